What follows belongs to an exercise in optimizing a design on an open flow for small area and a short achievable clock period; a production flow would make more cautious choices. Function was checked by simulation only, so behaviour that the tests miss may differ from the original. Runs are listed by start time; runs that overlapped did not see each other's results, and the first one shown may already differ from the original design. The series may have gaps, and a smaller design here may also do less where the tests do not look. No activity file was given, so power comes from the tool's default toggle rates.

**design/flow/constraint.sdc**
```tcl
create_clock -name core_clock -period 14.0 [get_ports {clk}]
set_input_delay 2.8000 -clock core_clock [delete_from_list [all_inputs] [get_ports {clk}]]
set_output_delay 2.8000 -clock core_clock [all_outputs]
set_load 0.01 [all_outputs]
```
**design/flow/design.v**
```verilog
`timescale 1ns / 1ps
module RAM_B(input clka,input wea,input [5:0]addra,input [31:0]dina,
output [31:0]douta);
reg [31:0]mem[0:63];
assign douta=mem[addra];
always@(posedge clka)
  if(wea)
    mem[addra]<=dina;
endmodule
`timescale 1ns / 1ps
module ALU(A,B,F,ALU_OP,ZF,OF);
input [31:0]A,B;
input [2:0]ALU_OP;
output reg ZF,OF;
output reg[31:0]F;
reg C32;
always@(*)
begin
 OF=1'b0;
 C32=1'b0;
 case(ALU_OP)
 3'b000:F=A&B;
 3'b001:F=A|B;
 3'b010:F=A^B;
 3'b011:F=~(A^B);
 3'b100:begin {C32,F}=A+B;OF=A[31]^B[31]^F[31]^C32;end
 3'b101:begin {C32,F}=A-B;OF=A[31]^B[31]^F[31]^C32;end
 3'b110:
 if(A<B)
   F=1;
 else
   F=0;
 3'b111:F=B<<A;
 endcase
 if(F==0)
  ZF=1;
 else
  ZF=0;
 end
 endmodule
`timescale 1ns / 1ps
module Register_file(R_Addr_A,R_Addr_B,W_Addr,Write_Reg,W_Data,Clk,Reset,R_Data_A,R_Data_B);
input [4:0]R_Addr_A;
input [4:0]R_Addr_B;
input [4:0]W_Addr;
input Write_Reg;
input [31:0]W_Data;
input Clk;
input Reset;
output [31:0]R_Data_A;
output [31:0]R_Data_B;
reg [31:0]REG_Files[0:31];
integer i;
assign R_Data_A=REG_Files[R_Addr_A];
assign R_Data_B=REG_Files[R_Addr_B];
always@(posedge Clk or posedge Reset)
begin
 if(Reset)
  for(i=0;i<=31;i=i+1)
  REG_Files[i]<=0;
  else 
  if(Write_Reg&&W_Addr!=0)
  REG_Files[W_Addr]<=W_Data;
  end
  endmodule
`timescale 1ns / 1ps
module OP_YIMA(inst,ALU_OP,rs,rt,rd,Write_Reg,
imm,imm_s,rt_imm_s,Mem_Write,address,w_r_s,wr_data_s,PC_s,ZF);
input [31:0]inst;
output reg[2:0]ALU_OP;
output reg[4:0]rs;
output reg[4:0]rt;
output reg[4:0]rd;
output reg Write_Reg;
output reg[15:0]imm;
output reg imm_s;
output reg rt_imm_s;
output reg Mem_Write;
output reg [25:0]address;
output reg[1:0] w_r_s;
output reg[1:0] wr_data_s;
output reg[1:0] PC_s;
input ZF;
always@(*)
begin
 rd=inst[15:11];
 rt=inst[20:16];
 rs=inst[25:21];
 imm=inst[15:0];
 address=inst[25:0];
 ALU_OP=3'b100;
 Write_Reg=0;
 imm_s=0;
 rt_imm_s=0;
 Mem_Write=0;
 w_r_s=2'b00;
 wr_data_s=2'b00;
 PC_s=2'b00;
if(inst[31:26]==6'b000000)
begin
case(inst[5:0])
6'b100000:begin ALU_OP=3'b100;Write_Reg=1;PC_s=2'b00;end
6'b100010:begin ALU_OP=3'b101;Write_Reg=1;PC_s=2'b00;end
6'b100100:begin ALU_OP=3'b000;Write_Reg=1;PC_s=2'b00;end
6'b100101:begin ALU_OP=3'b001;Write_Reg=1;PC_s=2'b00;end
6'b100110:begin ALU_OP=3'b010;Write_Reg=1;PC_s=2'b00;end
6'b100111:begin ALU_OP=3'b011;Write_Reg=1;PC_s=2'b00;end
6'b101011:begin ALU_OP=3'b110;Write_Reg=1;PC_s=2'b00;end
6'b000100:begin ALU_OP=3'b111;Write_Reg=1;PC_s=2'b00;end
6'b001000:begin ALU_OP=3'b100;Write_Reg=0;PC_s=2'b01;end
default:;
endcase
end
if(inst[31:29]==3'b001)
begin
rt_imm_s=1;
w_r_s=2'b01;
wr_data_s=2'b00;
case(inst[31:26])
6'b001000:begin imm_s=1;ALU_OP=3'b100;Write_Reg=1;end
6'b001100:begin imm_s=0;ALU_OP=3'b000;Write_Reg=1;end
6'b001110:begin imm_s=0;ALU_OP=3'b010;Write_Reg=1;end
6'b001011:begin imm_s=0;ALU_OP=3'b110;Write_Reg=1;end
default:;
endcase
end
if((inst[31:30]==2'b10)&&(inst[28:26]==3'b011))
begin
rt_imm_s=1;
imm_s=1;
w_r_s=2'b01;
wr_data_s=2'b01;
PC_s=2'b00;
case(inst[31:26])
6'b100011:begin Mem_Write=0; Write_Reg=1;ALU_OP=3'b100;end
6'b101011:begin Mem_Write=1; Write_Reg=0;ALU_OP=3'b100;end
default:;
endcase
end
if(inst[31:27]==5'b00010)
begin
 imm_s=1;
 case(inst[31:26])
 6'b000100:begin rt_imm_s=0;ALU_OP=3'b101;Write_Reg=0;Mem_Write=0;
 PC_s=(ZF?2'b10:2'b00);end
 6'b000101:begin rt_imm_s=0;ALU_OP=3'b101;Write_Reg=0;Mem_Write=0;
 PC_s=(ZF?2'b00:2'b10);end
 default:;
 endcase
 end
 if(inst[31:27]==5'b00001)
 begin
 case(inst[31:26])
 6'b000010:begin w_r_s=2'b00;Write_Reg=0;Mem_Write=0;PC_s=2'b11;end
 6'b000011:begin w_r_s=2'b10;wr_data_s=2'b10;Write_Reg=1;Mem_Write=0;PC_s=2'b11;end
 default:;
 endcase
 end
 end
endmodule
`timescale 1ns / 1ps
module pc(input clk,input rst,input [1:0]PC_s,input [31:0]R_Data_A,
input [31:0]imm_data,input [25:0]address,output reg [31:0]PC);
wire[31:0]PC_new;
assign PC_new=PC+4;
always@(posedge clk or posedge rst)
begin
  if(rst)
     PC<=32'h00000000;
  else 
   begin
	case(PC_s)
	2'b00:PC<=PC_new;
	2'b01:PC<=R_Data_A;
	2'b10:PC<=PC_new+(imm_data<<2);
	2'b11:PC<={PC_new[31:28],address,2'b00};
	endcase
end
end
endmodule
`timescale 1ns / 1ps
module TOP_RIJ_CPU(input rst,input clk,input [31:0]Inst_code,output ZF,
output OF,output [31:0]F,output [31:0]M_R_Data,output [31:0]PC);
wire Write_Reg;
wire [4:0]rs;
wire [4:0]rt;
wire [4:0]rd;
wire [31:0]imm_data; 
wire [15:0]imm;
wire [1:0]w_r_s;
wire imm_s; 
wire rt_imm_s; 
wire Mem_Write;
wire [1:0]wr_data_s;
wire [4:0]W_Addr;
wire [31:0]W_Data;
wire [31:0]R_Data_A;
wire [31:0]R_Data_B;
wire [31:0]ALU_B; 
wire [2:0]ALU_OP;
wire [1:0]PC_s;
wire [31:0]PC_new;
wire [25:0]address;
pc pc_connect(clk,rst,PC_s,R_Data_A,imm_data,address,PC);
OP_YIMA op(Inst_code,ALU_OP,rs,rt,rd,Write_Reg,imm,imm_s,
rt_imm_s,Mem_Write,address,w_r_s,wr_data_s,PC_s,ZF);
assign PC_new=PC+4;
assign W_Addr=(w_r_s[1])?5'b11111:((w_r_s[0])?rt:rd);
assign imm_data=(imm_s)?{{16{imm[15]}},imm}:{{16{1'b0}},imm};
Register_file R_connect(rs,rt,W_Addr,Write_Reg,W_Data,clk,rst,R_Data_A,R_Data_B);
assign ALU_B=(rt_imm_s)?imm_data:R_Data_B;
ALU ALU_connect(R_Data_A,ALU_B,F,ALU_OP,ZF,OF);
RAM_B Data_Mem (
  .clka(clk),  
  .wea(Mem_Write),  
  .addra(F[5:0]),  
  .dina(R_Data_B),  
  .douta(M_R_Data)  
);
  assign W_Data=(wr_data_s[1])?PC_new:((wr_data_s[0])?M_R_Data:F);
endmodule
```
**design/flow/run.sh**
```bash
#!/bin/bash
# synth_recipe.tcl (not shown) runs the flow's synth.tcl, then flattens the netlist and writes it again
# the make line also repeats each setting of config.mk as NAME=value (left out here)
make -C /OpenROAD-flow-scripts/flow DESIGN_CONFIG=/design/flow/config.mk WORK_HOME=/design/flow/orfs CLKGATE_MAP_FILE= SYNTH_SCRIPT=/design/flow/synth_recipe.tcl finish
```
**design/flow/config.mk**
```make
export PLATFORM = sky130hd
export DESIGN_NAME = TOP_RIJ_CPU
export DESIGN_NICKNAME = TOP_RIJ_CPU
export VERILOG_FILES = /design/flow/design.v
export SDC_FILE = /design/flow/constraint.sdc
export NUM_CORES = 4
export LEC_CHECK = 0
export CAP_MARGIN = 20
export CORE_MARGIN = 2
export CORE_UTILIZATION = 40
export SETUP_SLACK_MARGIN = 1.0
export SLEW_MARGIN = 20
```
==> flow_summary.json, run 1 <==
{
  "clkTransAtPathRegs_ps": 60,
  "dp_hpwl_microns": 499000,
  "final_layout_size_suffix_gt1_share_pct": 19.6,
  "synthTopCellsByCount": "2085 x nand2_1, 2048 x edfxtp_1, 1150 x o21ai_0, 1056 x dfrtp_1, 971 x nand3_1",
  "wl_per_cell_microns": 39.2,
  "die_h_microns": 607,
  "drc": 0,
  "synth-async-reset-ratio_pct": 34.0,
  "track_usage_pct": 40.1,
  "path_max_fanout": 15,
  "leakage_nw": 69.7,
  "die_w_microns": 607,
  "outcome": "timing/DRC/antenna clean",
  "cp_data_required_time_ps": 11200,
  "endpoint_kind": "output pin",
  "syn_to_final_growth_pct": 21.6,
  "portBuffers": 131,
  "drv_slew": 0,
  "drt_wl_total_microns": 755000,
  "skew_ps": 71.4,
  "crit_slowest_cell": "or3_1",
  "min_period_ps": 13010,
  "grt_pass1_wl_microns": 1020000,
  "ys_seq_elements": 3104,
  "insertion_delay_ps": 1030,
  "hp-class": "register to register",
  "critPathKind": "input port to output pin",
  "grt_pass1_vias": 120000,
  "synth_top_cell_area_share_pct": 42.3,
  "fin_area_sq_um": 177000,
  "power_density_nw_per_um2": 140,
  "ant_nets": 0,
  "rsz0062_at_grt": "false",
  "grt_antenna_before_repair": 73,
  "cts_made_buffers": 336,
  "slowest_delay_ps": 580,
  "cts.sinks": 3104,
  "core_sq_um": 362000,
  "synth_area_per_cell_sq_um": 11.0,
  "viasPerCell": 6.80,
  "arrival_ps": 10210,
  "yosysMostFrequentCell": "nand2_1",
  "synth_area_sq_um": 145000,
  "grt_start_max_net_pins": 141,
  "fin_nets": 14300,
  "hold_slack_ps": 407,
  "finalCritPeriodShare_pct": 93.0,
  "max-cap-violations": 0,
  "rows": 221,
  "gp_congestion": 1.10,
  "synth-edff-count": 2048,
  "yosysSeqAreaShare_pct": 60.5,
  "io_pins": 132,
  "fill_cells": 32500,
  "ys_types": 115,
  "vias": 131000,
  "cts_tree": "done",
  "yosysTopAreaCell": "edfxtp_1",
  "clock-root-buffer": "clkbuf_16",
  "setup_viol": 0,
  "syn_nets": 13400,
  "peakVddDrop_mv": 0.129,
  "place_inst": 18500,
  "hold_viol": 0,
  "synth_ff_type": "edfxtp_1",
  "cpMostUsedCell": "buf_4",
  "worst_slew_pin_slew_ps": 1330,
  "synth_area_leaders": "edfxtp_1 42%, dfrtp_1 18%, nand2_1 5.4%",
  "place_area_sq_um": 163000,
  "initialDrtViolationCount": 23800,
  "hold_buffers": 0,
  "ys_warn_count": 6,
  "fmax_mhz": 76.8,
  "cts_max_level": 5,
  "cts_buffer_depth": 4,
  "dr.pass1.iters": 13,
  "die_area_sq_um": 368000,
  "slew_headroom_pct": 11.1,
  "start_util_pct": 40.1,
  "fin_cells": 19300,
  "syn-instance-count": 13200,
  "grt_overflow": 0,
  "p_total_mw": 24.7,
  "start_kind": "input port",
  "fin_util_pct": 48.8
}
through the flow:
stage,setup WS [ps],setup TNS [ps]
floorplan,-3360,-3549780
detailed placement,-633,-6380
CTS,931,0
global route,921,0
finish,985,0
global placement,-892,-8710
power by group:
group / internal, mW / total (mW) / switching (mW) / leakage (nW)
clock network: 4.94 / 8.88 / 3.95 / 5.21
logic: 1.90 / 5.60 / 3.69 / 30.9
registers: 10.0 / 10.3 / 0.245 / 33.6
path summary, 6_finish.rpt:
kind | from | to | slack (ps) | cells after the start
max | Inst_code[22] | M_R_Data[9] | 990 | 35
min | R_connect.REG_Files[0][28] | R_connect.REG_Files[0][28] | 410 | 0
max reg2reg | R_connect.REG_Files[18][7] | R_connect.REG_Files[23][5] | 5610 | 34
min reg2reg | R_connect.REG_Files[0][28] | R_connect.REG_Files[0][28] | 410 | 0
max in group asynchronous | rst | R_connect.REG_Files[10][18] | 9130 | 5
min in group asynchronous | rst | R_connect.REG_Files[28][15] | 2400 | 3
kinds of logic (layout without fill, tap and decap cells):
logic type / after synthesis / in the layout / synth area share (%)
other: 0 / 73 / 0
AOI/OAI and AO/OA: 3230 / 3230 / 14.6
xor gates and xnor gates: 73 / 73 / 0.440
buffers and inverters: 1321 / 2540 / 4.18
adders and majority gates: 129 / 129 / 1.13
muxes: 363 / 363 / 2.68
DFF: 3104 / 3104 / 60.5
and+or+nand+nor: 4976 / 4979 / 16.4
state kept, by name, summed over array words and instances (netlist names):
register and count:
Data_Mem.mem 2048, R_connect.REG_Files 1024, pc_connect.PC 32
cell type report:
class | instances | area [sq um] | share of cell area [%]
flip-flops and latches | 3104 | 87900 | 49.8
multi-input cells | 8774 | 54100 | 30.7
repair buffers | 1781 | 17000 | 9.65
clock buffers | 435 | 9050 | 5.13
well taps | 4794 | 6000 | 3.40
clock inverters | 171 | 1610 | 0.909
inverters | 153 | 622 | 0.352
diodes | 73 | 183 | 0.103
per-layer routing:
metal / up-vias / GRT usage [%] / wire length, microns / share of wire, %
li1: 51600 / - / - / -
met5: - / 0.274 / 336 / 0.044
met3: 3432 / 14.0 / 106000 / 14
met4: 32 / 33.0 / 78400 / 10
met1: 64200 / 49.4 / 262000 / 35
met2: 11900 / 56.4 / 308000 / 41
placed cells by master (no fill, tap or decap), types with 69 or more instances in the layout:
cell	Yosys	routed
inv_1	145	139
clkdlybuf4s50_1	0	94
diode_2	0	73
clkbuf_1	676	76
a221oi_1	159	147
mux2i_1	233	230
nand2_1	2085	2077
buf_4	83	1358
nor2_4	1	88
a22oi_1	348	347
a31oi_1	145	133
nand4_1	235	235
o22ai_1	128	114
nand3_1	971	966
a311oi_1	72	71
edfxtp_1	2048	2048
clkbuf_16	0	346
ha_1	126	120
dfrtp_1	1056	1056
mux2_2	120	120
nor3_1	140	113
a2111oi_0	137	92
o21ai_0	1150	1126
o21ai_1	60	69
and3_1	601	596
a21oi_1	389	362
nor2_1	486	359
buf_12	0	212
a211oi_1	82	71
what timing repair did:
action	in CTS	in global routing
gates resized for setup	238	219
pin swaps	36	81
setup endpoints to repair	37	35
buffers inserted	42	54
cloned	10	6
endpoints found under the hold margin	0	0
critical path, delay by kind of cell:
kind,cells,cell delay (ps)
adders and majority gates,1,240
and+or+nand+nor,8,1720
buffers and inverters,15,2820
AOI/OAI and AO/OA,11,2510
==> inputs of run 2 (changes only) <==
==> design/flow/design.v (replaced) <==
`timescale 1ns / 1ps
module RAM_B(input clka,input wea,input [5:0]addra,input [31:0]dina,
output [31:0]douta);
wire [31:0] q [0:63];
genvar g;
generate
  for (g = 0; g < 64; g = g + 1) begin : w
    reg [31:0] d;
    always @(posedge clka)
      if (wea && addra == g)
        d <= dina;
    assign q[g] = d;
  end
endgenerate
reg [31:0] even, odd;
integer i;
always @(*) begin
  even = 32'd0;
  odd = 32'd0;
  for (i = 0; i < 32; i = i + 1) begin
    even = even | ({32{addra[5:1] == i}} & q[2*i]);
    odd  = odd  | ({32{addra[5:1] == i}} & q[2*i+1]);
  end
end
assign douta = addra[0] ? odd : even;
endmodule
`timescale 1ns / 1ps
module ALU(
  input  [31:0] A, B,
  input  op_add, op_sub, op_and, op_or, op_xor, op_xnor, op_sltu, op_shl,
  output [31:0] F,
  output ZF, OF,
  output eq            
);
wire sub = op_sub | op_sltu;
wire [31:0] Bx = B ^ {32{sub}};
wire [33:0] s33 = {1'b0, A, 1'b1} + {1'b0, Bx, sub};
wire [31:0] S = s33[32:1];
wire c32 = s33[33];
wire lt = ~c32;
wire ovf = (A[31] == Bx[31]) & (S[31] != A[31]);
wire [31:0] x = A ^ B;
wire [31:0] o = A | B;
wire [31:0] a = A & B;
wire big = |A[31:5];
wire [31:0] sh = big ? 32'd0 : (B << A[4:0]);
assign F = ({32{op_add | op_sub}} & S) |
           ({32{op_and}} & a) |
           ({32{op_or}}  & o) |
           ({32{op_xor}} & x) |
           ({32{op_xnor}} & ~x) |
           ({32{op_shl}} & sh) |
           {31'd0, op_sltu & lt};
assign eq = (A == B);
wire z_add = (x == {o[30:0], 1'b0});
wire z_and = ~|a;
wire z_or  = ~|o;
wire z_xor = eq;
wire z_xnor = &x;
wire z_shl = ~|sh;
assign ZF = (op_add & z_add) | (op_sub & eq) | (op_and & z_and) | (op_or & z_or) |
            (op_xor & z_xor) | (op_xnor & z_xnor) | (op_sltu & ~lt) | (op_shl & z_shl);
assign OF = (op_add | op_sub) & ovf;
endmodule
`timescale 1ns / 1ps
module Register_file(
  input  [4:0]  R_Addr_A,
  input  [4:0]  R_Addr_B,
  input  [4:0]  W_Addr,
  input         Write_Reg,
  input  [31:0] W_Data,
  input         Clk,
  input         Reset,
  output reg [31:0] R_Data_A,
  output reg [31:0] R_Data_B
);
reg [31:1] valid;
wire [31:0] q [0:31];
assign q[0] = 32'd0;
genvar g;
generate
  for (g = 1; g < 32; g = g + 1) begin : r
    wire we = Write_Reg & (W_Addr == g);
    reg [31:0] d;
    always @(posedge Clk)
      if (we)
        d <= W_Data;
    always @(posedge Clk or posedge Reset)
      if (Reset)
        valid[g] <= 1'b0;
      else if (we)
        valid[g] <= 1'b1;
    assign q[g] = d;
  end
endgenerate
integer i;
always @(*) begin
  R_Data_A = 32'd0;
  R_Data_B = 32'd0;
  for (i = 1; i < 32; i = i + 1) begin
    R_Data_A = R_Data_A | ({32{(R_Addr_A == i) & valid[i]}} & q[i]);
    R_Data_B = R_Data_B | ({32{(R_Addr_B == i) & valid[i]}} & q[i]);
  end
end
endmodule
`timescale 1ns / 1ps
module OP_YIMA(
  input  [31:0] inst,
  output op_add, op_sub, op_and, op_or, op_xor, op_xnor, op_sltu, op_shl,
  output use_imm,      
  output imm_sext,     
  output Write_Reg,
  output w_rt,         
  output w_31,         
  output wd_mem,       
  output wd_pc4,       
  output Mem_Write,
  output is_jr, is_beq, is_bne, is_jmp
);
wire [5:0] op = inst[31:26];
wire [5:0] fn = inst[5:0];
wire rtype  = (op == 6'b000000);
wire r_add  = rtype & (fn == 6'b100000);
wire r_sub  = rtype & (fn == 6'b100010);
wire r_and  = rtype & (fn == 6'b100100);
wire r_or   = rtype & (fn == 6'b100101);
wire r_xor  = rtype & (fn == 6'b100110);
wire r_xnor = rtype & (fn == 6'b100111);
wire r_sltu = rtype & (fn == 6'b101011);
wire r_sllv = rtype & (fn == 6'b000100);
wire r_jr   = rtype & (fn == 6'b001000);
wire i_grp  = (op[5:3] == 3'b001);
wire i_addi = (op == 6'b001000);
wire i_andi = (op == 6'b001100);
wire i_xori = (op == 6'b001110);
wire i_sltiu= (op == 6'b001011);
wire lw     = (op == 6'b100011);
wire sw     = (op == 6'b101011);
wire beq    = (op == 6'b000100);
wire bne    = (op == 6'b000101);
wire jal    = (op == 6'b000011);
wire jmp    = (op[5:1] == 5'b00001);
assign op_sub  = r_sub | beq | bne;
assign op_and  = r_and | i_andi;
assign op_or   = r_or;
assign op_xor  = r_xor | i_xori;
assign op_xnor = r_xnor;
assign op_sltu = r_sltu | i_sltiu;
assign op_shl  = r_sllv;
assign op_add  = ~(op_sub | op_and | op_or | op_xor | op_xnor | op_sltu | op_shl);
assign use_imm = i_grp | lw | sw;
assign imm_sext = i_addi | lw | sw;
assign Write_Reg = r_add | r_sub | r_and | r_or | r_xor | r_xnor | r_sltu | r_sllv |
                   i_addi | i_andi | i_xori | i_sltiu | lw | jal;
assign w_rt = ~rtype;
assign w_31 = jal;
assign wd_mem = lw;
assign wd_pc4 = jal;
assign Mem_Write = sw;
assign is_jr = r_jr;
assign is_beq = beq;
assign is_bne = bne;
assign is_jmp = jmp;
endmodule
`timescale 1ns / 1ps
module pc(input clk,input rst,input is_jr,input take_br,input is_jmp,
input [31:0]R_Data_A,input [15:0]imm,input [25:0]address,
output [31:0]PC_new,output reg [31:0]PC);
assign PC_new = {PC[31:2] + 30'd1, PC[1:0]};
wire [31:0] br = {PC_new[31:2] + {{14{imm[15]}}, imm}, PC[1:0]};
always@(posedge clk or posedge rst)
begin
  if(rst)
     PC<=32'h00000000;
  else if(is_jr)
     PC<=R_Data_A;
  else if(take_br)
     PC<=br;
  else if(is_jmp)
     PC<={PC_new[31:28],address,2'b00};
  else
     PC<=PC_new;
end
endmodule
`timescale 1ns / 1ps
module TOP_RIJ_CPU(input rst,input clk,input [31:0]Inst_code,output ZF,
output OF,output [31:0]F,output [31:0]M_R_Data,output [31:0]PC);
wire op_add, op_sub, op_and, op_or, op_xor, op_xnor, op_sltu, op_shl;
wire use_imm, imm_sext, Write_Reg, w_rt, w_31, wd_mem, wd_pc4, Mem_Write;
wire is_jr, is_beq, is_bne, is_jmp;
wire [4:0] rs = Inst_code[25:21];
wire [4:0] rt = Inst_code[20:16];
wire [4:0] rd = Inst_code[15:11];
wire [15:0] imm = Inst_code[15:0];
wire [31:0] R_Data_A, R_Data_B, PC_new;
wire eq;
OP_YIMA op(.inst(Inst_code), .op_add(op_add), .op_sub(op_sub), .op_and(op_and),
  .op_or(op_or), .op_xor(op_xor), .op_xnor(op_xnor), .op_sltu(op_sltu), .op_shl(op_shl),
  .use_imm(use_imm), .imm_sext(imm_sext), .Write_Reg(Write_Reg), .w_rt(w_rt), .w_31(w_31),
  .wd_mem(wd_mem), .wd_pc4(wd_pc4), .Mem_Write(Mem_Write),
  .is_jr(is_jr), .is_beq(is_beq), .is_bne(is_bne), .is_jmp(is_jmp));
wire [4:0] W_Addr = w_31 ? 5'd31 : (w_rt ? rt : rd);
wire [31:0] W_Data = wd_pc4 ? PC_new : (wd_mem ? M_R_Data : F);
Register_file R_connect(rs, rt, W_Addr, Write_Reg, W_Data, clk, rst, R_Data_A, R_Data_B);
wire [31:0] ALU_B = use_imm ? {{16{imm_sext & imm[15]}}, imm} : R_Data_B;
ALU ALU_connect(.A(R_Data_A), .B(ALU_B), .op_add(op_add), .op_sub(op_sub), .op_and(op_and),
  .op_or(op_or), .op_xor(op_xor), .op_xnor(op_xnor), .op_sltu(op_sltu), .op_shl(op_shl),
  .F(F), .ZF(ZF), .OF(OF), .eq(eq));
wire take_br = (is_beq & eq) | (is_bne & ~eq);
pc pc_connect(.clk(clk), .rst(rst), .is_jr(is_jr), .take_br(take_br), .is_jmp(is_jmp),
  .R_Data_A(R_Data_A), .imm(imm), .address(Inst_code[25:0]), .PC_new(PC_new), .PC(PC));
RAM_B Data_Mem(.clka(clk), .wea(Mem_Write), .addra(F[5:0]), .dina(R_Data_B), .douta(M_R_Data));
endmodule
==> run 2 against run 1 <==
Effect of this change: now fails the layout checks on antenna rules; via count down 17%; cell area down 7.5%; worst hold slack better by 150 ps; sequential power up 4%; routed wire length down 4.2%; highest routed layer unchanged.
==> flow_summary.json, run 2 <==
{
  "cts_made_buffers": 330,
  "clock-root-buffer": "clkbuf_16",
  "die_w_microns": 579,
  "fin_ws_ps": 768,
  "synth_area_sq_um": 132000,
  "peakVddDrop_mv": 0.0956,
  "gp_congestion": 1.06,
  "drv_slew": 0,
  "synth_area_leaders": "edfxtp_1 69%, a22oi_1 4.1%, nand4_1 2.4%",
  "hold_buffers": 0,
  "holdPathStages": 1,
  "cts_max_level": 5,
  "skew_ps": 125,
  "min_period_ps": 13230,
  "outcome": "failed layout checks",
  "core_sq_um": 328000,
  "synth-edff-count": 3040,
  "fin_util_pct": 49.8,
  "synth-async-reset-ratio_pct": 2.03,
  "synth_ff_type": "edfxtp_1",
  "final_cell_mix": "3040 x edfxtp_1, 1258 x buf_4, 714 x a22oi_1",
  "cpMostUsedCell": "buf_4",
  "yosysTopAreaCell": "edfxtp_1",
  "power_density_nw_per_um2": 151,
  "cts_buffer_depth": 4,
  "worst_slew_pin_slew_ps": 1290,
  "wl_per_cell_microns": 47.7,
  "track_usage_pct": 42.0,
  "synthTopCellsByCount": "3040 x edfxtp_1, 716 x a22oi_1, 514 x nand4_1, 503 x nand2_1, 488 x and3_1",
  "leakage_nw": 58.1,
  "slew_headroom_pct": 14.2,
  "rrSetupSlack_ps": 5060,
  "die_area_sq_um": 335000,
  "critical-path-top-delay-family": "simple AND/OR/NAND/NOR gates",
  "final_layout_size_suffix_gt1_share_pct": 22.7,
  "fmax_mhz": 75.6,
  "hold_start": "R_connect.valid[2]",
  "vias": 109000,
  "grt_antenna_before_repair": 98,
  "crit_slowest_cell": "a222oi_1",
  "dr.pass1.iters": 14,
  "fill_cells": 27800,
  "ys_seq_elements": 3103,
  "die_h_microns": 579,
  "rows": 210,
  "r2r-start": "R_connect.valid[24]",
  "clkTransAtPathRegs_ps": 50,
  "grt_pass1_vias": 99300,
  "hold_viol": 0,
  "hp-class": "register to register",
  "final_common_cell": "edfxtp_1",
  "drc": 0,
  "preCtsSetupSlack_ps": -583,
  "cp_num_buf_inv": 12,
  "io_pins": 132,
  "viasPerCell": 7.19,
  "insertion_delay_ps": 990,
  "path_max_fanout": 16,
  "synth_area_per_cell_sq_um": 14.4,
  "arrival_ps": 10430,
  "syn_to_final_growth_pct": 23.7,
  "syn-instance-count": 9164,
  "r2r_end": "R_connect.r[4].d[11]",
  "setup-tns-final_ps": 0,
  "portBuffers": 131,
  "synth_top_cell_area_share_pct": 69.1,
  "min_to": "R_connect.valid[2]",
  "ys_types": 106,
  "hold_slack_ps": 558,
  "rsz0062_at_grt": "true",
  "setup_viol": 0,
  "max-cap-violations": 0,
  "so.violations": "antenna rules",
  "cp_data_required_time_ps": 11200,
  "reg2reg_depth": 27,
  "p_total_mw": 24.6,
  "grt_overflow": 0,
  "start_kind": "input port",
  "critPathKind": "input port to output pin",
  "grt_start_max_net_pins": 65,
  "grt_pass1_wl_microns": 937000,
  "top_register": "Data_Mem.w.d",
  "drt_wl_total_microns": 723000,
  "initialDrtViolationCount": 23100,
  "syn_nets": 9326,
  "largest_register_ff_count": 2048,
  "ys_warn_count": 3,
  "dp_hpwl_microns": 485000,
  "reg_top3": "Data_Mem.w.d x2048, R_connect.r.d x992, pc_connect.PC x32",
  "cts.sinks": 3103,
  "yosysMostFrequentCell": "edfxtp_1",
  "ant_nets": 2,
  "start_util_pct": 40.3,
  "fin_nets": 10600,
  "cts_tree": "done",
  "endpoint_kind": "output pin",
  "slowest_delay_ps": 630,
  "yosysSeqAreaShare_pct": 70.3,
  "finalCritPeriodShare_pct": 94.5
}
run 2: timing repair:
action	CTS	global route
gates cloned	1	0
pin swaps	43	67
endpoints found under the setup margin	35	33
gates resized for setup	204	146
buffers inserted	30	18
run 2: kinds of logic (layout without fill, tap and decap cells):
group | after synthesis | in the layout | synth area share [%]
AND/OR/NAND/NOR | 2867 | 2867 | 12.2
other | 0 | 95 | 0
XOR/XNOR | 141 | 141 | 0.935
adder cells (fa/ha/maj) | 128 | 128 | 1.22
AO/OA/AOI/OAI | 2032 | 2032 | 12.1
multiplexers | 94 | 94 | 0.725
buffers and inverters | 799 | 2344 | 2.52
flip-flops | 3103 | 3103 | 70.3
run 2: cell type report:
cell class	count	area (sq um)	area share, %
diodes	95	238	0.146
well taps	4346	5440	3.33
inverters	128	508	0.311
clock inverters	205	2090	1.28
clock buffers	401	8640	5.29
multi-input cells	5262	38400	23.5
repair buffers	1610	15100	9.26
flip-flops and latches	3103	92900	56.8
run 2: layer usage:
metal	track usage, %	part of all wire (%)	vias up
met5	0.822	0.12	-
met4	20.7	6.2	59
met3	16.8	16	2259
met2	56.8	40	10900
met1	58.1	38	55300
li1	-	-	40400
run 2: how the worst max path moves through the flow:
stage,start,cells after the start,end,slack [ps]
floorplan,Inst_code[16],27,M_R_Data[18],1510
global placement,Inst_code[24],24,M_R_Data[27],-1250
detailed placement,Inst_code[24],26,M_R_Data[19],-580
CTS,Inst_code[16],32,M_R_Data[10],950
global route,Inst_code[16],32,M_R_Data[8],810
finish,Inst_code[24],27,M_R_Data[8],770
run 2: per-stage QoR:
step	area, sq um	instances
2_1_floorplan	132000	9164
3_3_place_gp	150000	14400
3_5_place_dp	150000	14400
4_1_cts	162000	15000
5_1_grt	163000	15100
6_report	163000	15200
run 2: power breakdown:
group          switching [mW]  leakage, nW  internal [mW]  total, mW
Combinational            3.37         24.0           1.73       5.09
Clock                    3.88         5.19           5.00       8.88
Sequential              0.125         28.9           10.5       10.7
Total                    7.37         58.1           17.3       24.6
==> inputs of run 3 (changes only) <==
--- a/design/flow/design.v
+++ b/design/flow/design.v
@@ -1,5 +1,5 @@
 `timescale 1ns / 1ps
-module RAM_B(input clka,input wea,input [5:0]addra,input [31:0]dina,
+module RAM_B(input clka,input wea,input [31:0]line,input a0,input [31:0]dina,
 output [31:0]douta);
 wire [31:0] q [0:63];
 genvar g;
@@ -7,22 +7,25 @@
   for (g = 0; g < 64; g = g + 1) begin : w
     reg [31:0] d;
     always @(posedge clka)
-      if (wea && addra == g)
+      if (wea && line[g/2] && (a0 == g%2))
         d <= dina;
     assign q[g] = d;
   end
 endgenerate
-reg [31:0] even, odd;
-integer i;
-always @(*) begin
-  even = 32'd0;
-  odd = 32'd0;
-  for (i = 0; i < 32; i = i + 1) begin
-    even = even | ({32{addra[5:1] == i}} & q[2*i]);
-    odd  = odd  | ({32{addra[5:1] == i}} & q[2*i+1]);
-  end
-end
-assign douta = addra[0] ? odd : even;
+genvar b, j;
+generate
+  for (b = 0; b < 32; b = b + 1) begin : rb
+    wire [31:0] ce, co;
+    for (j = 0; j < 32; j = j + 1) begin : c
+      assign ce[j] = q[2*j][b];
+      assign co[j] = q[2*j+1][b];
+    end
+    MEM_MUX64 m(.s(line), .de(ce), .dod(co), .a0(a0), .y(douta[b]));
+  end
+endgenerate
+endmodule
+module MEM_MUX64(input [31:0] s, input [31:0] de, input [31:0] dod, input a0, output y);
+assign y = a0 ? |(s & dod) : |(s & de);
 endmodule
 `timescale 1ns / 1ps
 module ALU(
@@ -30,7 +33,9 @@
   input  op_add, op_sub, op_and, op_or, op_xor, op_xnor, op_sltu, op_shl,
   output [31:0] F,
   output ZF, OF,
-  output eq            
+  output eq,           
+  output [31:0] mline,   
+  output ma0             
 );
 wire sub = op_sub | op_sltu;
 wire [31:0] Bx = B ^ {32{sub}};
@@ -52,6 +57,27 @@
            ({32{op_shl}} & sh) |
            {31'd0, op_sltu & lt};
 assign eq = (A == B);
+wire arith = op_add | op_sub;
+wire [5:0] dx = A[5:0] ^ Bx[5:0];
+wire [5:0] dg = A[5:0] & Bx[5:0];
+wire [5:0] dp = A[5:0] | Bx[5:0];
+wire c1 = dg[0] | (dp[0] & sub);
+wire [5:0] Fn = ({6{op_and}} & a[5:0]) | ({6{op_or}} & o[5:0]) |
+                ({6{op_xor}} & x[5:0]) | ({6{op_xnor}} & ~x[5:0]) |
+                ({6{op_shl}} & sh[5:0]) | {5'd0, op_sltu & lt};
+genvar k;
+generate
+  for (k = 0; k < 32; k = k + 1) begin : ml
+    wire [5:1] kb = k;
+    wire t1 = (dx[1] ^ kb[1]) == c1;
+    wire t2 = (kb[1] ? dg[1] : dp[1]) == (dx[2] ^ kb[2]);
+    wire t3 = (kb[2] ? dg[2] : dp[2]) == (dx[3] ^ kb[3]);
+    wire t4 = (kb[3] ? dg[3] : dp[3]) == (dx[4] ^ kb[4]);
+    wire t5 = (kb[4] ? dg[4] : dp[4]) == (dx[5] ^ kb[5]);
+    assign mline[k] = arith ? (t1 & t2 & t3 & t4 & t5) : (Fn[5:1] == k);
+  end
+endgenerate
+assign ma0 = arith ? (dx[0] ^ sub) : Fn[0];
 wire z_add = (x == {o[30:0], 1'b0});
 wire z_and = ~|a;
 wire z_or  = ~|o;
@@ -71,8 +97,8 @@
   input  [31:0] W_Data,
   input         Clk,
   input         Reset,
-  output reg [31:0] R_Data_A,
-  output reg [31:0] R_Data_B
+  output [31:0] R_Data_A,
+  output [31:0] R_Data_B
 );
 reg [31:1] valid;
 wire [31:0] q [0:31];
@@ -93,15 +119,30 @@
     assign q[g] = d;
   end
 endgenerate
-integer i;
-always @(*) begin
-  R_Data_A = 32'd0;
-  R_Data_B = 32'd0;
-  for (i = 1; i < 32; i = i + 1) begin
-    R_Data_A = R_Data_A | ({32{(R_Addr_A == i) & valid[i]}} & q[i]);
-    R_Data_B = R_Data_B | ({32{(R_Addr_B == i) & valid[i]}} & q[i]);
-  end
-end
+wire [31:1] sa, sb;
+generate
+  for (g = 1; g < 32; g = g + 1) begin : s
+    assign sa[g] = (R_Addr_A == g) & valid[g];
+    assign sb[g] = (R_Addr_B == g) & valid[g];
+  end
+endgenerate
+genvar b, j;
+generate
+  for (b = 0; b < 32; b = b + 1) begin : rb
+    wire [30:0] col;
+    for (j = 1; j < 32; j = j + 1) begin : c
+      assign col[j-1] = q[j][b];
+    end
+    wire ya, yb;
+    RF_MUX31 ma(.s(sa), .d(col), .y(ya));
+    RF_MUX31 mb(.s(sb), .d(col), .y(yb));
+    assign R_Data_A[b] = ya;
+    assign R_Data_B[b] = yb;
+  end
+endgenerate
+endmodule
+module RF_MUX31(input [30:0] s, input [30:0] d, output y);
+assign y = |(s & d);
 endmodule
 `timescale 1ns / 1ps
 module OP_YIMA(
@@ -194,6 +235,8 @@
 wire [15:0] imm = Inst_code[15:0];
 wire [31:0] R_Data_A, R_Data_B, PC_new;
 wire eq;
+wire [31:0] mline;
+wire ma0;
 OP_YIMA op(.inst(Inst_code), .op_add(op_add), .op_sub(op_sub), .op_and(op_and),
   .op_or(op_or), .op_xor(op_xor), .op_xnor(op_xnor), .op_sltu(op_sltu), .op_shl(op_shl),
   .use_imm(use_imm), .imm_sext(imm_sext), .Write_Reg(Write_Reg), .w_rt(w_rt), .w_31(w_31),
@@ -205,9 +248,9 @@
 wire [31:0] ALU_B = use_imm ? {{16{imm_sext & imm[15]}}, imm} : R_Data_B;
 ALU ALU_connect(.A(R_Data_A), .B(ALU_B), .op_add(op_add), .op_sub(op_sub), .op_and(op_and),
   .op_or(op_or), .op_xor(op_xor), .op_xnor(op_xnor), .op_sltu(op_sltu), .op_shl(op_shl),
-  .F(F), .ZF(ZF), .OF(OF), .eq(eq));
+  .F(F), .ZF(ZF), .OF(OF), .eq(eq), .mline(mline), .ma0(ma0));
 wire take_br = (is_beq & eq) | (is_bne & ~eq);
 pc pc_connect(.clk(clk), .rst(rst), .is_jr(is_jr), .take_br(take_br), .is_jmp(is_jmp),
   .R_Data_A(R_Data_A), .imm(imm), .address(Inst_code[25:0]), .PC_new(PC_new), .PC(PC));
-RAM_B Data_Mem(.clka(clk), .wea(Mem_Write), .addra(F[5:0]), .dina(R_Data_B), .douta(M_R_Data));
-endmodule
+RAM_B Data_Mem(.clka(clk), .wea(Mem_Write), .line(mline), .a0(ma0), .dina(R_Data_B), .douta(M_R_Data));
+endmodule
==> design/flow/flow/run.sh (new file) <==
#!/bin/bash
set -euo pipefail
export BUFFER_PORTS_ARGS="-buffer_cell sky130_fd_sc_hd__buf_4"
export CTS_ARGS="-sink_clustering_enable -repair_clock_nets -dont_use_dummy_load -sink_clustering_size 25 -sink_clustering_max_diameter 80"
export MAX_REPAIR_ANTENNAS_ITER_DRT=8
bash standard.sh > standard.log 2>&1
==> design/flow/standard.sh (new file) <==
#!/bin/bash
# synth_recipe.tcl (not shown) runs the flow's synth.tcl, then flattens the netlist and writes it again
# the make line also repeats each setting of config.mk as NAME=value (left out here)
make -C /OpenROAD-flow-scripts/flow DESIGN_CONFIG=/design/flow/config.mk WORK_HOME=/design/flow/orfs CLKGATE_MAP_FILE= SYNTH_SCRIPT=/design/flow/synth_recipe.tcl "${@:-finish}"
--- a/design/flow/config.mk
+++ b/design/flow/config.mk
@@ -8,5 +8,9 @@
 export CAP_MARGIN = 20
 export CORE_MARGIN = 2
 export CORE_UTILIZATION = 40
-export SETUP_SLACK_MARGIN = 1.0
+export PLACE_DENSITY = 0.5
+export SETUP_SLACK_MARGIN = 3.0
 export SLEW_MARGIN = 20
+export SYNTH_HIERARCHICAL = 1
+export SYNTH_MINIMUM_KEEP_SIZE = 0
+export TNS_END_PERCENT = 10
removed: design/flow/run.sh
==> run 3 against run 2 <==
Effect of this change: now clean on timing, DRC and antenna; register-to-register slack gained 540 ps; clock-buffer cell count shrank 236; clock power shrank 43%; clock skew shrank 1.5 ps; combinational power grew 16%; first-iteration DRC count shrank 40%; core utilization shrank 2.6 points; worst hold slack is essentially flat; via count shrank 19%; critical endpoint is now M_R_Data[21]; area after synthesis shrank 3.2%; worst setup slack gained 1100 ps; synthesized cell count shrank 16%.
==> flow_summary.json, run 3 <==
{
  "cts.sinks": 3103,
  "fill_cells": 27300,
  "r2r-start": "R_connect.valid[16]",
  "yosysMostFrequentCell": "edfxtp_1",
  "path_max_fanout": 21,
  "insertion_delay_ps": 930,
  "regArea_sq_um": 92900,
  "cts_buffer_depth": 4,
  "drt_wl_total_microns": 550000,
  "min_to": "R_connect.valid[8]",
  "grt_pass1_wl_microns": 738000,
  "grt_pass1_vias": 83200,
  "synth_area_leaders": "edfxtp_1 71%, a22oi_1 7.9%, a221oi_2 2.3%",
  "final_layout_size_suffix_gt1_share_pct": 24.3,
  "dr.pass1.iters": 9,
  "synth_top_cell_area_share_pct": 71.4,
  "synth-async-reset-ratio_pct": 2.03,
  "slew_headroom_pct": 16.9,
  "start_kind": "input port",
  "clkTransAtPathRegs_ps": 70,
  "cts_max_level": 4,
  "hold_start": "R_connect.valid[8]",
  "multiInputGateArea_sq_um": 37700,
  "vias": 87800,
  "hp-class": "register to register",
  "setup_viol": 0,
  "power_density_nw_per_um2": 144,
  "grt_start_max_net_pins": 65,
  "r2r_end": "R_connect.r[22].d[11]",
  "reg_top3": "Data_Mem.w.d x2048, R_connect.r.d x992, pc_connect.PC x32",
  "initialDrtViolationCount": 13800,
  "dp_hpwl_microns": 344000,
  "largest_register_ff_count": 2048,
  "wl_per_cell_microns": 42.4,
  "synth_area_sq_um": 128000,
  "cp_data_required_time_ps": 11200,
  "ys_warn_count": 9,
  "outcome": "timing/DRC/antenna clean",
  "fin_util_pct": 47.2,
  "fin_nets": 8956,
  "arrival_ps": 9300,
  "start_util_pct": 40.2,
  "core_sq_um": 318000,
  "yosysTopAreaCell": "edfxtp_1",
  "hold_viol": 0,
  "io_pins": 132,
  "holdPathStages": 1,
  "rows": 207,
  "worst_slew_pin_slew_ps": 1230,
  "final_common_cell": "edfxtp_1",
  "die_w_microns": 569,
  "skew_ps": 123,
  "cts_tree": "done",
  "ant_nets": 0,
  "leakage_nw": 49.0,
  "drc": 0,
  "synthTopCellsByCount": "3040 x edfxtp_1, 1353 x a22oi_1, 366 x nand4_1, 226 x a22o_1, 217 x nand3_1",
  "peakVddDrop_mv": 0.0922,
  "top_register": "Data_Mem.w.d",
  "rsz0062_at_grt": "true",
  "min_period_ps": 12100,
  "cts_made_buffers": 165,
  "reg2reg_depth": 25,
  "syn_nets": 7915,
  "syn_to_final_growth_pct": 17.6,
  "clock-root-buffer": "clkbuf_16",
  "synth_ff_type": "edfxtp_1",
  "synth_area_per_cell_sq_um": 16.5,
  "gp_congestion": 0.991,
  "fin_cells": 13000,
  "track_usage_pct": 33.3,
  "die_h_microns": 569,
  "synth-edff-count": 3040,
  "rrSetupSlack_ps": 5600,
  "ys_seq_elements": 3103,
  "critPathKind": "input port to output pin",
  "finalCritPeriodShare_pct": 86.4,
  "fmax_mhz": 82.7,
  "viasPerCell": 6.77,
  "drv_slew": 0,
  "syn-instance-count": 7732,
  "portBuffers": 131,
  "die_area_sq_um": 324000,
  "final_cell_mix": "3040 x edfxtp_1, 1334 x a22oi_1, 819 x buf_4",
  "endpoint_kind": "output pin",
  "max-cap-violations": 0,
  "grt_overflow": 0,
  "place_inst": 12400,
  "grt_antenna_before_repair": 41,
  "yosysSeqAreaShare_pct": 72.7,
  "ys_types": 106
}
==> run 3: cell count changes after synthesis, moves of 192 or more <==
cell      delta
clkbuf_1   -383
and3_1     -387
a221oi_2   +192
nand3_1    -200
a22oi_1    +637
nand2_1    -323
==> run 3: worst max-delay path by stage <==
stage          slack, ps  cells after the start            to     startpoint
5_1_grt             1940                     25   M_R_Data[6]  Inst_code[19]
4_1_cts             2210                     26  M_R_Data[18]  Inst_code[19]
2_1_floorplan       2880                     18   M_R_Data[0]  Inst_code[17]
3_3_place_gp        -470                     24  M_R_Data[31]  Inst_code[19]
3_5_place_dp         -60                     26  M_R_Data[26]  Inst_code[19]
6_report            1900                     24  M_R_Data[21]  Inst_code[24]
==> run 3: repair_timing <==
item / 4_1_cts / 5_1_grt
hold buffers: 0 / 0
buffers inserted: 290 / 31
endpoints found under the setup margin: 634 / 54
resized for setup: 619 / 47
gates cloned: 50 / 2
pin swaps: 249 / 31
==> run 3: report_power, final <==
group	switching, mW	internal, mW
clock	2.93	2.11
sequential	0.113	10.6
combinational	3.94	1.96
==> run 3: stage by stage <==
stage / total power, mW / hold WS [ps] / setup WS [ps] / instance area, sq um / TNS, ps
floorplan: 12.9 / 447 / 2880 / 129000 / 0
detailed placement: 16.0 / 508 / -61.3 / 139000 / -61.3
finish: 21.6 / 558 / 1900 / 150000 / 0
global route: 22.0 / 580 / 1940 / 150000 / 0
CTS: 21.5 / 548 / 2210 / 150000 / 0
global placement: 15.9 / 524 / -474 / 139000 / -1700
==> run 3: cell type report <==
cell class                 count  area share, %
timing repair buffer        1016           6.47
inverter                     155          0.392
sequential                  3103           61.8
antenna                       18         0.0300
tap                         4180           3.48
multi-input combinational   4332           25.1
clock buffer                 165           2.75
==> run 3: metal layers <==
metal	share of wire, %	wire length (microns)	up-vias	global-route usage (%)
met5	0.015	83	-	0
met1	38	209000	45700	43.4
met2	44	244000	5508	50.8
met4	8.0	44000	12	20.7
met3	9.7	53400	1207	7.04
li1	-	-	35300	-
==> run 3: logic make-up (layout without fill, tap and decap cells) <==
family | after synthesis | after routing | synth area share, %
xor+xnor | 148 | 148 | 1.01
fa+ha+maj | 149 | 149 | 1.49
simple gates | 1354 | 1389 | 6.05
mux | 185 | 185 | 1.80
flops | 3103 | 3103 | 72.7
other cells | 0 | 18 | 0
buf+inv | 334 | 1336 | 1.33
compound gates | 2459 | 2461 | 15.6
==> run 3: worst max-delay path, stage by stage <==
cell and delay, ps:
buf_12 130, nor3b_4 150, and3_4 250, buf_4 160, buf_6 150, a22oi_1 200
nand4_1 630, or4_4 730, buf_16 210, mux2_2 270, mux2i_1 120, mux2_4 320
o311a_4 340, and2_4 240, nand2_8 110, o22ai_4 230, buf_12 250, buf_4 170
a22oi_2 200, nand4_1 480, nor4_4 620, buf_4 220, a21oi_4 70, buf_4 170
==> run 3: Yosys stat by module, one instance, submodules excluded <==
| module | cells inside | times used | cell area (sq um) |
|---|---|---|---|
| RAM_B | 2125 | 1 | 62100 |
| Register_file | 1270 | 1 | 32200 |
| ALU | 991 | 1 | 7460 |
| pc | 491 | 1 | 3890 |
| TOP_RIJ_CPU | 173 | 1 | 1230 |
| OP_YIMA | 58 | 1 | 345 |
| MEM_MUX64 | 42 | 32 | 335 |
| RF_MUX31 | 20 | 64 | 154 |
==> inputs of run 4 (changes only) <==
--- a/design/flow/design.v
+++ b/design/flow/design.v
@@ -25,11 +25,21 @@
 endgenerate
 endmodule
 module MEM_MUX64(input [31:0] s, input [31:0] de, input [31:0] dod, input a0, output y);
-assign y = a0 ? |(s & dod) : |(s & de);
+wire [3:0] en, on;
+genvar k;
+generate
+  for (k = 0; k < 4; k = k + 1) begin : g
+    MUX8N ge(.s(s[8*k+7:8*k]), .d(de[8*k+7:8*k]), .yn(en[k]));
+    MUX8N go(.s(s[8*k+7:8*k]), .d(dod[8*k+7:8*k]), .yn(on[k]));
+  end
+endgenerate
+assign y = a0 ? ~&on : ~&en;
 endmodule
 `timescale 1ns / 1ps
 module ALU(
-  input  [31:0] A, B,
+  input  [31:0] A, B,    
+  input  [31:0] Br,
+  input  use_imm,
   input  op_add, op_sub, op_and, op_or, op_xor, op_xnor, op_sltu, op_shl,
   output [31:0] F,
   output ZF, OF,
@@ -37,18 +47,20 @@
   output [31:0] mline,   
   output ma0             
 );
-wire sub = op_sub | op_sltu;
+wire sub = op_sub;
 wire [31:0] Bx = B ^ {32{sub}};
-wire [33:0] s33 = {1'b0, A, 1'b1} + {1'b0, Bx, sub};
-wire [31:0] S = s33[32:1];
-wire c32 = s33[33];
-wire lt = ~c32;
+wire [31:0] S;
+ALU_ADD add_u(.A(A), .B(Bx), .ci(sub), .S(S));
+wire lt_r, lt_i, lt;
+ALU_LTU lt_u(.A(A), .B(Br), .lt(lt_r));
+ALU_LTI lti_u(.A(A), .imm(B[15:0]), .lt(lt_i));
+ALU_SEL2 lt_s(.s(use_imm), .a(lt_i), .b(lt_r), .y(lt));
 wire ovf = (A[31] == Bx[31]) & (S[31] != A[31]);
 wire [31:0] x = A ^ B;
 wire [31:0] o = A | B;
 wire [31:0] a = A & B;
-wire big = |A[31:5];
-wire [31:0] sh = big ? 32'd0 : (B << A[4:0]);
+wire [31:0] sh;
+ALU_SHL sh_u(.A(A), .B(Br), .sh(sh));
 assign F = ({32{op_add | op_sub}} & S) |
            ({32{op_and}} & a) |
            ({32{op_or}}  & o) |
@@ -56,15 +68,17 @@
            ({32{op_xnor}} & ~x) |
            ({32{op_shl}} & sh) |
            {31'd0, op_sltu & lt};
-assign eq = (A == B);
+assign eq = (A == Br);
 wire arith = op_add | op_sub;
 wire [5:0] dx = A[5:0] ^ Bx[5:0];
 wire [5:0] dg = A[5:0] & Bx[5:0];
 wire [5:0] dp = A[5:0] | Bx[5:0];
-wire c1 = dg[0] | (dp[0] & sub);
+wire c1 = sub ? (A[0] | ~B[0]) : (A[0] & B[0]);
+wire [5:0] B_lo = Br[5:0];
+wire [5:0] sh_lo = ~|A[31:3] ? (B_lo << A[2:0]) : 6'd0;
 wire [5:0] Fn = ({6{op_and}} & a[5:0]) | ({6{op_or}} & o[5:0]) |
                 ({6{op_xor}} & x[5:0]) | ({6{op_xnor}} & ~x[5:0]) |
-                ({6{op_shl}} & sh[5:0]) | {5'd0, op_sltu & lt};
+                ({6{op_shl}} & sh_lo);
 genvar k;
 generate
   for (k = 0; k < 32; k = k + 1) begin : ml
@@ -77,16 +91,62 @@
     assign mline[k] = arith ? (t1 & t2 & t3 & t4 & t5) : (Fn[5:1] == k);
   end
 endgenerate
-assign ma0 = arith ? (dx[0] ^ sub) : Fn[0];
+wire ma0_o = arith ? x[0] : Fn[0];
+MA0_SEL ma0_s(.op_sltu(op_sltu), .use_imm(use_imm), .lt_r(lt_r), .lt_i(lt_i), .o(ma0_o), .ma0(ma0));
 wire z_add = (x == {o[30:0], 1'b0});
 wire z_and = ~|a;
 wire z_or  = ~|o;
-wire z_xor = eq;
+wire z_xor = ~|x;
 wire z_xnor = &x;
 wire z_shl = ~|sh;
 assign ZF = (op_add & z_add) | (op_sub & eq) | (op_and & z_and) | (op_or & z_or) |
             (op_xor & z_xor) | (op_xnor & z_xnor) | (op_sltu & ~lt) | (op_shl & z_shl);
 assign OF = (op_add | op_sub) & ovf;
+endmodule
+module ALU_ADD(input [31:0] A, input [31:0] B, input ci, output [31:0] S);
+wire [32:0] s33 = {A, 1'b1} + {B, ci};
+assign S = s33[32:1];
+endmodule
+module ALU_LTU(input [31:0] A, input [31:0] B, output lt);
+wire [31:0] l0 = ~A & B;
+wire [31:0] e0 = ~(A ^ B);
+wire [15:0] l1, e1;
+wire [7:0] l2, e2;
+wire [3:0] l3, e3;
+wire [1:0] l4, e4;
+genvar i;
+generate
+  for (i = 0; i < 16; i = i + 1) begin : t1
+    assign l1[i] = l0[2*i+1] | (e0[2*i+1] & l0[2*i]);
+    assign e1[i] = e0[2*i+1] & e0[2*i];
+  end
+  for (i = 0; i < 8; i = i + 1) begin : t2
+    assign l2[i] = l1[2*i+1] | (e1[2*i+1] & l1[2*i]);
+    assign e2[i] = e1[2*i+1] & e1[2*i];
+  end
+  for (i = 0; i < 4; i = i + 1) begin : t3
+    assign l3[i] = l2[2*i+1] | (e2[2*i+1] & l2[2*i]);
+    assign e3[i] = e2[2*i+1] & e2[2*i];
+  end
+  for (i = 0; i < 2; i = i + 1) begin : t4
+    assign l4[i] = l3[2*i+1] | (e3[2*i+1] & l3[2*i]);
+    assign e4[i] = e3[2*i+1] & e3[2*i];
+  end
+endgenerate
+assign lt = l4[1] | (e4[1] & l4[0]);
+endmodule
+module ALU_SHL(input [31:0] A, input [31:0] B, output [31:0] sh);
+wire big = |A[31:5];
+assign sh = big ? 32'd0 : (B << A[4:0]);
+endmodule
+module ALU_LTI(input [31:0] A, input [15:0] imm, output lt);
+assign lt = ~|A[31:16] & (A[15:0] < imm);
+endmodule
+module ALU_SEL2(input s, input a, input b, output y);
+assign y = s ? a : b;
+endmodule
+module MA0_SEL(input op_sltu, input use_imm, input lt_r, input lt_i, input o, output ma0);
+assign ma0 = op_sltu ? (use_imm ? lt_i : lt_r) : o;
 endmodule
 `timescale 1ns / 1ps
 module Register_file(
@@ -142,7 +202,18 @@
 endgenerate
 endmodule
 module RF_MUX31(input [30:0] s, input [30:0] d, output y);
-assign y = |(s & d);
+wire [3:0] yn;
+MUX8N g0(.s(s[7:0]),   .d(d[7:0]),   .yn(yn[0]));
+MUX8N g1(.s(s[15:8]),  .d(d[15:8]),  .yn(yn[1]));
+MUX8N g2(.s(s[23:16]), .d(d[23:16]), .yn(yn[2]));
+MUX7N g3(.s(s[30:24]), .d(d[30:24]), .yn(yn[3]));
+assign y = ~&yn;
+endmodule
+module MUX8N(input [7:0] s, input [7:0] d, output yn);
+assign yn = ~|(s & d);
+endmodule
+module MUX7N(input [6:0] s, input [6:0] d, output yn);
+assign yn = ~|(s & d);
 endmodule
 `timescale 1ns / 1ps
 module OP_YIMA(
@@ -246,7 +317,7 @@
 wire [31:0] W_Data = wd_pc4 ? PC_new : (wd_mem ? M_R_Data : F);
 Register_file R_connect(rs, rt, W_Addr, Write_Reg, W_Data, clk, rst, R_Data_A, R_Data_B);
 wire [31:0] ALU_B = use_imm ? {{16{imm_sext & imm[15]}}, imm} : R_Data_B;
-ALU ALU_connect(.A(R_Data_A), .B(ALU_B), .op_add(op_add), .op_sub(op_sub), .op_and(op_and),
+ALU ALU_connect(.A(R_Data_A), .B(ALU_B), .Br(R_Data_B), .use_imm(use_imm), .op_add(op_add), .op_sub(op_sub), .op_and(op_and),
   .op_or(op_or), .op_xor(op_xor), .op_xnor(op_xnor), .op_sltu(op_sltu), .op_shl(op_shl),
   .F(F), .ZF(ZF), .OF(OF), .eq(eq), .mline(mline), .ma0(ma0));
 wire take_br = (is_beq & eq) | (is_bne & ~eq);
==> run 4 against run 3 <==
Effect of this change: cell area is 1.5% higher; clock-buffer cell count is 3 lower; worst hold slack worse by 28 ps; critical endpoint is now OF; die area is 1.7% higher; final cell count is 3.5% higher; combinational power is 3% lower.
==> flow_summary.json, run 4 <==
{
  "outcome": "timing/DRC/antenna clean",
  "max-cap-violations": 0,
  "cts_made_buffers": 162,
  "dp_hpwl_microns": 333000,
  "grt_start_max_net_pins": 72,
  "rrSetupSlack_ps": 6270,
  "path_max_fanout": 10,
  "ys_seq_elements": 3103,
  "cp_data_required_time_ps": 11200,
  "crit_slowest_cell": "nand4_1",
  "cts_buffer_depth": 4,
  "slew_headroom_pct": 12.8,
  "preCtsSetupSlack_ps": 1090,
  "portBuffers": 131,
  "hold_start": "R_connect.valid[13]",
  "worst_slew_pin_slew_ps": 1310,
  "track_usage_pct": 34.1,
  "fill_cells": 27900,
  "setup-tns-final_ps": 0,
  "syn_to_final_growth_pct": 17.4,
  "ant_nets": 0,
  "synth_compound_area_share_pct": 14.9,
  "clkTransAtPathRegs_ps": 70,
  "ys_warn_count": 9,
  "r2r-start": "R_connect.valid[1]",
  "synthSimpleGateAreaFrac_pct": 7.61,
  "hp-class": "register to register",
  "min_period_ps": 11250,
  "insertion_delay_ps": 950,
  "rows": 209,
  "fmax_mhz": 88.9,
  "grt_antenna_before_repair": 67,
  "critical-path-top-delay-family": "simple AND/OR/NAND/NOR gates",
  "synth_adder_area_share_pct": 1.82,
  "drc": 0,
  "power_density_nw_per_um2": 140,
  "cts_tree": "done",
  "synth-edff-count": 3040,
  "drv_slew": 0,
  "endpoint_kind": "output pin",
  "die_area_sq_um": 329000,
  "cp_cell_sequence": "buf_12, and3b_2, buf_4, and3_2, a222oi_1, and3_1, nand4_1, inv_1, o21ai_0, xor2_1, ha_1, a21o_1, a21o_1, a21oi_1, o21ai_0, a221oi_1, o21ai_1, xnor2_1, and3_1, a21oi_1, nor2_1, buf_4",
  "syn-instance-count": 8078,
  "final_common_cell": "edfxtp_1",
  "synth_area_leaders": "edfxtp_1 70%, a22oi_1 11%, and4_1 3.3%",
  "fin_nets": 9297,
  "regArea_sq_um": 92900,
  "arrival_ps": 8450,
  "ys_types": 116,
  "viasPerCell": 6.85,
  "wl_per_cell_microns": 43.6,
  "skew_ps": 103,
  "grt_pass1_vias": 85900,
  "final_cell_mix": "3040 x edfxtp_1, 1914 x a22oi_1, 693 x buf_4",
  "place_inst": 12700,
  "reg2reg_depth": 24,
  "initialDrtViolationCount": 15300,
  "io_pins": 132,
  "clock-root-buffer": "clkbuf_16",
  "final_layout_size_suffix_gt1_share_pct": 20.5,
  "top_register": "Data_Mem.w.d",
  "cts.sinks": 3103,
  "drt_wl_total_microns": 585000,
  "setup_viol": 0,
  "p_total_mw": 21.4,
  "start_kind": "input port",
  "synth-async-reset-ratio_pct": 2.03,
  "finalCritPeriodShare_pct": 80.4,
  "start_util_pct": 40.1,
  "reg_top3": "Data_Mem.w.d x2048, R_connect.r.d x992, pc_connect.PC x32",
  "holdPathStages": 1,
  "yosysSeqAreaShare_pct": 71.5,
  "place_area_sq_um": 140000,
  "hold_slack_ps": 530,
  "peakVddDrop_mv": 0.116,
  "synth_top_cell_area_share_pct": 70.3,
  "die_w_microns": 574,
  "fin_ws_ps": 2750,
  "fin_area_sq_um": 152000,
  "critPathKind": "input port to output pin",
  "synth_top_family_by_area": "compound AO/OA/AOI/OAI gates",
  "fin_util_pct": 47.1,
  "synth.mux.area_fraction_pct": 1.41,
  "yosysTopAreaCell": "edfxtp_1",
  "leakage_nw": 47.5,
  "slowest_delay_ps": 660,
  "rsz0062_at_grt": "true",
  "vias": 91900,
  "r2r_end": "R_connect.r[25].d[25]",
  "synth_area_sq_um": 130000,
  "synth_area_per_cell_sq_um": 16.1,
  "hold_viol": 0,
  "largest_register_ff_count": 2048,
  "multiInputGateArea_sq_um": 38100,
  "min_to": "R_connect.valid[13]",
  "synth-xor-area-share_pct": 1.26,
  "core_sq_um": 324000,
  "fin_cells": 13400,
  "grt_overflow": 0,
  "dr.pass1.iters": 12,
  "synth_ff_type": "edfxtp_1",
  "synthTopCellsByCount": "3040 x edfxtp_1, 1930 x a22oi_1, 489 x and4_1, 212 x inv_1, 186 x ha_1",
  "cts_max_level": 4,
  "syn_nets": 8300,
  "gp_congestion": 0.964,
  "yosysMostFrequentCell": "edfxtp_1",
  "grt_pass1_wl_microns": 769000,
  "die_h_microns": 574,
  "cp_num_buf_inv": 4
}
## run 4: modules after synthesis, one instance, submodules excluded, excerpt
module / copies in the design / cells / area (sq um)
ALU: 1 / 670 / 4800
ALU_LTI: 1 / 57 / 413
ALU_LTU: 1 / 106 / 781
MA0_SEL: 1 / 3 / 18.8
OP_YIMA: 1 / 58 / 345
Register_file: 1 / 1270 / 32200
## run 4: layout make-up
class                   instances  area share, %
well taps                    4325           3.55
flip-flops and latches       3103           60.9
clock buffers                 162           2.66
multi-input cells            4596           25.0
inverters                     213          0.526
diodes                         28         0.0459
repair buffers                999           7.33
## run 4: kinds of logic after synthesis
family,Yosys count
buf+inv,413
fa+ha+maj,188
compound gates,2567
xor+xnor,187
simple gates,1456
mux,164
flops,3103
## run 4: worst max-delay path by stage
| stage | startpoint | cells past startpoint | endpoint |
|---|---|---|---|
| 6_report | Inst_code[19] | 22 | OF |
| 5_1_grt | Inst_code[19] | 24 | M_R_Data[26] |
| 4_1_cts | Inst_code[19] | 22 | M_R_Data[5] |
| 3_5_place_dp | Inst_code[22] | 22 | M_R_Data[5] |
| 3_3_place_gp | Inst_code[22] | 20 | M_R_Data[5] |
| 2_1_floorplan | Inst_code[20] | 17 | M_R_Data[0] |
## run 4: routing by layer
metal,vias to the layer above,GRT usage (%),share of wire [%]
met3,1512,7.19,10
li1,36500,-,-
met1,47800,42.5,36
met4,38,23.3,8.5
met5,-,0,0.043
met2,6169,53.6,45
## run 4: power breakdown
group | switching, mW | total, mW | internal [mW]
registers | 0.107 | 10.6 | 10.5
logic | 3.82 | 5.72 | 1.90
clock network | 2.92 | 4.99 | 2.07
## run 4: worst reg2reg max path: stages (launching register included)
cell       delay [ps]
dfrtp_1           660
and3_4            380
buf_12            160
a22oi_1           170
and4_2            350
nand4_1           270
mux2_4            390
xor2_1            150
buf_4             150
ha_1              190
xor2_1            310
or2_1             550
or2_2             280
o22ai_4            90
buf_12            180
buf_4             170
clkbuf_16         180
a22oi_1           190
and4_2            320
and4b_4           430
a22oi_2           130
buf_4             160
mux2i_1           850
o21ai_4           480
buf_4             350
## run 4: repair_timing
action                     in CTS  in global routing
hold buffers                    0                  0
buffers inserted              380                 70
pin swaps                     200                 87
setup endpoints to repair      60                 50
gates cloned                   81                 19
gates resized for setup       479                146
==> inputs of run 5 (changes only) <==
--- a/design/flow/design.v
+++ b/design/flow/design.v
@@ -33,7 +33,16 @@
     MUX8N go(.s(s[8*k+7:8*k]), .d(dod[8*k+7:8*k]), .yn(on[k]));
   end
 endgenerate
-assign y = a0 ? ~&on : ~&en;
+wire ye, yo;
+MEM_NAND4 ne(.a(en), .y(ye));
+MEM_NAND4 no(.a(on), .y(yo));
+MEM_MUX2 m(.s(a0), .a(yo), .b(ye), .y(y));
+endmodule
+module MEM_NAND4(input [3:0] a, output y);
+assign y = ~&a;
+endmodule
+module MEM_MUX2(input s, input a, input b, output y);
+assign y = s ? a : b;
 endmodule
 `timescale 1ns / 1ps
 module ALU(
@@ -210,10 +219,25 @@
 assign y = ~&yn;
 endmodule
 module MUX8N(input [7:0] s, input [7:0] d, output yn);
-assign yn = ~|(s & d);
+wire [1:0] u;
+RF_AO4 g0(.s(s[3:0]), .d(d[3:0]), .y(u[0]));
+RF_AO4 g1(.s(s[7:4]), .d(d[7:4]), .y(u[1]));
+RF_NOR2 o0(.a(u[0]), .b(u[1]), .y(yn));
 endmodule
 module MUX7N(input [6:0] s, input [6:0] d, output yn);
-assign yn = ~|(s & d);
+wire [1:0] u;
+RF_AO4 g0(.s(s[3:0]), .d(d[3:0]), .y(u[0]));
+RF_AO3 g1(.s(s[6:4]), .d(d[6:4]), .y(u[1]));
+RF_NOR2 o0(.a(u[0]), .b(u[1]), .y(yn));
+endmodule
+module RF_AO4(input [3:0] s, input [3:0] d, output y);
+assign y = (s[0] & d[0]) | (s[1] & d[1]) | (s[2] & d[2]) | (s[3] & d[3]);
+endmodule
+module RF_AO3(input [2:0] s, input [2:0] d, output y);
+assign y = (s[0] & d[0]) | (s[1] & d[1]) | (s[2] & d[2]);
+endmodule
+module RF_NOR2(input a, input b, output y);
+assign y = ~(a | b);
 endmodule
 `timescale 1ns / 1ps
 module OP_YIMA(
@@ -278,8 +302,41 @@
 module pc(input clk,input rst,input is_jr,input take_br,input is_jmp,
 input [31:0]R_Data_A,input [15:0]imm,input [25:0]address,
 output [31:0]PC_new,output reg [31:0]PC);
-assign PC_new = {PC[31:2] + 30'd1, PC[1:0]};
-wire [31:0] br = {PC_new[31:2] + {{14{imm[15]}}, imm}, PC[1:0]};
+wire [32:2] ic;
+assign ic[2] = 1'b1;
+genvar i;
+generate
+  for (i = 2; i < 32; i = i + 1) begin : inc
+    assign PC_new[i] = PC[i] ^ ic[i];
+    assign ic[i+1] = PC[i] & ic[i];
+  end
+endgenerate
+assign PC_new[1:0] = PC[1:0];
+wire [18:2] bc;
+wire [17:2] bl;
+assign bc[2] = 1'b1;
+generate
+  for (i = 2; i < 18; i = i + 1) begin : lo
+    wire a = PC[i];
+    wire b = imm[i-2];
+    assign bl[i] = a ^ b ^ bc[i];
+    assign bc[i+1] = (a & b) | (bc[i] & (a ^ b));
+  end
+endgenerate
+wire [32:18] pc1, mc1;
+wire [31:18] hp, hm;
+assign pc1[18] = 1'b1;
+assign mc1[18] = 1'b1;
+generate
+  for (i = 18; i < 32; i = i + 1) begin : hi
+    assign hp[i] = PC[i] ^ pc1[i];
+    assign pc1[i+1] = PC[i] & pc1[i];
+    assign hm[i] = PC[i] ^ mc1[i];
+    assign mc1[i+1] = ~PC[i] & mc1[i];
+  end
+endgenerate
+wire [31:18] bh = (imm[15] == bc[18]) ? PC[31:18] : (bc[18] ? hp : hm);
+wire [31:0] br = {bh, bl, PC[1:0]};
 always@(posedge clk or posedge rst)
 begin
   if(rst)
--- a/design/flow/config.mk
+++ b/design/flow/config.mk
@@ -7,8 +7,8 @@
 export LEC_CHECK = 0
 export CAP_MARGIN = 20
 export CORE_MARGIN = 2
-export CORE_UTILIZATION = 40
-export PLACE_DENSITY = 0.5
+export CORE_UTILIZATION = 55
+export PLACE_DENSITY = 0.62
 export SETUP_SLACK_MARGIN = 3.0
 export SLEW_MARGIN = 20
 export SYNTH_HIERARCHICAL = 1
==> run 5 against run 4 <==
Effect of this change: still clean; total power fell by 4.6%; non-clock buffer count fell by 303; worst setup slack got worse by 75 ps; critical path type unchanged; largest cell class unchanged.
==> flow_summary.json, run 5 <==
{
  "dp_hpwl_microns": 323000,
  "slew_headroom_pct": 17.3,
  "grt_pass1_vias": 84400,
  "hp-class": "register to register",
  "portBuffers": 131,
  "die_w_microns": 491,
  "grt_overflow": 0,
  "hold_viol": 0,
  "pwr-share-seq_pct": 52.3,
  "yosysMostFrequentCell": "edfxtp_1",
  "die_h_microns": 491,
  "dr.pass1.iters": 13,
  "min_period_ps": 11330,
  "ys_seq_elements": 3103,
  "fin_nets": 9844,
  "drt_wl_total_microns": 503000,
  "insertion_delay_ps": 870,
  "synth_area_per_cell_sq_um": 14.5,
  "finalCritPeriodShare_pct": 80.9,
  "track_usage_pct": 40.9,
  "skew_ps": 107,
  "place_area_sq_um": 139000,
  "outcome": "timing/DRC/antenna clean",
  "peakVddDrop_mv": 0.125,
  "path_max_fanout": 53,
  "p_comb_share_pct": 24.6,
  "initialDrtViolationCount": 18400,
  "power_density_nw_per_um2": 140,
  "critPathKind": "input port to output pin",
  "drt-met1-wl_microns": 182000,
  "p_switching_mw": 6.45,
  "leakage_nw": 51.9,
  "ant_nets": 0,
  "cp_data_required_time_ps": 11200,
  "fmax_mhz": 88.3,
  "fin_area_sq_um": 146000,
  "start_kind": "input port",
  "worst_slew_pin_slew_ps": 1230,
  "die_area_sq_um": 241000,
  "reg_top3": "Data_Mem.w.d x2048, R_connect.r.d x992, pc_connect.PC x32",
  "routed-wl-met2_microns": 213000,
  "yosysTopAreaCell": "edfxtp_1",
  "viasPerCell": 7.17,
  "rsz0062_at_grt": "true",
  "top_layer": "met5",
  "grt_antenna_before_repair": 45,
  "clkTransAtPathRegs_ps": 60,
  "largest_register_ff_count": 2048,
  "wl_per_cell_microns": 39.4,
  "rows": 178,
  "grt_pass1_wl_microns": 687000,
  "cts_buffer_depth": 3,
  "arrival_ps": 8530,
  "clkPwrFrac_pct": 23.1,
  "top_register": "Data_Mem.w.d",
  "synth-edff-count": 3040,
  "io_pins": 132,
  "setup-tns-final_ps": 0,
  "synth-async-reset-ratio_pct": 2.03,
  "syn-instance-count": 8980,
  "synth_area_sq_um": 130000,
  "endpoint_kind": "output pin",
  "synth_ff_type": "edfxtp_1",
  "core_sq_um": 236000,
  "cts_made_buffers": 151,
  "wl_met3_microns": 78900,
  "p_int_mw": 13.9,
  "syn_nets": 9209,
  "setup_viol": 0,
  "fin_util_pct": 61.8,
  "cts.sinks": 3103,
  "final_common_cell": "edfxtp_1",
  "ys_warn_count": 9,
  "p_total_mw": 20.4,
  "vias": 91600,
  "cts_tree": "done",
  "max-cap-violations": 0,
  "final_cell_mix": "3040 x edfxtp_1, 1932 x a22oi_1, 1118 x nand2_1",
  "cts_max_level": 4,
  "synthTopCellsByCount": "3040 x edfxtp_1, 1933 x a22oi_1, 1134 x nand2_1, 669 x nor2_1, 258 x inv_1",
  "synth_top_cell_area_share_pct": 70.0,
  "grt_start_max_net_pins": 70,
  "clock-root-buffer": "clkbuf_16",
  "start_util_pct": 55.4,
  "gp_congestion": 1.03,
  "final_layout_size_suffix_gt1_share_pct": 14.2,
  "drv_slew": 0,
  "ys_types": 110,
  "syn_to_final_growth_pct": 11.7,
  "switching_share_pct": 31.6,
  "synth_area_leaders": "edfxtp_1 70%, a22oi_1 11%, nand2_1 3.3%",
  "drc": 0,
  "yosysSeqAreaShare_pct": 71.2
}
[run 5: modules after synthesis, one instance, submodules excluded, excerpt]
module | cell area [sq um] | cells inside | copies in the design
OP_YIMA | 345 | 58 | 1
ALU_ADD | 1670 | 235 | 1
ALU_LTI | 413 | 57 | 1
MEM_NAND4 | 6.26 | 1 | 64
RF_MUX31 | 6.26 | 1 | 64
RF_AO3 | 13.8 | 2 | 64
Register_file | 32200 | 1270 | 1
ALU_LTU | 781 | 106 | 1
MA0_SEL | 18.8 | 3 | 1
[run 5: layout make-up]
type,instances,area (sq um)
antenna,9,22.5
clock buffer,151,3780
fill,17900,90000
inverter,259,972
multi-input combinational,5404,37300
sequential,3103,92900
tap,3150,3940
timing repair buffer,696,6750
[run 5: cells by family after synthesis]
logic type               after synthesis  synth area share, %
AO/OA/AOI/OAI                       2477                 14.2
flip-flops                          3103                 71.2
multiplexers                         188                 1.74
buffers and inverters                475                 1.76
adder cells (fa/ha/maj)              195                 1.96
XOR/XNOR                             142                0.964
AND/OR/NAND/NOR                     2400                 8.21
[run 5: critical path, stage by stage]
cell      delay (ps)
buf_4            160
and3_1           220
and3_2           330
buf_4            250
a222oi_1         270
inv_1             90
nor2_1           310
nand4_1          400
buf_6            320
nor4_1           300
and3_4           310
nand4_2          170
o211ai_1         140
buf_4            170
buf_4            160
o31ai_4          100
buf_12           170
a22oi_1          340
nand2_1          290
nor2_2           270
nand4_1          200
mux2_4           370
buf_4            160
[run 5: worst paths after layout]
kind	from	endpoint	slack, ps	cells past startpoint
worst max register to register	pc_connect.PC[2]	pc_connect.PC[27]	4920	26
min in group asynchronous	rst	R_connect.valid[9]	2070	3
worst min-delay path	R_connect.valid[16]	R_connect.valid[16]	490	1
worst max-delay path	Inst_code[25]	M_R_Data[11]	2670	23
max in group asynchronous	rst	pc_connect.PC[17]	11440	3
worst min register to register	R_connect.valid[16]	R_connect.valid[16]	490	1
[run 5: power groups by stage]
stage | logic, mW | clock network [mW] | registers, mW
floorplan | 2.09 | 0 | 10.8
global placement | 4.58 | 0 | 10.9
detailed placement | 4.63 | 0 | 10.9
CTS | 4.84 | 4.71 | 10.7
global route | 5.06 | 5.00 | 10.7
finish | 5.02 | 4.71 | 10.7
[run 5: per-layer routing]
layer,track usage (%),vias to the layer above
met5,0,-
met4,18.4,24
met3,13.3,1049
met2,58.7,7143
met1,57.3,46300
li1,-,37100
[run 5: what timing repair did]
item	4_1_cts	5_1_grt
resized for setup	367	27
endpoints found under the hold margin	0	0
hold buffers	0	0
endpoints found under the setup margin	60	50
pin swaps	69	3
buffers inserted	89	1
cloned	20	1
[run 5: per-stage QoR]
stage / setup slack [ps] / cells / hold WS, ps
2_1_floorplan: 3010 / 8980 / 448
3_3_place_gp: 1160 / 12500 / 471
3_5_place_dp: 1140 / 12500 / 478
4_1_cts: 2960 / 12800 / 494
5_1_grt: 2720 / 12800 / 517
6_report: 2670 / 12800 / 488
==> inputs of run 6 (changes only) <==
--- a/design/flow/design.v
+++ b/design/flow/design.v
@@ -189,12 +189,8 @@
   end
 endgenerate
 wire [31:1] sa, sb;
-generate
-  for (g = 1; g < 32; g = g + 1) begin : s
-    assign sa[g] = (R_Addr_A == g) & valid[g];
-    assign sb[g] = (R_Addr_B == g) & valid[g];
-  end
-endgenerate
+RF_DEC dec_a(.addr(R_Addr_A), .valid(valid), .s(sa));
+RF_DEC dec_b(.addr(R_Addr_B), .valid(valid), .s(sb));
 genvar b, j;
 generate
   for (b = 0; b < 32; b = b + 1) begin : rb
@@ -239,6 +235,26 @@
 module RF_NOR2(input a, input b, output y);
 assign y = ~(a | b);
 endmodule
+module RF_DEC(input [4:0] addr, input [31:1] valid, output [31:1] s);
+wire [4:0] na = ~addr;
+wire [7:0] hn;
+wire [31:1] ln;
+genvar h, g;
+generate
+  for (h = 0; h < 8; h = h + 1) begin : hi
+    RF_NAND3 n(.a(h[2] ? addr[4] : na[4]), .b(h[1] ? addr[3] : na[3]),
+               .c(h[0] ? addr[2] : na[2]), .y(hn[h]));
+  end
+  for (g = 1; g < 32; g = g + 1) begin : lo
+    RF_NAND3 n(.a(g[1] ? addr[1] : na[1]), .b(g[0] ? addr[0] : na[0]),
+               .c(valid[g]), .y(ln[g]));
+    RF_NOR2 o(.a(hn[g/4]), .b(ln[g]), .y(s[g]));
+  end
+endgenerate
+endmodule
+module RF_NAND3(input a, input b, input c, output y);
+assign y = ~(a & b & c);
+endmodule
 `timescale 1ns / 1ps
 module OP_YIMA(
   input  [31:0] inst,
--- a/design/flow/config.mk
+++ b/design/flow/config.mk
@@ -7,8 +7,8 @@
 export LEC_CHECK = 0
 export CAP_MARGIN = 20
 export CORE_MARGIN = 2
-export CORE_UTILIZATION = 55
-export PLACE_DENSITY = 0.62
+export CORE_UTILIZATION = 60
+export PLACE_DENSITY = 0.66
 export SETUP_SLACK_MARGIN = 3.0
 export SLEW_MARGIN = 20
 export SYNTH_HIERARCHICAL = 1
==> run 6 against run 5 <==
Effect of this change: sequential power barely moved; worst hold slack gained 25 ps; final cell count fell by 0.78%; non-clock buffer count up 137; largest power group unchanged; synthesized cell count increased by 0.31%; worst setup slack lost 130 ps; maximum frequency down 1.1%; core utilization increased by 6.6 points; area after synthesis is essentially flat; critical path depth grew 2; routed wire length rose by 0.56%; still clean on timing, DRC and antenna.
==> flow_summary.json, run 6 <==
{
  "min_to": "R_connect.valid[28]",
  "synth_top_cell_area_share_pct": 70.0,
  "arrival_ps": 8660,
  "cts_max_level": 4,
  "cp_data_required_time_ps": 11200,
  "setup_viol": 0,
  "clkTransAtPathRegs_ps": 80,
  "yosysMostFrequentCell": "edfxtp_1",
  "die_w_microns": 470,
  "skew_ps": 130,
  "grt_antenna_before_repair": 54,
  "ys_seq_elements": 3103,
  "max-cap-violations": 0,
  "syn_to_final_growth_pct": 13.6,
  "endpoint_kind": "output pin",
  "final_cell_mix": "3040 x edfxtp_1, 1907 x a22oi_1, 1058 x nand2_1",
  "die_h_microns": 470,
  "grt_start_max_net_pins": 69,
  "ant_nets": 0,
  "start_kind": "input port",
  "insertion_delay_ps": 900,
  "fmax_mhz": 87.3,
  "synth_area_leaders": "edfxtp_1 70%, a22oi_1 11%, nand2_1 3.2%",
  "yosysSeqAreaShare_pct": 71.2,
  "largest_register_ff_count": 2048,
  "peakVddDrop_mv": 0.157,
  "startpoint": "Inst_code[17]",
  "drc": 0,
  "path_max_fanout": 66,
  "hold_start": "R_connect.valid[28]",
  "final_layout_size_suffix_gt1_share_pct": 17.6,
  "hold_buffers": 0,
  "outcome": "timing/DRC/antenna clean",
  "cts_buffer_depth": 3,
  "synth_area_per_cell_sq_um": 14.5,
  "r2r-start": "pc_connect.PC[2]",
  "rsz0062_at_grt": "true",
  "min_period_ps": 11460,
  "cts_tree": "done",
  "cts_made_buffers": 151,
  "rows": 171,
  "synthTopCellsByCount": "3040 x edfxtp_1, 1933 x a22oi_1, 1122 x nand2_1, 714 x nor2_1, 270 x inv_1",
  "hold_viol": 0,
  "io_pins": 132,
  "slew_headroom_pct": 19.2,
  "power_density_nw_per_um2": 139,
  "grt_overflow": 0,
  "reg2reg_depth": 25,
  "fin_nets": 10000,
  "rrSetupSlack_ps": 5770,
  "core_sq_um": 217000,
  "dr.pass1.iters": 10,
  "syn_nets": 9237,
  "hp-class": "register to register",
  "fin_util_pct": 68.4,
  "reg_top3": "Data_Mem.w.d x2048, R_connect.r.d x992, pc_connect.PC x32",
  "portBuffers": 131,
  "syn-instance-count": 9008,
  "leakage_nw": 52.5,
  "dp_hpwl_microns": 325000,
  "die_area_sq_um": 221000,
  "ys_types": 105,
  "drv_slew": 0,
  "viasPerCell": 7.34,
  "gp_congestion": 1.03,
  "finalCritPeriodShare_pct": 81.8,
  "track_usage_pct": 45.0,
  "grt_pass1_vias": 85600,
  "clock-root-buffer": "clkbuf_16",
  "vias": 93000,
  "r2r_end": "pc_connect.PC[28]",
  "worst_slew_pin_slew_ps": 1210,
  "synth-edff-count": 3040,
  "drt_wl_total_microns": 506000,
  "grt_pass1_wl_microns": 688000,
  "holdPathStages": 1,
  "top_register": "Data_Mem.w.d",
  "wl_per_cell_microns": 39.9,
  "ys_warn_count": 9,
  "final_common_cell": "edfxtp_1",
  "synth-async-reset-ratio_pct": 2.03,
  "setup-tns-final_ps": 0,
  "critPathKind": "input port to output pin",
  "start_util_pct": 60.2,
  "synth_ff_type": "edfxtp_1",
  "cts.sinks": 3103,
  "yosysTopAreaCell": "edfxtp_1",
  "initialDrtViolationCount": 18600,
  "synth_area_sq_um": 130000
}
-- run 6: final cells by class --
cell class | count | area (sq um)
Clock buffer | 151 | 3780
Sequential cell | 3103 | 92900
Antenna cell | 25 | 62.6
Fill cell | 14800 | 68400
Timing Repair Buffer | 833 | 7960
Multi-Input combinational cell | 5435 | 38800
Tap cell | 2854 | 3570
Inverter | 271 | 1060
-- run 6: critical path, cell delays in order --
cell	delay [ps]
buf_16	100
clkinvlp_4	170
nand3_2	140
nor2_4	80
a222oi_1	500
inv_1	140
nor2_4	330
nand4_1	340
buf_8	250
mux2_4	330
inv_4	70
ha_4	200
mux2i_2	190
nand2_2	160
o21bai_4	250
nand4_1	170
buf_12	150
o32ai_4	100
buf_12	200
a22oi_2	250
nand2_2	100
nor2_4	390
nand4_1	410
mux2_4	500
buf_6	160
-- run 6: how the worst max path moves through the flow --
stage	to	slack, ps
final	M_R_Data[15]	2540
after global routing	F[31]	2670
after CTS	M_R_Data[15]	2980
after detailed placement	M_R_Data[15]	860
after global placement	M_R_Data[15]	670
after floorplan	M_R_Data[0]	3020
-- run 6: logic make-up after synthesis --
group                    share of synthesized area (%)
multiplexers                                      1.68
flip-flops                                        71.2
XOR/XNOR                                         0.981
adder cells (fa/ha/maj)                           1.96
buffers and inverters                             1.77
AO/OA/AOI/OAI                                     14.2
AND/OR/NAND/NOR                                   8.14
-- run 6: power breakdown --
group	internal, mW	total [mW]	switching (mW)
Combinational	1.46	5.21	3.75
Clock	1.93	4.70	2.77
Sequential	10.5	10.6	0.116
Total	13.9	20.6	6.63
-- run 6: per-module statistics from Yosys (local to each module, per instance), a selection --
module,flip-flops and latches,cells inside
ALU_LTU,0,106
ALU,0,647
RF_MUX31,0,1
ALU_LTI,0,57
RF_DEC,0,5
ALU_SEL2,0,1
-- run 6: metrics by stage --
step | area [sq um] | setup slack [ps] | instances | hold WS (ps) | power, mW
after floorplan | 131000 | 3020 | 9008 | 467 | 12.9
after global placement | 138000 | 672 | 12200 | 485 | 15.4
after detailed placement | 138000 | 861 | 12200 | 486 | 15.4
after CTS | 147000 | 2980 | 12600 | 511 | 20.2
after global routing | 148000 | 2670 | 12700 | 526 | 20.8
final | 148000 | 2540 | 12700 | 513 | 20.6
-- run 6: what timing repair did --
action / in CTS / in global routing
pin swaps: 182 / 48
gates resized for setup: 606 / 79
endpoints found under the setup margin: 66 / 52
gates cloned: 33 / 2
buffers inserted: 275 / 19
-- run 6: metal layers --
metal	share of wire, %	vias to the layer above	GRT usage, %
li1	-	37500	-
met1	34	46200	61.1
met2	41	7943	62.1
met3	17	1393	18.3
met4	7.0	40	24.3
met5	0.10	-	0.844
==> inputs of run 7 (changes only) <==
--- a/design/flow/design.v
+++ b/design/flow/design.v
@@ -189,8 +189,12 @@
   end
 endgenerate
 wire [31:1] sa, sb;
-RF_DEC dec_a(.addr(R_Addr_A), .valid(valid), .s(sa));
-RF_DEC dec_b(.addr(R_Addr_B), .valid(valid), .s(sb));
+generate
+  for (g = 1; g < 32; g = g + 1) begin : s
+    assign sa[g] = (R_Addr_A == g) & valid[g];
+    assign sb[g] = (R_Addr_B == g) & valid[g];
+  end
+endgenerate
 genvar b, j;
 generate
   for (b = 0; b < 32; b = b + 1) begin : rb
@@ -235,26 +239,6 @@
 module RF_NOR2(input a, input b, output y);
 assign y = ~(a | b);
 endmodule
-module RF_DEC(input [4:0] addr, input [31:1] valid, output [31:1] s);
-wire [4:0] na = ~addr;
-wire [7:0] hn;
-wire [31:1] ln;
-genvar h, g;
-generate
-  for (h = 0; h < 8; h = h + 1) begin : hi
-    RF_NAND3 n(.a(h[2] ? addr[4] : na[4]), .b(h[1] ? addr[3] : na[3]),
-               .c(h[0] ? addr[2] : na[2]), .y(hn[h]));
-  end
-  for (g = 1; g < 32; g = g + 1) begin : lo
-    RF_NAND3 n(.a(g[1] ? addr[1] : na[1]), .b(g[0] ? addr[0] : na[0]),
-               .c(valid[g]), .y(ln[g]));
-    RF_NOR2 o(.a(hn[g/4]), .b(ln[g]), .y(s[g]));
-  end
-endgenerate
-endmodule
-module RF_NAND3(input a, input b, input c, output y);
-assign y = ~(a & b & c);
-endmodule
 `timescale 1ns / 1ps
 module OP_YIMA(
   input  [31:0] inst,
--- a/design/flow/config.mk
+++ b/design/flow/config.mk
@@ -7,8 +7,8 @@
 export LEC_CHECK = 0
 export CAP_MARGIN = 20
 export CORE_MARGIN = 2
-export CORE_UTILIZATION = 60
-export PLACE_DENSITY = 0.66
+export CORE_UTILIZATION = 65
+export PLACE_DENSITY = 0.7
 export SETUP_SLACK_MARGIN = 3.0
 export SLEW_MARGIN = 20
 export SYNTH_HIERARCHICAL = 1
==> run 7 against run 6 <==
Effect of this change: via count is 0.25% lower; sequential share of layout area up 0.94 points; cell area fell by 1.5%; critical endpoint is now ZF; total power shrank 0.92%; register-to-register slack worse by 260 ps; final cell count fell by 2.7%; largest power group unchanged; first-iteration DRC count increased by 1.1%; maximum frequency grew 1.5%; global-route usage grew 0.91 points.
==> flow_summary.json, run 7 <==
{
  "peakVddDrop_mv": 0.144,
  "hold_buffers": 0,
  "ys_seq_elements": 3103,
  "power_density_nw_per_um2": 140,
  "yosysSeqAreaShare_pct": 71.2,
  "hp-class": "register to register",
  "syn_to_final_growth_pct": 11.8,
  "grt_pass1_vias": 86100,
  "endpoint_kind": "output pin",
  "die_area_sq_um": 204000,
  "dr.pass1.iters": 13,
  "syn-instance-count": 8980,
  "final_common_cell": "edfxtp_1",
  "ys_warn_count": 9,
  "path_max_fanout": 67,
  "die_h_microns": 452,
  "grt_start_max_net_pins": 72,
  "cts_max_level": 4,
  "gp_congestion": 1.03,
  "worst_slew_pin_slew_ps": 1200,
  "setup_viol": 0,
  "core_sq_um": 200000,
  "place_inst": 12000,
  "synthSimpleGateAreaFrac_pct": 8.21,
  "synth_area_sq_um": 130000,
  "drc": 0,
  "clkTransAtPathRegs_ps": 100,
  "synthTopCellsByCount": "3040 x edfxtp_1, 1933 x a22oi_1, 1134 x nand2_1, 669 x nor2_1, 258 x inv_1",
  "synth-xor-area-share_pct": 0.964,
  "synth-async-reset-ratio_pct": 2.03,
  "rows": 164,
  "cpMostUsedCell": "buf_4",
  "grt_overflow": 0,
  "io_pins": 132,
  "die_w_microns": 452,
  "outcome": "timing/DRC/antenna clean",
  "hold_start": "R_connect.valid[24]",
  "cts_tree": "done",
  "synth_top_family_by_area": "compound AO/OA/AOI/OAI gates",
  "r2r-start": "pc_connect.PC[2]",
  "reg_top3": "Data_Mem.w.d x2048, R_connect.r.d x992, pc_connect.PC x32",
  "slew_headroom_pct": 19.9,
  "start_util_pct": 65.3,
  "synth-edff-count": 3040,
  "initialDrtViolationCount": 18800,
  "drv_slew": 0,
  "slowest_delay_ps": 500,
  "synth.mux.area_fraction_pct": 1.74,
  "top_register": "Data_Mem.w.d",
  "cts.sinks": 3103,
  "insertion_delay_ps": 890,
  "skew_ps": 160,
  "ant_nets": 0,
  "place_area_sq_um": 138000,
  "fill_cells": 12500,
  "critPathKind": "input port to output pin",
  "cts_made_buffers": 150,
  "hold_slack_ps": 507,
  "min_to": "R_connect.valid[24]",
  "track_usage_pct": 45.9,
  "grt_pass1_wl_microns": 654000,
  "synth_top_cell_area_share_pct": 70.0,
  "arrival_ps": 8490,
  "start_kind": "input port",
  "portBuffers": 131,
  "fin_area_sq_um": 146000,
  "max-cap-violations": 0,
  "clock-root-buffer": "clkbuf_16",
  "leakage_nw": 52.2,
  "synth_area_leaders": "edfxtp_1 70%, a22oi_1 11%, nand2_1 3.3%",
  "hold_viol": 0,
  "fin_cells": 12300,
  "dp_hpwl_microns": 305000,
  "rsz0062_at_grt": "true",
  "wl_per_cell_microns": 38.9,
  "yosysMostFrequentCell": "edfxtp_1",
  "ys_types": 110,
  "cp_data_required_time_ps": 11200,
  "setup-tns-final_ps": 0,
  "vias": 92800,
  "drt_wl_total_microns": 479000,
  "viasPerCell": 7.53,
  "syn_nets": 9209,
  "grt_antenna_before_repair": 30,
  "fmax_mhz": 88.6,
  "finalCritPeriodShare_pct": 80.6,
  "synth_ff_type": "edfxtp_1",
  "min_period_ps": 11290,
  "synth_area_per_cell_sq_um": 14.5,
  "rrSetupSlack_ps": 5510,
  "final_layout_size_suffix_gt1_share_pct": 15.5,
  "largest_register_ff_count": 2048,
  "holdPathStages": 1,
  "fin_nets": 9892,
  "synth_adder_area_share_pct": 1.96,
  "yosysTopAreaCell": "edfxtp_1",
  "final_cell_mix": "3040 x edfxtp_1, 1917 x a22oi_1, 1123 x nand2_1",
  "cp_cell_sequence": "buf_4, and3b_1, and3_1, buf_4, buf_4, a22oi_1, nand2_1, nor2_1, nand4_1, buf_4, buf_4, mux2_2, or2_2, a311oi_1, o22ai_1, nor4_1, nand4_1, or3_1, o2111ai_1, a211o_1, buf_4",
  "crit_slowest_cell": "a311oi_1",
  "synth_compound_area_share_pct": 14.2,
  "r2r_end": "pc_connect.PC[31]",
  "cts_buffer_depth": 3,
  "reg2reg_depth": 25
}
[run 7: how the worst max path moves through the flow]
stage	start	endpoint	slack (ps)	depth (start not counted)
3_3_place_gp	Inst_code[22]	M_R_Data[18]	1150	22
3_5_place_dp	Inst_code[22]	M_R_Data[18]	1080	22
5_1_grt	Inst_code[19]	OF	2790	25
2_1_floorplan	Inst_code[23]	M_R_Data[0]	3010	20
4_1_cts	Inst_code[17]	M_R_Data[20]	2950	24
6_report	Inst_code[19]	ZF	2710	21
[run 7: kinds of logic (layout without fill, tap and decap cells)]
kind of cell,Yosys count,in the layout
other,0,9
AOI/OAI and AO/OA,2477,2477
muxes,188,188
xor gates and xnor gates,142,142
buffers and inverters,475,1151
DFF,3103,3103
and+or+nand+nor,2400,2405
adders and majority gates,195,195
[run 7: Yosys stat by module, one instance, submodules excluded, excerpt]
| module | flops+latches | cells inside | cell area [sq um] |
|---|---|---|---|
| ALU_LTI | 0 | 57 | 413 |
| RF_AO4 | 0 | 3 | 18.8 |
| MEM_NAND4 | 0 | 1 | 6.26 |
| OP_YIMA | 0 | 58 | 345 |
| pc | 32 | 360 | 3150 |
| MA0_SEL | 0 | 3 | 18.8 |
| TOP_RIJ_CPU | 0 | 173 | 1230 |
| RAM_B | 2048 | 2125 | 62100 |
| RF_MUX31 | 0 | 1 | 6.26 |
| ALU_LTU | 0 | 106 | 781 |
| ALU_SEL2 | 0 | 1 | 15.0 |
| Register_file | 1023 | 1270 | 32200 |
| MEM_MUX2 | 0 | 1 | 15.0 |
[run 7: where the power goes]
group	internal [mW]	switching (mW)	leakage, nW
Clock	1.92	2.76	1.85
Sequential	10.5	0.109	28.9
Combinational	1.49	3.56	21.5
[run 7: worst max-delay path: cells and delay by family]
kind                   cells  cell delay (ps)
buffers and inverters      6             1420
AOI/OAI and AO/OA          5             1290
muxes                      1              460
and+or+nand+nor            9             2430
[run 7: per-layer routing]
metal  wire [microns]  up-vias  track usage [%]
met4            34100       36             24.8
met3            87200     1491             19.0
li1                 -    37200                -
met1           161000    45700             62.5
met5              706        -            0.956
met2           196000     8407             63.2
[run 7: what timing repair did]
item	in CTS	in global routing
cloned	10	13
gates resized for setup	339	180
buffers inserted	124	49
pin swaps	87	33
setup endpoints to repair	63	52
[run 7: through the flow]
stage / power (mW) / util [%] / setup WS, ps
final: 20.4 / 73.1 / 2710
after global routing: 20.6 / 73.1 / 2790
after CTS: 20.0 / 72.4 / 2950
after detailed placement: 15.3 / 69.2 / 1080
after global placement: 15.3 / 69.1 / 1150
after floorplan: 12.9 / - / 3010
[run 7: area by class of cell]
cell class,count,area [sq um],area share (%)
sequential,3103,92900,63.6
multi-input combinational,5407,37900,26.0
timing repair buffer,742,7110,4.88
clock buffer,150,3750,2.57
tap,2656,3320,2.28
inverter,259,976,0.669
antenna,9,22.5,0.0154
==> inputs of run 8 (changes only) <==
--- a/design/flow/design.v
+++ b/design/flow/design.v
@@ -189,12 +189,8 @@
   end
 endgenerate
 wire [31:1] sa, sb;
-generate
-  for (g = 1; g < 32; g = g + 1) begin : s
-    assign sa[g] = (R_Addr_A == g) & valid[g];
-    assign sb[g] = (R_Addr_B == g) & valid[g];
-  end
-endgenerate
+RF_DEC dec_a(.addr(R_Addr_A), .valid(valid), .s(sa));
+RF_DEC dec_b(.addr(R_Addr_B), .valid(valid), .s(sb));
 genvar b, j;
 generate
   for (b = 0; b < 32; b = b + 1) begin : rb
@@ -239,6 +235,26 @@
 module RF_NOR2(input a, input b, output y);
 assign y = ~(a | b);
 endmodule
+module RF_DEC(input [4:0] addr, input [31:1] valid, output [31:1] s);
+wire [4:0] na = ~addr;
+wire [7:0] hn;
+wire [31:1] ln;
+genvar h, g;
+generate
+  for (h = 0; h < 8; h = h + 1) begin : hi
+    RF_NAND3 n(.a(h[2] ? addr[4] : na[4]), .b(h[1] ? addr[3] : na[3]),
+               .c(h[0] ? addr[2] : na[2]), .y(hn[h]));
+  end
+  for (g = 1; g < 32; g = g + 1) begin : lo
+    RF_NAND3 n(.a(g[1] ? addr[1] : na[1]), .b(g[0] ? addr[0] : na[0]),
+               .c(valid[g]), .y(ln[g]));
+    RF_NOR2 o(.a(hn[g/4]), .b(ln[g]), .y(s[g]));
+  end
+endgenerate
+endmodule
+module RF_NAND3(input a, input b, input c, output y);
+assign y = ~(a & b & c);
+endmodule
 `timescale 1ns / 1ps
 module OP_YIMA(
   input  [31:0] inst,
==> run 8 against run 7 <==
Effect of this change: maximum frequency is 1.5% lower; still clean on timing, DRC and antenna; critical endpoint is now M_R_Data[4]; routed wire length rose by 5.8%; first-iteration DRC count increased by 10%; via count up 3.4%; synthesized cell count is 0.31% higher; combinational power rose by 4%; core utilization grew 1.6 points; clock power hardly changed; critical path type unchanged.
==> flow_summary.json, run 8 <==
{
  "synth_top_cell_area_share_pct": 70.0,
  "die_w_microns": 452,
  "rows": 164,
  "portBuffers": 131,
  "final_layout_size_suffix_gt1_share_pct": 18.2,
  "hold_viol": 0,
  "io_pins": 132,
  "die_area_sq_um": 204000,
  "fin_nets": 10000,
  "slowest_delay_ps": 570,
  "fmax_mhz": 87.2,
  "endpoint_kind": "output pin",
  "clkTransAtPathRegs_ps": 100,
  "viasPerCell": 7.69,
  "dp_hpwl_microns": 311000,
  "cpMostUsedCell": "buf_4",
  "crit_slowest_cell": "or4b_4",
  "synth_area_per_cell_sq_um": 14.5,
  "cts_made_buffers": 151,
  "hold_buffers": 0,
  "synthTopCellsByCount": "3040 x edfxtp_1, 1933 x a22oi_1, 1122 x nand2_1, 714 x nor2_1, 270 x inv_1",
  "path_max_fanout": 66,
  "vias": 95900,
  "cts_buffer_depth": 3,
  "max-cap-violations": 0,
  "setup-tns-final_ps": 0,
  "ys_seq_elements": 3103,
  "start_kind": "input port",
  "synth_area_leaders": "edfxtp_1 70%, a22oi_1 11%, nand2_1 3.2%",
  "p_total_mw": 20.6,
  "ant_nets": 0,
  "syn_nets": 9237,
  "slew_headroom_pct": 17.1,
  "synth_area_sq_um": 130000,
  "cp_num_buf_inv": 8,
  "outcome": "timing/DRC/antenna clean",
  "yosysTopAreaCell": "edfxtp_1",
  "fin_area_sq_um": 149000,
  "largest_register_ff_count": 2048,
  "die_h_microns": 452,
  "hp-class": "register to register",
  "synth-edff-count": 3040,
  "gp_congestion": 1.02,
  "place_area_sq_um": 138000,
  "drv_slew": 0,
  "finalCritPeriodShare_pct": 81.9,
  "final_common_cell": "edfxtp_1",
  "drt_wl_total_microns": 507000,
  "rsz0062_at_grt": "true",
  "ys_types": 105,
  "fill_cells": 12000,
  "setup_viol": 0,
  "min_period_ps": 11470,
  "top_register": "Data_Mem.w.d",
  "core_sq_um": 199000,
  "grt_antenna_before_repair": 55,
  "synth-async-reset-ratio_pct": 2.03,
  "peakVddDrop_mv": 0.130,
  "arrival_ps": 8670,
  "fin_cells": 12500,
  "wl_per_cell_microns": 40.6,
  "final_cell_mix": "3040 x edfxtp_1, 1875 x a22oi_1, 1074 x nand2_1",
  "cp_data_required_time_ps": 11200,
  "insertion_delay_ps": 870,
  "grt_start_max_net_pins": 73,
  "drc": 0,
  "worst_slew_pin_slew_ps": 1240,
  "syn-instance-count": 9008,
  "cts_max_level": 4,
  "track_usage_pct": 48.0,
  "syn_to_final_growth_pct": 14.3,
  "fin_util_pct": 74.7,
  "skew_ps": 115,
  "cts.sinks": 3103,
  "cts_tree": "done",
  "reg_top3": "Data_Mem.w.d x2048, R_connect.r.d x992, pc_connect.PC x32",
  "rrSetupSlack_ps": 5660,
  "leakage_nw": 52.8,
  "clock-root-buffer": "clkbuf_16",
  "critical-path-top-delay-family": "simple AND/OR/NAND/NOR gates",
  "grt_pass1_vias": 87100,
  "grt_pass1_wl_microns": 680000,
  "start_util_pct": 65.3,
  "yosysSeqAreaShare_pct": 71.2,
  "place_inst": 11900,
  "ys_warn_count": 9,
  "grt_overflow": 0,
  "dr.pass1.iters": 12,
  "yosysMostFrequentCell": "edfxtp_1",
  "power_density_nw_per_um2": 138,
  "synth_ff_type": "edfxtp_1",
  "initialDrtViolationCount": 20800,
  "critPathKind": "input port to output pin"
}
## run 8: cell count changes after synthesis, sizes merged, moves of 8 or more
cell	previous run	this run
a21oi	80	88
and2	17	7
and3	106	42
clkbuf	78	70
inv	259	271
nand2	1134	1122
nand3	59	135
nand4	185	176
nor2	672	718
o31ai	17	7
## run 8: routing by layer
| metal | global-route usage [%] | vias up | share of wire, % |
|---|---|---|---|
| met4 | 26.6 | 56 | 7.5 |
| met1 | 63.9 | 47000 | 32 |
| met5 | 0.816 | - | 0.14 |
| li1 | - | 37500 | - |
| met2 | 65.9 | 9423 | 41 |
| met3 | 21.6 | 1868 | 19 |
## run 8: path summary, 6_finish.rpt
path	start	endpoint	depth (start not counted)
setup / recovery	Inst_code[25]	M_R_Data[4]	25
setup reg to reg	pc_connect.PC[2]	pc_connect.PC[29]	26
hold / removal	R_connect.valid[27]	R_connect.valid[27]	1
min in group asynchronous	rst	R_connect.valid[24]	3
hold reg to reg	R_connect.valid[27]	R_connect.valid[27]	1
max in group asynchronous	rst	pc_connect.PC[3]	3
## run 8: report_power, final
group          switching [mW]  internal [mW]  leakage, nW  total, mW
sequential              0.108           10.5         28.9       10.6
combinational            3.73           1.50         22.0       5.23
clock                    2.77           1.93         1.86       4.70
total                    6.61           14.0         52.8       20.6
## run 8: what timing repair did
action / 4_1_cts / 5_1_grt
hold endpoints to repair: 0 / 0
cloned: 37 / 24
pin swaps: 108 / 150
resized for setup: 444 / 360
endpoints found under the setup margin: 63 / 59
setup buffers: 210 / 81
## run 8: final cells by class
cell class | instances | area, sq um | area share, %
Timing Repair inverter | 1 | 7.51 | 0.00504
Multi-Input combinational cell | 5440 | 39100 | 26.3
Clock buffer | 151 | 3780 | 2.54
Timing Repair Buffer | 833 | 8720 | 5.86
Antenna cell | 28 | 70.1 | 0.0470
Tap cell | 2656 | 3320 | 2.23
Inverter | 271 | 1050 | 0.708
Sequential cell | 3103 | 92900 | 62.4
## run 8: stage by stage
step,hold slack (ps),setup slack (ps)
3_3_place_gp,498,625
2_1_floorplan,467,3020
5_1_grt,538,2570
3_5_place_dp,499,529
4_1_cts,525,2830
6_report,536,2530
## run 8: cell families (layout without fill, tap and decap cells)
family | after synthesis | in the layout | synth area share, %
flip-flops | 3103 | 3103 | 71.2
AO/OA/AOI/OAI | 2485 | 2488 | 14.2
AND/OR/NAND/NOR | 2414 | 2428 | 8.14
buffers and inverters | 482 | 1256 | 1.77
adder cells (fa/ha/maj) | 195 | 195 | 1.96
multiplexers | 183 | 183 | 1.68
XOR/XNOR | 146 | 146 | 0.981
other | 0 | 28 | 0
## run 8: per-module statistics from Yosys, one instance, submodules excluded, excerpt
module,times used,cells inside
ALU_ADD,1,235
MEM_NAND4,64,1
RF_MUX31,64,1
ALU_SHL,1,245
RAM_B,1,2125
RF_NOR2,574,1
ALU_LTI,1,57
RF_AO3,64,2
Register_file,1,1178
TOP_RIJ_CPU,1,173
RF_NAND3,78,1
ALU,1,647
OP_YIMA,1,58
MA0_SEL,1,3
ALU_LTU,1,106
## run 8: worst reg2reg max path, cell delays in order, from the launching register on
cell	delay, ps
dfrtp_1	470
inv_1	140
ha_1	160
inv_1	50
fa_1	390
fa_1	400
fa_1	410
fa_1	430
fa_1	410
fa_1	420
fa_1	420
fa_1	400
fa_1	390
fa_1	390
fa_1	390
fa_1	390
fa_1	380
inv_1	80
fa_1	160
inv_1	50
fa_1	540
nor4_4	280
nand3_2	190
nor2_1	270
inv_1	70
a2111oi_0	360
nand3b_1	160

re-timing with driven ports:
The results above use ideal ports. As a check the final layouts listed here were re-extracted and re-timed, cells and wires unchanged.
Step 1: set_driving_cell puts a clkbuf_16 on clk and a buf_2 on each other input, an assumption about the parent block.
Step 2, shift: input delay + t, output delay - t, t = (earliest + latest rising clock arrival at the registers) / 2. This alone moves slack from input paths to output paths.
Slacks: ideal / step 1 / step 2; pairs: ideal / step 1.
run | t, ns | setup slack, ns | worst setup path at the end | latest minus earliest clock arrival (ns) | cell pins on the clock port's net
run 1 | 1.106 | 0.985 / 0.894 / 0.894 | input to output | 0.072 / 0.072 | 1
run 2 | 1.026 | 0.768 / 0.737 / 0.737 | input to output | 0.124 / 0.125 | 1
run 3 | 0.978 | 1.904 / 1.787 / 1.787 | input to output | 0.123 / 0.123 | 1
run 4 | 1.006 | 2.749 / 2.690 / 2.690 | input to output | 0.102 / 0.103 | 1
run 5 | 0.913 | 2.674 / 2.652 / 2.547 | input to register | 0.120 / 0.119 | 1
run 6 | 0.925 | 2.544 / 2.455 / 2.455 | input to output | 0.132 / 0.133 | 1
run 7 | 0.909 | 2.710 / 2.683 / 2.683 | input to output | 0.175 / 0.176 | 1
run 8 | 0.922 | 2.534 / 2.441 / 2.441 | input to output | 0.142 / 0.141 | 1
For run 5, which loses most, drivers alone change the setup slack by -0.022 ns; drivers and shift together by -0.127 ns.
